This is an optimization exercise on Yosys and OpenROAD, whose aim is small area, not a production implementation. The RTL was checked by simulation tests, not by an equivalence proof against the original design. Runs are listed by start time; runs that overlapped did not see each other's results, and the first one shown may already differ from the original design. The series may have gaps, and a smaller design here may also do less where the tests do not look.

## flow/design.v

```verilog
`timescale 1ns / 1ps
module var_clock #(parameter[31:0] M = 7)(input clk , input rst , output reg SLOW_CLOCK , output tick);
    reg[31:0] COUNT;
    assign tick = (COUNT == 0) & ~SLOW_CLOCK;
    always@(posedge clk)
    begin
        if(rst)
        begin
            COUNT <= 32'b0;
            SLOW_CLOCK <= 1'b0;
        end
        else begin
            COUNT <= (COUNT == M) ? 0 : COUNT +1;
            if(COUNT == 0)
            begin
                SLOW_CLOCK <= ~SLOW_CLOCK;
            end
        end
    end
endmodule
`timescale 1ns / 1ps
module Counter_100MHZ(input clk , rst , start , input[31:0] threshold , output reg reached);
    reg[31:0] count;
    always@(posedge clk)
    begin
        if(rst)
        begin
            count <= 32'b0;
            reached <= 0;
        end
        else if(start == 1'b1)
        begin
            count <= count + 1;
            if(count >= threshold)
            begin
                reached <= 1;
            end
            else begin
                reached <= 0;
            end
        end
        else begin
            count <= 0;
            reached <= 0;
        end
    end
endmodule
`timescale 1ns / 1ps
module ButtonDebouncing(input button , clk , rst , output reg DebouncedSignal);
    reg start;
    wire reached;
    reg pressed;
    Counter_100MHZ counter(.clk(clk) , .rst(rst) , .start(start) , .threshold(32'd2500) , .reached(reached));
    wire tick1khz;
    var_clock #(.M(32'd5)) clock_1khz(.clk(clk) , .rst(rst) , .SLOW_CLOCK() , .tick(tick1khz));
    always @ (posedge clk)
    begin
        if(rst)
        begin
            DebouncedSignal <= 1'b0;
            start <= 1'b0;
            pressed <= 1'b0;
        end
        else if(tick1khz)
        begin
            if(pressed == 1'b0)
            begin
                if(button == 1'b1)
                begin
                    DebouncedSignal <= 1'b1;
                    start <= 1'b1;
                    pressed <= 1'b1;
                end
                else begin
                    DebouncedSignal <= 1'b0;
                end
            end
            if(button == 1'b0 & reached == 1'b1)
            begin
                pressed <= 1'b0;
                start <= 1'b0;
            end
        end
    end
endmodule
`timescale 1ns / 1ps
module isColourPixel(input[6:0] min_x , max_x , input[5:0] min_y , max_y , input[12:0] pixel_index ,output isColouredPixel);
    wire[12:0] x_coor = pixel_index % 13'd96;
    wire[12:0] y_coor = pixel_index / 13'd96;
    assign isColouredPixel = (x_coor >= min_x && x_coor <= max_x)
                           && (y_coor >= min_y && y_coor <= max_y);
endmodule
`timescale 1ns / 1ps
module WithinXY(
    input [6:0] PlayerMinX , PlayerMaxX , 
    input [5:0] PlayerMinY , PlayerMaxY ,
    input[6:0] min_x , max_x , 
    input[5:0] min_y , max_y , 
    output collided
);
    assign collided = ~(
        PlayerMaxX < min_x ||
        PlayerMinX > max_x ||
        PlayerMinY > max_y ||
        PlayerMaxY < min_y
    );
endmodule
`timescale 1ns / 1ps
module Walls(
    input[12:0] pixel_index , 
    output walls
);
    wire TopWall , LeftWall , RightWall , BottomWall;
    isColourPixel TopBlock(.min_x(0) , .max_x(95) , .min_y(0) , .max_y(0) , .pixel_index(pixel_index) , .isColouredPixel(TopWall));
    isColourPixel LeftBlock(.min_x(0) , .max_x(2) , .min_y(0) , .max_y(63) , .pixel_index(pixel_index) , .isColouredPixel(LeftWall));
    isColourPixel RightBlock(.min_x(93) , .max_x(95) , .min_y(0) , .max_y(63) , .pixel_index(pixel_index) , .isColouredPixel(RightWall));
    isColourPixel BottomBlock(.min_x(1) , .max_x(0) , .min_y(1) , .max_y(0) , .pixel_index(pixel_index) , .isColouredPixel(BottomWall));
    assign walls = TopWall | LeftWall | RightWall | BottomWall;
endmodule
`timescale 1ns / 1ps
module CentreConcreteBlock 
#(
    parameter dimensions = 9 , 
    parameter minX = 3 ,maxX = 93 ,
    parameter minY = 1 , maxY = 64
)(
    input[12:0] pixel_index , 
    output CenterBlock
);
    localparam num_x_blocks = (maxX - minX) / dimensions; 
    localparam num_y_blocks = (maxY - minY) / dimensions;
    genvar x , y;
    wire[((maxY - minY)/dimensions) * ((maxX - minX)/dimensions) - 1 : 0]  block;
    generate
        for (x = minX +dimensions; x < maxX; x = x + 2*dimensions) begin : outer_loop
            for (y = minY + dimensions; y < maxY; y = y + 2*dimensions) begin : mod_inst
                isColourPixel Block(
                    .min_x(x) , .max_x(x+dimensions-1) , 
                    .min_y(y) , .max_y(y+dimensions-1) , 
                    .pixel_index(pixel_index) , .isColouredPixel(block[(num_x_blocks * ((y - minY)/dimensions)) + (((x - minX)/dimensions))])
                );
            end
        end
    endgenerate
    genvar xi , yi;
    generate
        for (xi = 0; xi < num_x_blocks; xi = xi + 1) begin : tie_x
            for (yi = 0; yi < num_y_blocks; yi = yi + 1) begin : tie_y
                if (!((xi % 2 == 1) && (yi % 2 == 1))) begin : tie
                    assign block[(num_x_blocks * yi) + xi] = 1'b0;
                end
            end
        end
    endgenerate
    assign CenterBlock = |block;
endmodule
`timescale 1ns / 1ps
module ConcreteBlocks
#(
    parameter dimensions = 9 , 
    parameter minX = 3 ,maxX = 93 ,
    parameter minY = 1 , maxY = 64
)(
    input[12:0] pixel_index , 
    output walls , CenterBlock
);
    Walls SideWall(.pixel_index(pixel_index) , .walls(walls));
    CentreConcreteBlock #(dimensions,minX,maxX,minY,maxY)Concrete(.pixel_index(pixel_index) , .CenterBlock(CenterBlock));
endmodule
`timescale 1ns / 1ps
module CollisionCheck
#(
    parameter dimensions = 9 , 
    parameter minX = 3 ,maxX = 93 ,
    parameter minY = 1 , maxY = 64
)(
    input [6:0] PlayerMinX , PlayerMaxX , 
    input [5:0] PlayerMinY , PlayerMaxY ,
    output isCollisionWithImmutable
);
    localparam num_x_blocks = (maxX - minX) / dimensions; 
    localparam num_y_blocks = (maxY - minY) / dimensions;
    genvar x , y;
    wire[((maxY - minY)/dimensions) * ((maxX - minX)/dimensions) - 1 : 0]  block;
    wire TopWall , LeftWall , RightWall , BottomWall;
    generate
        for (x = minX +dimensions; x < maxX; x = x + 2*dimensions) begin : outer_loop
            for (y = minY + dimensions; y < maxY; y = y + 2*dimensions) begin : mod_inst
                WithinXY Block(
                    .PlayerMinX(PlayerMinX) , .PlayerMaxX(PlayerMaxX) , 
                    .PlayerMinY(PlayerMinY) , .PlayerMaxY(PlayerMaxY) , 
                    .min_x(x) , .max_x(x+dimensions-1) , 
                    .min_y(y) , .max_y(y+dimensions-1) , 
                    .collided(block[(num_x_blocks * ((y - minY)/dimensions)) + (((x - minX)/dimensions))])
                );
            end
        end
    endgenerate
    genvar xi , yi;
    generate
        for (xi = 0; xi < num_x_blocks; xi = xi + 1) begin : tie_x
            for (yi = 0; yi < num_y_blocks; yi = yi + 1) begin : tie_y
                if (!((xi % 2 == 1) && (yi % 2 == 1))) begin : tie
                    assign block[(num_x_blocks * yi) + xi] = 1'b0;
                end
            end
        end
    endgenerate
    WithinXY Top(.PlayerMinX(PlayerMinX) , .PlayerMaxX(PlayerMaxX) , .PlayerMinY(PlayerMinY) , .PlayerMaxY(PlayerMaxY) , .min_x(0) , .max_x(95) , .min_y(0) , .max_y(0) , .collided(TopWall));
    WithinXY Left(.PlayerMinX(PlayerMinX) , .PlayerMaxX(PlayerMaxX) , .PlayerMinY(PlayerMinY) , .PlayerMaxY(PlayerMaxY) , .min_x(0) , .max_x(2) , .min_y(0) , .max_y(63) , .collided(LeftWall));
    WithinXY Right(.PlayerMinX(PlayerMinX) , .PlayerMaxX(PlayerMaxX) , .PlayerMinY(PlayerMinY) , .PlayerMaxY(PlayerMaxY) , .min_x(93) , .max_x(95) , .min_y(0) , .max_y(63) , .collided(RightWall));
    assign isCollisionWithImmutable = |block | TopWall | LeftWall | RightWall;
endmodule
`timescale 1ns / 1ps
module SquareTracker 
#(
    parameter dimensions = 9 , 
    parameter minX = 3 ,maxX = 93 ,
    parameter minY = 1 , maxY = 64
)(
    input clk , rst ,
    input [6:0] PlayerMinX , PlayerMaxX , 
    input [5:0] PlayerMinY , PlayerMaxY ,
    output reg[6:0] Player1Block
);
    localparam num_x_blocks = (maxX - minX) / dimensions; 
    localparam num_y_blocks = (maxY - minY) / dimensions;
    genvar x , y;
    wire[((maxY - minY)/dimensions) * ((maxX - minX)/dimensions) - 1 : 0]  blocks;
    wire TopWall , LeftWall , RightWall , BottomWall;
    generate
        for (x = minX; x < maxX; x = x + dimensions) begin : outer_loop
            for (y = minY ; y < maxY; y = y + dimensions) begin : mod_inst
                WithinXY Block(
                    .PlayerMinX(PlayerMinX) , .PlayerMaxX(PlayerMaxX) , 
                    .PlayerMinY(PlayerMinY) , .PlayerMaxY(PlayerMaxY) , 
                    .min_x(x) , .max_x(x+dimensions-1) , 
                    .min_y(y) , .max_y(y+dimensions-1) , 
                    .collided(blocks[(num_x_blocks * ((y - minY)/dimensions)) + (((x - minX)/dimensions))])
                );
            end
        end
    endgenerate
    integer i;
    reg [3:0] xBlock;
    reg [2:0] yBlock;
    reg [6:0] min_x;
    reg [5:0] min_y;
    reg[6:0] FirstBlock , SecondBlock;
    reg BlocksSet;
    wire[6:0] FirstBlockMod10 = FirstBlock % 7'd10;
    wire[6:0] FirstBlockDiv10 = FirstBlock / 7'd10;
    always @ (posedge clk)
    begin
        if(rst)
        begin
            FirstBlock <= 7'b0;
            SecondBlock <= 7'b0;
            BlocksSet <= 0;
            Player1Block <= 7'b0;
            xBlock <= 0;
            yBlock <= 0;
            min_x <= 0;
            min_y <= 0;
        end
        else if(!BlocksSet)
        begin
            for (i = 0; i < 70; i = i + 1) 
            begin
                if(blocks[i])
                begin
                    if(FirstBlock == 7'b0)
                    begin
                        FirstBlock <= i;
                    end
                    else
                    begin
                        SecondBlock <= i;
                    end
                end
            end
            BlocksSet <= 1;
        end
        else begin
            FirstBlock <= 0;
            SecondBlock <= 0;
            if(SecondBlock == 7'b0)
            begin
                Player1Block <= FirstBlock;
            end
            else if((SecondBlock - FirstBlock) == 1)
            begin
                xBlock <= FirstBlockMod10 + 1;
                min_x <= 3 + (xBlock - 1) * 9 ;
                if(PlayerMinX - min_x > 5)
                begin
                    Player1Block <= SecondBlock;
                end
                else
                begin
                    Player1Block <= FirstBlock;
                end
            end
            else
            begin
                yBlock <= FirstBlockDiv10 + 1;
                min_y <= 3 + (yBlock - 1) * 9 ;
                if(PlayerMinY - min_y > 5)
                begin
                    Player1Block <= SecondBlock;
                end
                else
                begin
                    Player1Block <= FirstBlock;
                end
            end
            BlocksSet <= 0;
        end
    end
endmodule
`timescale 1ns / 1ps
module Player(
    input[12:0] pixel_index ,
    input[6:0] PlayerMinX , PlayerMaxX , input[5:0] PlayerMinY , PlayerMaxY ,
    output player
);
    isColourPixel Player1(.min_x(PlayerMinX) , .max_x(PlayerMaxX) , .min_y(PlayerMinY) , .max_y(PlayerMaxY) , .pixel_index(pixel_index) , .isColouredPixel(player));
endmodule
`timescale 1ns / 1ps
module PlayerMovement 
#(
    parameter[6:0] InitialMinX = 4 , InitialMaxX = 10 , InitialMinY = 2, InitialMaxY = 8,
    parameter dimensions = 9 , minX = 3 ,maxX = 93 , minY = 1 , maxY = 64
)(
    input clk , rst,
    input initiate_reset,
    input[12:0] pixel_index ,
    input btnU , btnD , btnL , btnR , btnC , 
    input player_isReviving,
    input start_game,
    output reg[6:0] PlayerMinX , PlayerMaxX ,
    output reg[5:0] PlayerMinY , PlayerMaxY ,
    output [6:0] PlayerBlock ,
    output player
);
   SquareTracker  #(dimensions,minX,maxX,minY,maxY) TrackPlayer1Square(
       .clk(clk), .rst(rst),
       .PlayerMinX(PlayerMinX) , .PlayerMaxX(PlayerMaxX) , 
       .PlayerMinY(PlayerMinY) , .PlayerMaxY(PlayerMaxY) ,
       .Player1Block(PlayerBlock)
    );
    reg[6:0] FuturePlayerMinX , FuturePlayerMaxX; 
    reg[5:0] FuturePlayerMinY , FuturePlayerMaxY;
    reg FutureCheck;
    wire Collide_Immutable;
    CollisionCheck #(dimensions,minX,maxX,minY,maxY) Collision(
        .PlayerMinX(FuturePlayerMinX) , .PlayerMaxX(FuturePlayerMaxX) , 
        .PlayerMinY(FuturePlayerMinY) , .PlayerMaxY(FuturePlayerMaxY) ,
        .isCollisionWithImmutable(Collide_Immutable)
    );
    Player Player1(
        .pixel_index(pixel_index) ,
        .PlayerMinX(PlayerMinX) , .PlayerMaxX(PlayerMaxX) , 
        .PlayerMinY(PlayerMinY) , .PlayerMaxY(PlayerMaxY) ,
        .player(player)
    );
    wire tick40hz;
    var_clock #(.M(32'd155)) clk40hz(.clk(clk) , .rst(rst) , .SLOW_CLOCK() , .tick(tick40hz));
    wire isBottomBound = PlayerMaxY > 62;
    reg[2:0] button;
    always @ (posedge clk)
    begin
        if(rst)
        begin
            FutureCheck <= 0;
            PlayerMinX <= InitialMinX;
            PlayerMaxX <= InitialMaxX;
            PlayerMinY <= InitialMinY;
            PlayerMaxY <= InitialMaxY;
            FuturePlayerMinX <= InitialMinX;
            FuturePlayerMaxX <= InitialMaxX;
            FuturePlayerMinY <= InitialMinY;
            FuturePlayerMaxY <= InitialMaxY;
            button <= 0;
        end
        else if(~tick40hz)
        begin
        end
        else if(start_game)
        begin
            if(btnU & (button == 0 || button == 5) & ~initiate_reset)
            begin
                if(FutureCheck)
                begin
                    if(~Collide_Immutable)
                    begin
                        PlayerMinY <= PlayerMinY - 1;
                        PlayerMaxY <= PlayerMaxY - 1;
                    end
                    else begin
                        FuturePlayerMinY <= PlayerMinY;
                        FuturePlayerMaxY <= PlayerMaxY;
                    end
                    FutureCheck <= 0;
                end
                else begin
                    FuturePlayerMinY <= FuturePlayerMinY - 1;
                    FuturePlayerMaxY <= FuturePlayerMaxY - 1;
                    FutureCheck <= 1;
                end
                button <= 0;
            end
            else if(btnD & (button == 1 || button == 5) & ~initiate_reset)
            begin
                if(FutureCheck)
                begin
                    if(~Collide_Immutable && ~isBottomBound)
                    begin
                        PlayerMinY <= PlayerMinY + 1;
                        PlayerMaxY <= PlayerMaxY + 1;
                    end
                    else begin
                        FuturePlayerMinY <= PlayerMinY;
                        FuturePlayerMaxY <= PlayerMaxY;
                    end
                    FutureCheck <= 0;
                end
                else begin
                    FuturePlayerMinY <= FuturePlayerMinY + 1;
                    FuturePlayerMaxY <= FuturePlayerMaxY + 1;
                    FutureCheck <= 1;
                end
                button <= 1;
            end
            else if(btnL  & (button == 2 || button == 5) & ~initiate_reset)
            begin
                if(FutureCheck)
                begin
                    if(~Collide_Immutable)
                    begin
                        PlayerMinX <= PlayerMinX - 1;
                        PlayerMaxX <= PlayerMaxX - 1;
                    end
                    else begin
                        FuturePlayerMinX <= PlayerMinX;
                        FuturePlayerMaxX <= PlayerMaxX;
                    end
                    FutureCheck <= 0;
                end
                else begin
                    FuturePlayerMinX <= FuturePlayerMinX - 1;
                    FuturePlayerMaxX <= FuturePlayerMaxX - 1;
                    FutureCheck <= 1;
                end
                button <= 2;
            end
            else if(btnR  & (button == 3 || button == 5) & ~initiate_reset)
            begin
                if(FutureCheck)
                begin
                    if(~Collide_Immutable)
                    begin
                        PlayerMinX <= PlayerMinX + 1;
                        PlayerMaxX <= PlayerMaxX + 1;
                    end
                    else begin
                        FuturePlayerMinX <= PlayerMinX;
                        FuturePlayerMaxX <= PlayerMaxX;
                    end
                    FutureCheck <= 0;
                end
                else begin
                    FuturePlayerMinX <= FuturePlayerMinX + 1;
                    FuturePlayerMaxX <= FuturePlayerMaxX + 1;
                    FutureCheck <= 1;
                end
                button <= 3;
            end
            else begin
                FutureCheck <= 0;
                FuturePlayerMinY <= PlayerMinY;
                FuturePlayerMaxY <= PlayerMaxY;
                FuturePlayerMinX <= PlayerMinX;
                FuturePlayerMaxX <= PlayerMaxX;
                button <= 5;
            end
            if(player_isReviving)
            begin
                FutureCheck <= 0;
                PlayerMinX <= InitialMinX;
                PlayerMaxX <= InitialMaxX;
                PlayerMinY <= InitialMinY;
                PlayerMaxY <= InitialMaxY;
                FuturePlayerMinX <= InitialMinX;
                FuturePlayerMaxX <= InitialMaxX;
                FuturePlayerMinY <= InitialMinY;
                FuturePlayerMaxY <= InitialMaxY;
                button <= 5;
            end
        end
        else begin
            FutureCheck <= 0;
            PlayerMinX <= InitialMinX;
            PlayerMaxX <= InitialMaxX;
            PlayerMinY <= InitialMinY;
            PlayerMaxY <= InitialMaxY;
            FuturePlayerMinX <= InitialMinX;
            FuturePlayerMaxX <= InitialMaxX;
            FuturePlayerMinY <= InitialMinY;
            FuturePlayerMaxY <= InitialMaxY;
            button <= 5;
        end
    end
endmodule
`timescale 1ns / 1ps
module BlockIsImmutable(
    input[6:0] BombBlock,
    output Immutable
    );
    assign Immutable = (BombBlock == 11) | (BombBlock == 13) | (BombBlock == 15) | (BombBlock == 17) | (BombBlock == 19) | (BombBlock == 31) | (BombBlock == 33) | (BombBlock == 35) | (BombBlock == 37) | (BombBlock == 39) | (BombBlock == 51) | (BombBlock == 53) | (BombBlock == 55) | (BombBlock == 57) | (BombBlock == 59);
endmodule
`timescale 1ns / 1ps
module BlockColourPixel #(parameter[6:0] dimension = 9 , parameter[6:0] MaxBlocks = 69)(
    input[6:0] BombBlock,
    input[12:0] pixel_index ,
    output isColouredPixel
);
        wire[3:0] xBlock;
        wire[2:0] yBlock;
        wire[6:0] min_x , max_x;
        wire[5:0] min_y , max_y;
        wire[6:0] BombBlockMod10 = BombBlock % 7'd10;
        wire[6:0] BombBlockDiv10 = BombBlock / 7'd10;
        assign xBlock = BombBlockMod10 + 1;
        assign yBlock = BombBlockDiv10 + 1;
        assign min_x = 3 + (xBlock - 1) * dimension;
        assign max_x = 3 + (xBlock * dimension) - 1;
        assign min_y = 1 + (yBlock - 1) * dimension;
        assign max_y = 1 + (yBlock * dimension) - 1;
        wire[6:0] x_coor;
        assign x_coor = (pixel_index % 13'd96);
        wire[5:0] y_coor;
        assign y_coor = (pixel_index / 13'd96);
        assign isColouredPixel = (BombBlock >= 0 && BombBlock <= MaxBlocks) 
        ? (x_coor >= min_x && x_coor <= max_x)&& (y_coor >= min_y && y_coor <= max_y)
        : 0;
endmodule
`timescale 1ns / 1ps
module FreeBomb #(parameter[6:0] Maxbombcount = 5)(
    input clk , rst ,
    input [Maxbombcount-1 : 0]ActiveBombs,
    input Player1DebouncedBtnC , Player2DebouncedBtnC , Player3DebouncedBtnC , Player4DebouncedBtnC , 
    input start_game,
    input player1_isReviving,player2_isReviving,player3_isReviving,player4_isReviving,
    output reg[7:0] FreeBombIdx,
    output reg edge_registered ,
    output reg [(Maxbombcount * 2) - 1 : 0] WhichPlayerBomb
);
    integer k;
    reg reassign;
    reg[1:0] triggered_player;
    always @(posedge clk)
    begin
        if(rst)
        begin
            FreeBombIdx <= Maxbombcount - 1;
            edge_registered <= 0;
            WhichPlayerBomb <= 0;
            reassign <= 1;
            triggered_player <= 0;
        end
        else begin
        if(Player1DebouncedBtnC == 1 & ~player1_isReviving & start_game & ~edge_registered)
        begin
            edge_registered <= 1;
            triggered_player <= 0;
        end
        else if(Player2DebouncedBtnC == 1 & ~player2_isReviving & start_game & ~edge_registered)
        begin
            edge_registered <= 1;
            triggered_player <= 1;
        end
        else if(Player3DebouncedBtnC == 1 & ~player3_isReviving & start_game & ~edge_registered)
        begin
            edge_registered <= 1;
            triggered_player <= 2;
        end
        else if(Player4DebouncedBtnC == 1 & ~player4_isReviving & start_game & ~edge_registered)
        begin
            edge_registered <= 1;
            triggered_player <= 3;
        end
        else begin
            edge_registered <= 0;
            if(~edge_registered & reassign)
            begin
                FreeBombIdx <= 99;
                for(k = 0 ; k < Maxbombcount ; k = k+1)
                begin
                    if(ActiveBombs[k] == 0)
                    begin
                        if(k != FreeBombIdx)
                        begin
                            FreeBombIdx <= k;
                            reassign <= 0;
                        end
                    end
                end
            end
        end
        if(FreeBombIdx == 99 | ActiveBombs[FreeBombIdx] == 1)
        begin
            reassign <= 1;
            WhichPlayerBomb <= WhichPlayerBomb & ~(2'b11 << (FreeBombIdx * 2));
            WhichPlayerBomb <= WhichPlayerBomb | triggered_player << (FreeBombIdx * 2);
        end
        end
    end
endmodule
`timescale 1ns / 1ps
module BombCounter(
    input clk , rst ,
    input immediate_explode,
    input[7:0] FreeBomb,
    input[7:0] MyNumber,
    input edge_registered ,
    output reg active
);
    reg[31:0] count;
    always @ (posedge clk)
    begin
        if(rst)
        begin
            active <= 0;
            count <= 32'd62500;
        end
        else begin
        if(edge_registered && (MyNumber == FreeBomb))
        begin
            active <= 1;
        end
        if(active == 1'b1)
        begin
            count <= count - 1;
            if(count == 0 | immediate_explode)
            begin
                active <= 1'b0;
                count <= 32'd62500;
            end
        end
        end
    end
endmodule
`timescale 1ns / 1ps
module ExplodeBomb(
    input clk, rst,
    input[6:0] Player1Block,Player2Block,Player3Block,Player4Block,
    input [12:0] pixel_index,
    input[6:0] BombBlock,
    input active , 
    output ExplosionAnimation ,
    output player1_died,  player2_died ,player3_died,player4_died,
    output [6:0] Up1 , Up2 , Left1 , Left2 , Right1 , Right2 , Down1 , Down2 ,
    output reg explode
);
    wire[8:0] blocks;
    reg initialise;            
    reg[31:0] counter;    
    wire ImmutableUp , ImmutableDown, ImmutableLeft, ImmutableRight;
    wire[6:0] Up , Down , Left , Right;
    wire[6:0] BombBlockMod10 = BombBlock % 7'd10;
    assign Up = BombBlock - 10;
    assign Down = BombBlock + 10;
    assign Left = BombBlock - 1;
    assign Right = BombBlock + 1;
    BlockIsImmutable ModuleUp(.BombBlock(Up), .Immutable(ImmutableUp));
    BlockIsImmutable ModuleDown(.BombBlock(Down), .Immutable(ImmutableDown));
    BlockIsImmutable ModuleLeft(.BombBlock(Left), .Immutable(ImmutableLeft));
    BlockIsImmutable ModuleRight(.BombBlock(Right), .Immutable(ImmutableRight));
    assign Up1 = (BombBlock < 10 | ImmutableUp) ? BombBlock : BombBlock - 10;
    assign Up2 = (BombBlock < 20 | (Up1 == BombBlock)) ? BombBlock : BombBlock - 20;
    assign Left1 = (BombBlockMod10 <= 0 | ImmutableLeft) ? BombBlock : BombBlock - 1;
    assign Left2 = (BombBlockMod10 <= 1 | (Left1 == BombBlock)) ? BombBlock : BombBlock - 2;
    assign Right1 = (BombBlockMod10 >= 9 | ImmutableRight) ? BombBlock : BombBlock + 1;
    assign Right2 = (BombBlockMod10 >= 8 | (Right1 == BombBlock)) ? BombBlock : BombBlock + 2;
    assign Down1 = (BombBlock > 60 | ImmutableDown) ? BombBlock : BombBlock + 10;
    assign Down2 = (BombBlock > 50 | (Down1 == BombBlock)) ? BombBlock : BombBlock + 20;
    assign player1_died = explode ? ((Player1Block == Up1) | (Player1Block == Up2) | (Player1Block == Down1) | (Player1Block == Down2) 
                        | (Player1Block == Left1) | (Player1Block == Left2) | (Player1Block == Right1) | (Player1Block == Right2) | (Player1Block == BombBlock)) : 0;
    assign player2_died = explode ? ((Player2Block == Up1) | (Player2Block == Up2) | (Player2Block == Down1) | (Player2Block == Down2) 
                        | (Player2Block == Left1) | (Player2Block == Left2) | (Player2Block == Right1) | (Player2Block == Right2) | (Player2Block == BombBlock)) : 0;
    assign player3_died = explode ? ((Player3Block == Up1) | (Player3Block == Up2) | (Player3Block == Down1) | (Player3Block == Down2) 
                        | (Player3Block == Left1) | (Player3Block == Left2) | (Player3Block == Right1) | (Player3Block == Right2) | (Player3Block == BombBlock)) : 0;
    assign player4_died = explode ? ((Player4Block == Up1) | (Player4Block == Up2) | (Player4Block == Down1) | (Player4Block == Down2) 
                        | (Player4Block == Left1) | (Player4Block == Left2) | (Player4Block == Right1) | (Player4Block == Right2) | (Player4Block == BombBlock)) : 0;
    BlockColourPixel BombExplosion1(.BombBlock(BombBlock) , .pixel_index(pixel_index) , .isColouredPixel(blocks[0]));
    BlockColourPixel BombExplosion2(.BombBlock(Up1) , .pixel_index(pixel_index) , .isColouredPixel(blocks[1]));
    BlockColourPixel BombExplosion3(.BombBlock(Up2) , .pixel_index(pixel_index) , .isColouredPixel(blocks[2]));
    BlockColourPixel BombExplosion4(.BombBlock(Down1) , .pixel_index(pixel_index) , .isColouredPixel(blocks[3]));
    BlockColourPixel BombExplosion5(.BombBlock(Down2) , .pixel_index(pixel_index) , .isColouredPixel(blocks[4]));
    BlockColourPixel BombExplosion6(.BombBlock(Left1) , .pixel_index(pixel_index) , .isColouredPixel(blocks[5]));
    BlockColourPixel BombExplosion7(.BombBlock(Left2) , .pixel_index(pixel_index) , .isColouredPixel(blocks[6]));
    BlockColourPixel BombExplosion8(.BombBlock(Right1) , .pixel_index(pixel_index) , .isColouredPixel(blocks[7]));
    BlockColourPixel BombExplosion9(.BombBlock(Right2) , .pixel_index(pixel_index) , .isColouredPixel(blocks[8]));
    assign ExplosionAnimation = explode 
            ? (blocks[0] | blocks[1] | blocks[2] | blocks[3] | blocks[4] | blocks[5] | blocks[6] | blocks[7] | blocks[8])
            : 0;
    always @ (posedge clk)
    begin
        if(rst)
        begin
            initialise <= 0;
            explode <= 0;
            counter <= 32'd2500;
        end
        else begin
        if(active & ~initialise)
        begin
            initialise <= 1;
        end
        if(~active & initialise)
        begin 
            initialise <= 0;
            explode <= 1;
        end  
        if(explode == 1)
        begin
            counter <= counter - 1;
            if(counter == 0)
            begin
                counter <= 1250;
                explode <= 0;
            end      
        end   
        end
    end
endmodule
`timescale 1ns / 1ps
module TriggerExplosion #(parameter[6:0] Maxbombcount = 5)(
    input[6:0] BombBlock ,
    input [1 : 0] WhichPlayerBomb,
    input [2:0] Player1SW,
    input active,
    input[69:0] blocksAffectedByExplosion,
    output immediate_explode
);
    wire ExplodeByExplosion = blocksAffectedByExplosion[BombBlock] & active;
    wire ExplodeByManual = &Player1SW & (WhichPlayerBomb == 0);
    assign immediate_explode = (ExplodeByExplosion | ExplodeByManual) ? 1 : 0;
endmodule
`timescale 1ns / 1ps
module Bomb(
    input clk, rst,
    input[12:0] pixel_index ,
    input[6:0] Player1Block , Player2Block,Player3Block,Player4Block,
    input Player1DebouncedBtnC , Player2DebouncedBtnC, Player3DebouncedBtnC, Player4DebouncedBtnC, 
    input[15:0] SW,
    input player1_isReviving, player2_isReviving,player3_isReviving,player4_isReviving,
    input start_game,
    output reg bomb ,
    output ExplosionAnimations ,
    output player1_die , player2_die ,player3_die,player4_die
);  
    wire[3:0] xBlock;
    wire[2:0] yBlock;
    wire[6:0] BombMinX , BombMaxX;
    wire[5:0] BombMinY , BombMaxY;
    parameter dimension = 9;
    parameter[6:0] Maxbombcount = 3; 
    reg[25:0] Bombs [0:Maxbombcount-1];
    reg[6:0] BombsBlock [0:Maxbombcount-1];
    wire[6:0] ExplosionRadiusBlocks[0 : Maxbombcount-1][0:7];
    wire[69:0] ExplosionBlocks;
    wire[Maxbombcount-1 :0] bombs;
    wire[Maxbombcount-1 :0] explode;
    wire[Maxbombcount-1 : 0] ActiveBombs;
    wire[Maxbombcount-1 : 0] player1_died;
    wire[Maxbombcount-1 : 0] player2_died;
    wire[Maxbombcount-1 : 0] player3_died;
    wire[Maxbombcount-1 : 0] player4_died;
    wire[Maxbombcount-1 : 0] immediate_explode;
    wire[(Maxbombcount * 2) - 1 : 0] WhichPlayerBomb;
    wire[7:0] FreeBomb;
    wire edge_registered;
    wire[Maxbombcount-1 : 0] ExplosionAnimation;
    reg[69:0] blocksAffectedByExplosion;
    assign player1_die = |player1_died;
    assign player2_die = |player2_died;
    assign player3_die = |player3_died;
    assign player4_die = |player4_died;
    integer k;
    FreeBomb #(Maxbombcount)FindFreeBomb(
        .clk(clk) , .rst(rst) , 
        .ActiveBombs(ActiveBombs) ,
        .FreeBombIdx(FreeBomb) , 
        .Player1DebouncedBtnC(Player1DebouncedBtnC) ,
        .Player2DebouncedBtnC(Player2DebouncedBtnC) ,
        .Player3DebouncedBtnC(Player3DebouncedBtnC) ,
        .Player4DebouncedBtnC(Player4DebouncedBtnC) ,
        .edge_registered(edge_registered),
        .player1_isReviving(player1_isReviving),
        .player2_isReviving(player2_isReviving),
        .player3_isReviving(player3_isReviving),
        .player4_isReviving(player4_isReviving),
        .start_game(start_game),
        .WhichPlayerBomb(WhichPlayerBomb)
    );
    genvar j;
    generate
        for(j = 0 ; j < Maxbombcount ; j = j+1)
        begin : mod_inst
            isColourPixel BombDrop(
                .min_x(Bombs[j][25:19]) , .max_x(Bombs[j][18:12]) , 
                .min_y(Bombs[j][11:6]) , .max_y(Bombs[j][5:0]) , 
                .pixel_index(pixel_index) , .isColouredPixel(bombs[j])
            );
        end
    endgenerate
    generate
        for(j = 0 ; j < Maxbombcount ; j = j+1)
        begin : mod_inst1
            BombCounter Bombcounter(
                .immediate_explode(immediate_explode[j]),
                .clk(clk) , .rst(rst) , 
                .active(ActiveBombs[j]) , .FreeBomb(FreeBomb) , 
                .MyNumber(j) ,
                .edge_registered(edge_registered)
            );
        end
    endgenerate
    generate
        for(j = 0 ; j < Maxbombcount ; j = j+1)
        begin : mod_inst2
            ExplodeBomb ExplodeAnimation(
                .clk(clk), .rst(rst), 
                .pixel_index(pixel_index),
                .BombBlock(BombsBlock[j]),    
                .active(ActiveBombs[j]),   
                .Player1Block(Player1Block), .Player2Block(Player2Block),.Player3Block(Player3Block),.Player4Block(Player4Block), 
                .ExplosionAnimation(ExplosionAnimation[j]),
                .player1_died(player1_died[j]),.player2_died(player2_died[j]),.player3_died(player3_died[j]),.player4_died(player4_died[j]),
                .Up1(ExplosionRadiusBlocks[j][0]) , .Up2(ExplosionRadiusBlocks[j][1]),
                .Left1(ExplosionRadiusBlocks[j][2]) , .Left2(ExplosionRadiusBlocks[j][3]),
                .Right1(ExplosionRadiusBlocks[j][4]) , .Right2(ExplosionRadiusBlocks[j][5]),
                .Down1(ExplosionRadiusBlocks[j][6]) , .Down2(ExplosionRadiusBlocks[j][7]),
                .explode(explode[j])
            );
        end
    endgenerate
    generate
        for(j = 0 ; j < Maxbombcount ; j = j+1)
        begin : mod_inst3
            TriggerExplosion #(Maxbombcount) TriggerForBlockJ(
                .BombBlock(BombsBlock[j]) ,
                .WhichPlayerBomb(WhichPlayerBomb[j*2 +1 : j*2]),
                .Player1SW(SW[15:13]),
                .active(ActiveBombs[j]),
                .blocksAffectedByExplosion(blocksAffectedByExplosion),
                .immediate_explode(immediate_explode[j])
            );
        end
    endgenerate
    wire[6:0] PlayerBlock;
    assign PlayerBlock = SW[5] ? Player1Block : SW[6] ? Player2Block : SW[7] ? Player3Block : Player4Block;
    assign ExplosionAnimations = |ExplosionAnimation;
    wire[6:0] PlayerBlockMod10 = PlayerBlock % 7'd10;
    wire[6:0] PlayerBlockDiv10 = PlayerBlock / 7'd10;
    assign xBlock = PlayerBlockMod10 + 1;
    assign yBlock = PlayerBlockDiv10 + 1;
    assign BombMinX = 3 + (xBlock - 1) * dimension;
    assign BombMaxX = 3 + (xBlock * dimension) - 1;
    assign BombMinY = 1 + (yBlock - 1) * dimension;
    assign BombMaxY = 1 + (yBlock * dimension) - 1;
    always @ (posedge clk)
    begin
        if(rst)
        begin
            for(k = 0 ; k < Maxbombcount ; k = k+1)
            begin
                Bombs[k] <= 26'b0;
                BombsBlock[k] <= 7'b0;
            end
            bomb <= 1'b0;
        end
        else begin
        if(FreeBomb != 99)
        begin
            BombsBlock[FreeBomb] <= PlayerBlock;
            Bombs[FreeBomb][25:19] <= BombMinX;
            Bombs[FreeBomb][18:12] <= BombMaxX;
            Bombs[FreeBomb][11:6] <= BombMinY;
            Bombs[FreeBomb][5:0] <= BombMaxY;
        end
        bomb <= 1'b0; 
        for(k = 0 ; k < Maxbombcount ; k = k+1)
        begin
            if(bombs[k] == 1'b1 && ActiveBombs[k] == 1'b1)
            begin
                bomb <= 1'b1;
            end
        end
        end
    end
    integer x,y;
    always @ (posedge clk)
    begin
        if(rst)
            blocksAffectedByExplosion <= 70'b0;
        else begin
        blocksAffectedByExplosion <= 70'b0;
        for(x = 0 ; x < Maxbombcount ; x = x+1)
        begin
            if(explode[x] == 1'b1)
            begin
                for(y = 0 ; y < 8 ; y = y + 1)
                begin
                    if((ExplosionRadiusBlocks[x][y]) < 70)
                    begin
                       blocksAffectedByExplosion[ExplosionRadiusBlocks[x][y]] <= 1'b1;
                    end
                end
            end
        end
        end
    end
endmodule
`timescale 1ns / 1ps
module AnimateDeath(
    input clk,rst,PlayerBlinkClk,
    input player,
    input player_die,
    output player_status,
    output reg isReviving
);
    wire reached;
    Counter_100MHZ counter(.clk(clk) , .rst(rst) , .start(isReviving) , .threshold(32'd62_500) , .reached(reached));
       always @(posedge clk)
       begin
           if(rst)
               isReviving <= 0;
           else begin
           if(player_die & ~isReviving)
           begin
               isReviving <= 1;
           end
           if(reached == 1)
               isReviving <= 0;
           end
       end
       assign player_status = isReviving ? (PlayerBlinkClk & player) : player;
endmodule
`timescale 1ns / 1ps
module PixelDataControl(
    input clk , rst , 
    input player1_die,player2_die,player3_die,player4_die,
    input CenterBlock , walls , 
    input player1 , player2 , player3 , player4 , 
    input bomb , ExplosionAnimations,
    input start_game ,
    output reg[15:0] pixel_data ,
    output player1_isReviving ,player2_isReviving,player3_isReviving,player4_isReviving
);
   wire[15:0] WHITE = 16'hFFFF;
   wire[15:0] BLUE = 16'h001F;
   wire[15:0] GREEN = 16'h07E0;
   wire[15:0] RED = 16'hF800;
   wire[15:0] BLACK = 16'h0000;
   wire[15:0] DARK_GREY = 16'h1042;
   wire[15:0] BROWN = 16'hA52A;
   wire[15:0] ORANGE = 16'hFCA0;
   wire PlayerBlinkClk;
   var_clock #(.M(32'd1249)) player_blink(.clk(clk) , .rst(rst) , .SLOW_CLOCK(PlayerBlinkClk) , .tick());
   wire player1_status , player2_status,player3_status,player4_status , player_status;
   assign player_status = player1_status | player2_status | player3_status | player4_status;
   AnimateDeath Player1(
       .clk(clk), .rst(rst), .PlayerBlinkClk(PlayerBlinkClk),
       .player(player1),
       .player_die(player1_die),
       .player_status(player1_status),
       .isReviving(player1_isReviving)
   );
   AnimateDeath Player2(
      .clk(clk), .rst(rst), .PlayerBlinkClk(PlayerBlinkClk),
      .player(player2),
      .player_die(player2_die),
      .player_status(player2_status),
      .isReviving(player2_isReviving)
    );
    AnimateDeath Player3(
        .clk(clk), .rst(rst), .PlayerBlinkClk(PlayerBlinkClk),
        .player(player3),
        .player_die(player3_die),
        .player_status(player3_status),
        .isReviving(player3_isReviving)
    );
    AnimateDeath Player4(
        .clk(clk), .rst(rst), .PlayerBlinkClk(PlayerBlinkClk),
        .player(player4),
        .player_die(player4_die),
        .player_status(player4_status),
        .isReviving(player4_isReviving)
    );
   always @(posedge clk)
   begin
       if(rst)
       begin
           pixel_data <= 16'b0;
       end
       else if(~start_game)
       begin
           pixel_data <= WHITE;
       end
       else if(CenterBlock)
       begin
           pixel_data <= DARK_GREY;
       end
       else if(walls)
           pixel_data <= BROWN;
       else if(player_status)
           pixel_data <= GREEN;
       else if(ExplosionAnimations)
           pixel_data <= ORANGE;
       else if(bomb)
           pixel_data <= RED;
       else
           pixel_data <= BLACK;
   end
endmodule
`timescale 1ns / 1ps
module PixelControl(
    input clk , rst ,
    input initiate_reset,
    input btnU , btnD , btnL , btnR , btnC ,
    input [15:0]SW , 
    input DebouncedBtnC ,
    input [12:0] pixel_index ,
    input start_game,
    output[15:0] pixel_data ,
    output player1_isReviving,player2_isReviving,player3_isReviving,player4_isReviving
);
   parameter dimensions = 9;
   parameter minX = 3 ,maxX = 93;
   parameter minY = 1 , maxY = 64;
   parameter player_dimensions = 7;
   wire CenterBlock , walls;
   ConcreteBlocks #(dimensions,minX,maxX,minY,maxY) ConcreteBlock(
      .pixel_index(pixel_index) ,
      .walls(walls) , .CenterBlock(CenterBlock)
   );
   wire player1;
   wire[6:0] Player1MinX , Player1MaxX;
   wire[5:0] Player1MinY , Player1MaxY;
   wire btnUPlayer1,btnDPlayer1,btnLPlayer1,btnRPlayer1,btnCPlayer1,Player1DebouncedBtnC;
   wire[6:0] Player1Block;
   wire player1_die;
   assign btnUPlayer1 = SW[5] ? btnU : 0;
   assign btnDPlayer1 = SW[5] ? btnD : 0;
   assign btnLPlayer1 = SW[5] ? btnL : 0;
   assign btnRPlayer1 = SW[5] ? btnR : 0;
   assign btnCPlayer1 = SW[5] ? btnC : 0;
   assign Player1DebouncedBtnC = SW[5] ? DebouncedBtnC : 0;
   wire btnUPlayer2,btnDPlayer2,btnLPlayer2,btnRPlayer2,btnCPlayer2 ,Player2DebouncedBtnC;
   wire player2;
   wire[6:0] Player2MinX , Player2MaxX;
   wire[5:0] Player2MinY , Player2MaxY;
   wire[6:0] Player2Block;
   wire player2_die;
   assign btnUPlayer2 = SW[6] ? btnU : 0;
   assign btnDPlayer2 = SW[6] ? btnD : 0;
   assign btnLPlayer2 = SW[6] ? btnL : 0;
   assign btnRPlayer2 = SW[6] ? btnR : 0;
   assign btnCPlayer2 = SW[6] ? btnC : 0;
   assign Player2DebouncedBtnC = SW[6] ? DebouncedBtnC : 0;
   wire btnUPlayer3,btnDPlayer3,btnLPlayer3,btnRPlayer3,btnCPlayer3, Player3DebouncedBtnC;
   wire player3;
   wire[6:0] Player3MinX , Player3MaxX;
   wire[5:0] Player3MinY , Player3MaxY;
   wire[6:0] Player3Block;
   wire player3_die;
   assign btnUPlayer3 = SW[7] ? btnU : 0;
   assign btnDPlayer3 = SW[7] ? btnD : 0;
   assign btnLPlayer3 = SW[7] ? btnL : 0;
   assign btnRPlayer3 = SW[7] ? btnR : 0;
   assign btnCPlayer3 = SW[7] ? btnC : 0;
   assign Player3DebouncedBtnC = SW[7] ? DebouncedBtnC : 0;
   wire btnUPlayer4,btnDPlayer4,btnLPlayer4,btnRPlayer4,btnCPlayer4,Player4DebouncedBtnC;
   wire player4;
   wire[6:0] Player4MinX , Player4MaxX;
   wire[5:0] Player4MinY , Player4MaxY;
   wire[6:0] Player4Block;
   wire player4_die;
   assign btnUPlayer4 = SW[8] ? btnU : 0;
   assign btnDPlayer4 = SW[8] ? btnD : 0;
   assign btnLPlayer4 = SW[8] ? btnL : 0;
   assign btnRPlayer4 = SW[8] ? btnR : 0;
   assign btnCPlayer4 = SW[8] ? btnC : 0;
   assign Player4DebouncedBtnC = SW[8] ? DebouncedBtnC : 0;
   PlayerMovement 
   #(4,10,2,8,dimensions,minX,maxX,minY,maxY) 
   Player1MovementControl(
       .clk(clk) , .rst(rst),
       .btnU(btnUPlayer1) , .btnD(btnDPlayer1) , .btnL(btnLPlayer1) , .btnR(btnRPlayer1) , .btnC(btnCPlayer1) ,
       .pixel_index(pixel_index) ,
       .player_isReviving(player1_isReviving),
       .start_game(start_game), .initiate_reset(initiate_reset),
       .player(player1),
       .PlayerMinX(Player1MinX) , .PlayerMaxX(Player1MaxX) ,
       .PlayerMinY(Player1MinY) , .PlayerMaxY(Player1MaxY) ,
       .PlayerBlock(Player1Block)
   );
  PlayerMovement 
  #(87,93,2,8,dimensions,minX,maxX,minY,maxY) 
  Player2MovementControl(
      .clk(clk) , .rst(rst),
      .btnU(btnUPlayer2) , .btnD(btnDPlayer2) , .btnL(btnLPlayer2) , .btnR(btnRPlayer2) , .btnC(btnCPlayer2) ,
      .pixel_index(pixel_index) ,
      .player_isReviving(player2_isReviving),
      .start_game(start_game), .initiate_reset(initiate_reset),
      .player(player2),
      .PlayerMinX(Player2MinX) , .PlayerMaxX(Player2MaxX) ,
      .PlayerMinY(Player2MinY) , .PlayerMaxY(Player2MaxY) ,
      .PlayerBlock(Player2Block)
  );
    PlayerMovement 
    #(4,10,57,63,dimensions,minX,maxX,minY,maxY) 
    Player3MovementControl(
        .clk(clk) , .rst(rst),
        .btnU(btnUPlayer3) , .btnD(btnDPlayer3) , .btnL(btnLPlayer3) , .btnR(btnRPlayer3) , .btnC(btnCPlayer3) ,
        .pixel_index(pixel_index) ,
        .player_isReviving(player3_isReviving),
        .start_game(start_game), .initiate_reset(initiate_reset),
        .player(player3),
        .PlayerMinX(Player3MinX) , .PlayerMaxX(Player3MaxX) ,
        .PlayerMinY(Player3MinY) , .PlayerMaxY(Player3MaxY) ,
        .PlayerBlock(Player3Block)
    );
    PlayerMovement 
    #(87,93,57,63,dimensions,minX,maxX,minY,maxY) 
    Player4MovementControl(
        .clk(clk) , .rst(rst),
        .btnU(btnUPlayer4) , .btnD(btnDPlayer4) , .btnL(btnLPlayer4) , .btnR(btnRPlayer4) , .btnC(btnCPlayer4) ,
        .pixel_index(pixel_index) ,
        .player_isReviving(player4_isReviving),
        .start_game(start_game), .initiate_reset(initiate_reset),
        .player(player4),
        .PlayerMinX(Player4MinX) , .PlayerMaxX(Player4MaxX) ,
        .PlayerMinY(Player4MinY) , .PlayerMaxY(Player4MaxY) ,
        .PlayerBlock(Player4Block)
    );
   wire bomb;
   wire ExplosionAnimations;
   Bomb BombControl(
       .clk(clk), .rst(rst),
       .pixel_index(pixel_index) ,
       .bomb(bomb),.SW(SW),
       .Player1Block(Player1Block) ,
       .Player1DebouncedBtnC(Player1DebouncedBtnC), 
       .player1_die(player1_die),
       .player1_isReviving(player1_isReviving),
       .Player2Block(Player2Block) ,
       .Player2DebouncedBtnC(Player2DebouncedBtnC), 
       .player2_die(player2_die),
       .player2_isReviving(player3_isReviving),
       .Player3Block(Player3Block) ,
       .Player3DebouncedBtnC(Player3DebouncedBtnC), 
       .player3_die(player3_die),
       .player3_isReviving(player3_isReviving),
       .Player4Block(Player4Block),
       .Player4DebouncedBtnC(Player4DebouncedBtnC), 
       .player4_die(player4_die),
       .player4_isReviving(player4_isReviving),
       .ExplosionAnimations(ExplosionAnimations),
       .start_game(start_game)
   );
   PixelDataControl ColourControl(
       .clk(clk) , .rst(rst) , 
       .player1_die(player1_die), .player2_die(player2_die), .player3_die(player3_die), .player4_die(player4_die),
       .walls(walls) , .CenterBlock(CenterBlock), 
       .player1(player1) , .player2(player2) ,.player3(player3) ,.player4(player4) ,
       .bomb(bomb) , .ExplosionAnimations(ExplosionAnimations),
       .pixel_data(pixel_data) ,
       .player1_isReviving(player1_isReviving) , .player2_isReviving(player2_isReviving) ,
       .player3_isReviving(player3_isReviving) , .player4_isReviving(player4_isReviving) ,
       .start_game(start_game)
   );
endmodule
`timescale 1ns / 1ps
module GameReset(
    input clk, rst,
    input SW1,
    input btnU , btnD , btnL , btnR ,
    output reg  start_game ,
    output reg initiate_reset
);
    reg[31:0] count;
    always @ (posedge clk)
    begin
        if(rst)
        begin
            start_game <= 0;
            initiate_reset <= 0;
            count <= 0;
        end
        else begin
        if(btnU & btnD & btnL & btnR)
        begin
            initiate_reset <= 1;
            count <= (count == 62_500) ? count : count + 1;
        end 
        else begin
            initiate_reset <= 0;
            count <= 0;
        end
        if(SW1)
        begin
            start_game <= 1;
        end
        if(count == 62_500)
        begin
            start_game <= 0;
        end
        end
    end
endmodule
`timescale 1ns / 1ps
module SevenSegDisplay(
    input clk, rst, tick200hz,
    input start_game ,
    output reg[3:0] an ,
    output reg[6:0] seg ,
    output reg dp
);      
    wire tick1hz;
    var_clock #(.M(32'd6249)) onehz(.clk(clk) , .rst(rst) , .SLOW_CLOCK() , .tick(tick1hz));
    parameter[5:0] game_mins = 10;
    parameter[5:0] game_seconds = 0;
    reg[15:0] total_seconds;
    reg[3:0] durations [0 : 3];
    wire[15:0] seconds_div600 = total_seconds / 16'd600;
    wire[15:0] seconds_div60 = total_seconds / 16'd60;
    wire[15:0] seconds_mod60 = total_seconds % 16'd60;
    wire[15:0] minutes_mod10 = seconds_div60 % 16'd10;
    wire[15:0] tens_of_seconds = seconds_mod60 / 16'd10;
    wire[15:0] seconds_mod10 = total_seconds % 16'd10;
    always @ (posedge clk)
    begin
        if(rst)
        begin
            total_seconds <= game_mins*60 + game_seconds;
            durations[3] <= 0;
            durations[2] <= 0;
            durations[1] <= 0;
            durations[0] <= 0;
        end
        else if(tick1hz)
        begin
        if(start_game)
        begin
            total_seconds <= total_seconds - 1;
        end
        else begin
            total_seconds <= game_mins*60 + game_seconds;
        end
        durations[3] <= seconds_div600;
        durations[2] <= minutes_mod10;
        durations[1] <= tens_of_seconds;
        durations[0] <= seconds_mod10;
        end
    end 
    reg[1:0] duration_loopcount;
    always @ (posedge clk)
    begin
        if(rst)
        begin
            an <= 4'b1111;
            seg <= 7'b111_1111;
            dp <= 1'b1;
            duration_loopcount <= 0;
        end
        else if(tick200hz)
        begin
        an <= (4'b1111) & ~(1 << duration_loopcount);
        case(durations[duration_loopcount])
            0 : seg <= 7'b1000000;
            1 : seg <= 7'b1111001;
            2 : seg <= 7'b0100100;
            3 : seg <= 7'b0110000;
            4 : seg <= 7'b0011001;
            5 : seg <= 7'b0010010;
            6 : seg <= 7'b000_0010;
            7 : seg <= 7'b111_1000;
            8 : seg <= 7'b000_0000;
            9 : seg <= 7'b001_1000;
            default : seg <= 7'b011_1111;
        endcase
        duration_loopcount <= duration_loopcount + 1;
        end
    end
endmodule
`timescale 1ns / 1ps
module BomberGameTopLevel(
    input clk ,
    input rst ,
    input[15:0] SW,
    input btnU , btnD , btnL , btnR , btnC ,
    input[12:0] pixel_index,
    output[15:0] pixel_data,
    output[3:0] an,
    output[6:0] seg,
    output dp
);
    wire start_game;
    wire initiate_reset;
    wire tick200hz;
    var_clock #(.M(30)) twohundredhz(.clk(clk) , .rst(rst) , .SLOW_CLOCK() , .tick(tick200hz));
    wire DebouncedBtnC;
    ButtonDebouncing DebounceC(.button(btnC) , .clk(clk) , .rst(rst) , .DebouncedSignal(DebouncedBtnC));
    wire player1_isReviving,player2_isReviving,player3_isReviving,player4_isReviving;
    PixelControl pixelColourControl(
        .clk(clk), .rst(rst),
        .initiate_reset(initiate_reset),
        .btnU(btnU) , .btnD(btnD) , .btnL(btnL) , .btnR(btnR) , .btnC(btnC) ,
        .SW(SW),
        .pixel_index(pixel_index), .pixel_data(pixel_data) ,
        .DebouncedBtnC(DebouncedBtnC) ,
        .player1_isReviving(player1_isReviving),
        .player2_isReviving(player2_isReviving),
        .player3_isReviving(player3_isReviving),
        .player4_isReviving(player4_isReviving),
        .start_game(start_game)
    );
    SevenSegDisplay SevenSegControl(
        .clk(clk), .rst(rst), .tick200hz(tick200hz),
        .an(an),
        .seg(seg),
        .dp(dp) ,
        .start_game(start_game)
    );     
    GameReset ResetControl(
        .clk(clk), .rst(rst),
        .SW1(SW[1]),
        .btnU(btnU) , .btnD(btnD) , .btnL(btnL) , .btnR(btnR) ,
        .start_game(start_game),
        .initiate_reset(initiate_reset)
    );
endmodule
```

## flow/run.sh

```bash
#!/bin/bash
# synth_recipe.tcl (not shown) runs the flow's synth.tcl, then flattens the netlist and writes it again
# the make line also repeats each setting of config.mk as NAME=value (left out here)
make -C /OpenROAD-flow-scripts/flow DESIGN_CONFIG=/design/flow/config.mk WORK_HOME=/design/flow/orfs CLKGATE_MAP_FILE= SYNTH_SCRIPT=/design/flow/synth_recipe.tcl finish
```

## flow/config.mk

```make
export PLATFORM = sky130hd
export DESIGN_NAME = BomberGameTopLevel
export DESIGN_NICKNAME = BomberGameTopLevel
export VERILOG_FILES = /design/flow/design.v
export SDC_FILE = /design/flow/constraint.sdc
export NUM_CORES = 8
export LEC_CHECK = 0
export CAP_MARGIN = 20
export CORE_MARGIN = 2
export CORE_UTILIZATION = 40
export PLACE_DENSITY = 0.45
export SLEW_MARGIN = 20
```

## flow/constraint.sdc

```tcl
create_clock -name core_clock -period 20.0 [get_ports {clk}]
set_input_delay 4.0000 -clock core_clock [delete_from_list [all_inputs] [get_ports {clk}]]
set_output_delay 4.0000 -clock core_clock [all_outputs]
set_load 0.01 [all_outputs]
```

==> results of run 1 <==
## cell families after synthesis
| family | Yosys count | synth area share (%) |
|---|---|---|
| buf+inv | 2221 | 5.361 |
| mux | 314 | 2.540 |
| compound gates | 6359 | 26.25 |
| fa+ha+maj | 1712 | 13.59 |
| simple gates | 7745 | 23.16 |
| other cells | 1 | 0.002365 |
| xor+xnor | 2243 | 12.43 |
| flops | 1281 | 16.66 |
## metrics by stage
stage	area [um^2]	std cells	setup slack, ps
detailed placement	164900	26410	3202
floorplan	158600	21880	6420
finish	170600	26730	2824
global placement	164900	26400	3192
global route	170600	26720	1757
CTS	170500	26710	3184
## layout by cell type, fill, tap and decap left out, drive strengths merged, types with 180 or more instances in the layout
cell,synthesis,layout
o221ai,234,234
o31ai,194,194
nor4,260,260
xnor2,1499,1499
a21o,210,210
dfxtp,1203,1203
mux2i,210,210
a211oi,273,273
buf,253,510
nand2,1805,1805
nor2,2443,2443
a21oi,1542,1542
ha,1664,1664
a31oi,355,355
nand4,247,247
o22ai,449,449
nand2b,367,367
nor2b,286,286
or3,180,180
clkbuf,1014,239
xor2,742,742
nand3,761,761
inv,925,939
nor3,594,594
o21ai,1433,1433
and3,244,244
## worst paths after layout
check / start / end / slack (ps) / cells past startpoint
min: twohundredhz.SLOW_CLOCK$_SDFFE_PP0N_ / twohundredhz.SLOW_CLOCK$_SDFFE_PP0N_ / 450 / 2
max reg2reg: register / pixelColourControl.ColourControl.pixel_data[10]$_SDFF_PP0_ / 2820 / 62
max: register / pixelColourControl.ColourControl.pixel_data[10]$_SDFF_PP0_ / 2820 / 62
min reg2reg: twohundredhz.SLOW_CLOCK$_SDFFE_PP0N_ / twohundredhz.SLOW_CLOCK$_SDFFE_PP0N_ / 450 / 2
## layout make-up
cell class	count	share of cell area, %
Inverter	954	2.107
Clock buffer	239	2.870
Antenna cell	12	0.01760
Tap cell	5242	3.844
Multi-Input combinational cell	18370	72.64
Timing Repair Buffer	558	2.593
Sequential cell	1281	15.51
Clock inverter	66	0.4135
## critical path, delay by kind of cell (launching register included)
family                     cells  cell delay (ps)
DFF                            1              360
buffers and inverters          7             1100
muxes                          2             1040
AOI/OAI and AO/OA             24             6660
and+or+nand+nor               12             2740
adders and majority gates     10             3360
xor gates and xnor gates       7             1800
## metal layers
metal	global-route usage (%)	vias up	wire length (um)
li1	-	78870	-
met1	42.34	77960	292200
met2	48.03	6240	279000
met3	4.505	1291	46670
met4	13.88	12	33690
met5	0	-	88
==> summary.txt, run 1 <==
Outcome = timing/DRC/antenna clean
Post-DR vias/cell = 6.150
Setup TNS = 0 ps
Critical path class = reg -> reg
Row count = 231
DP HPWL = 485400 um
CTS Buf Count = 171
Relative slew slack = 15.80%
FILL cells = 41420
Multi-input logic area = 124000 um^2
Slowest-stage cell, CP = a2111oi_0
Number of flops mapped to enable cells by yosys = 78
Ys Warns = 452
Detailed Route Iter0 Violations = 16130
Critical Path RT = 20800 ps
Clock Path Buffers = 4
Boundary Pins = 64
H-tree levels = 4
GRT overflow = 0
Final Critical Period = 17180 ps
Final setup fails = 0
Die Span X = 633.7 um
GPL Wtd Cong = 1.022
Mapped Nets = 23600
Worst-Margin Slew = 1247 ps
DR pass1 iterations = 13
Setup crit start kind = register
Die area = 401500 um^2
GRT Resource Usage Total = 30.98%
Min-delay worst type = reg -> reg
Synth cell types = 127
Cts repair resizes = 0
Area grow syn2layout = 7.599%
Synthesized area = 158600 um^2
Vias in the first global route = 151100
Area fraction of the dominant cell type after synthesis = 15.19%
Largest cells by area after synthesis = dfxtp_1 15%, ha_1 13%, xnor2_1 8.3%
Most frequent cell after synthesis = nor2_1
Final core occ = 43.16%
Post-Syn Instances = 21880
Post-synthesis async set-or-reset flop share = 0%
Port-buffer cells = 54
First-pass GRT wire length = 973200 um
Post-CTS Hold Fix Bufs = 0
Antenna violations before repair = 28
Synthesis-stage register bit count = 1281
Crit path largest cell delay = 910 ps
Post-synth top cells = 2439 x nor2_1, 1804 x nand2_1, 1664 x ha_1
Most used cell, CP = ha_1
Worst-Skew Late Latency = 940 ps
WHS = 448.2 ps
Post-layout nets = 23070
Pins Over Slew Limit = 0
Post-Route WL = 651700 um
Final-report hold violation count = 0
Post-synth top area cell = dfxtp_1
Routed len/inst = 24.38 um
Initial Util = 40.11%
Final worst-path cycle share = 85.88%
Share of layout cells above drive strength 1 = 5.803%
CP arrival = 17980 ps
Synth Flop Type = dfxtp_1
CTS tree = done
Antenna viol nets, final = 0
Crit end category = register
# DRC = 0
Critical path fanouts, max = 22
Chip height = 633.7 um
Max cap viols = 0
Vias after detailed routing = 164400
Seq. cell area = 26470 um^2
Mapped Avg Cell Area = 7.249 um^2
Clock-pin slew on the worst setup and hold paths = 60 ps
Sink Count = 1281
Largest net degree at the start of global routing = 75
CTS root buf = clkbuf_16
Post-CTS setup buffer count = 0
Fmax achieved = 0.05822 GHz
RSZ-0062 raised after global routing = false
Clk_skew = 84.35 ps
Core footprint = 395400 um^2
Post-synthesis sequential area ratio = 16.66%
Power of run 1 is not shown: the default activity estimate is doubtful for this run.
==> inputs of run 2 (changes only) <==
==> flow/design.v (replaced) <==
`timescale 1ns / 1ps
module BomberGameTopLevel(
    input clk ,
    input rst ,
    input[15:0] SW,
    input btnU , btnD , btnL , btnR , btnC ,
    input[12:0] pixel_index,
    output[15:0] pixel_data,
    output[3:0] an,
    output[6:0] seg,
    output dp
);
    function [9:0] t_hi(input [7:0] i);
        case (i)
            8'd3: t_hi = 10'd0;
            8'd6: t_hi = 10'd1;
            8'd9: t_hi = 10'd2;
            8'd12: t_hi = 10'd3;
            8'd15: t_hi = 10'd4;
            8'd18: t_hi = 10'd5;
            8'd21: t_hi = 10'd6;
            8'd24: t_hi = 10'd7;
            8'd27: t_hi = 10'd8;
            8'd30: t_hi = 10'd16;
            8'd33: t_hi = 10'd17;
            8'd36: t_hi = 10'd18;
            8'd39: t_hi = 10'd19;
            8'd42: t_hi = 10'd20;
            8'd45: t_hi = 10'd21;
            8'd48: t_hi = 10'd22;
            8'd51: t_hi = 10'd23;
            8'd54: t_hi = 10'd24;
            8'd57: t_hi = 10'd32;
            8'd60: t_hi = 10'd33;
            8'd63: t_hi = 10'd34;
            8'd66: t_hi = 10'd35;
            8'd69: t_hi = 10'd36;
            8'd72: t_hi = 10'd37;
            8'd75: t_hi = 10'd38;
            8'd78: t_hi = 10'd39;
            8'd81: t_hi = 10'd40;
            8'd84: t_hi = 10'd48;
            8'd87: t_hi = 10'd49;
            8'd90: t_hi = 10'd50;
            8'd93: t_hi = 10'd51;
            8'd96: t_hi = 10'd52;
            8'd99: t_hi = 10'd53;
            8'd102: t_hi = 10'd54;
            8'd105: t_hi = 10'd55;
            8'd108: t_hi = 10'd56;
            8'd111: t_hi = 10'd64;
            8'd114: t_hi = 10'd65;
            8'd117: t_hi = 10'd66;
            8'd120: t_hi = 10'd67;
            8'd123: t_hi = 10'd68;
            8'd126: t_hi = 10'd69;
            8'd129: t_hi = 10'd70;
            8'd132: t_hi = 10'd71;
            8'd135: t_hi = 10'd72;
            8'd138: t_hi = 10'd80;
            8'd141: t_hi = 10'd81;
            8'd144: t_hi = 10'd82;
            8'd147: t_hi = 10'd83;
            8'd150: t_hi = 10'd84;
            8'd153: t_hi = 10'd85;
            8'd156: t_hi = 10'd86;
            8'd159: t_hi = 10'd87;
            8'd162: t_hi = 10'd88;
            8'd165: t_hi = 10'd96;
            8'd168: t_hi = 10'd97;
            8'd171: t_hi = 10'd98;
            8'd174: t_hi = 10'd99;
            8'd177: t_hi = 10'd100;
            8'd180: t_hi = 10'd101;
            8'd183: t_hi = 10'd102;
            8'd186: t_hi = 10'd103;
            8'd189: t_hi = 10'd104;
            8'd0: t_hi = 10'd128;
            8'd4: t_hi = 10'd256;
            8'd7: t_hi = 10'd257;
            8'd10: t_hi = 10'd258;
            8'd13: t_hi = 10'd259;
            8'd16: t_hi = 10'd260;
            8'd19: t_hi = 10'd261;
            8'd22: t_hi = 10'd262;
            8'd25: t_hi = 10'd263;
            8'd28: t_hi = 10'd264;
            8'd31: t_hi = 10'd272;
            8'd34: t_hi = 10'd273;
            8'd37: t_hi = 10'd274;
            8'd40: t_hi = 10'd275;
            8'd43: t_hi = 10'd276;
            8'd46: t_hi = 10'd277;
            8'd49: t_hi = 10'd278;
            8'd52: t_hi = 10'd279;
            8'd55: t_hi = 10'd280;
            8'd58: t_hi = 10'd288;
            8'd61: t_hi = 10'd289;
            8'd64: t_hi = 10'd290;
            8'd67: t_hi = 10'd291;
            8'd70: t_hi = 10'd292;
            8'd73: t_hi = 10'd293;
            8'd76: t_hi = 10'd294;
            8'd79: t_hi = 10'd295;
            8'd82: t_hi = 10'd296;
            8'd85: t_hi = 10'd304;
            8'd88: t_hi = 10'd305;
            8'd91: t_hi = 10'd306;
            8'd94: t_hi = 10'd307;
            8'd97: t_hi = 10'd308;
            8'd100: t_hi = 10'd309;
            8'd103: t_hi = 10'd310;
            8'd106: t_hi = 10'd311;
            8'd109: t_hi = 10'd312;
            8'd112: t_hi = 10'd320;
            8'd115: t_hi = 10'd321;
            8'd118: t_hi = 10'd322;
            8'd121: t_hi = 10'd323;
            8'd124: t_hi = 10'd324;
            8'd127: t_hi = 10'd325;
            8'd130: t_hi = 10'd326;
            8'd133: t_hi = 10'd327;
            8'd136: t_hi = 10'd328;
            8'd139: t_hi = 10'd336;
            8'd142: t_hi = 10'd337;
            8'd145: t_hi = 10'd338;
            8'd148: t_hi = 10'd339;
            8'd151: t_hi = 10'd340;
            8'd154: t_hi = 10'd341;
            8'd157: t_hi = 10'd342;
            8'd160: t_hi = 10'd343;
            8'd163: t_hi = 10'd344;
            8'd166: t_hi = 10'd352;
            8'd169: t_hi = 10'd353;
            8'd172: t_hi = 10'd354;
            8'd175: t_hi = 10'd355;
            8'd178: t_hi = 10'd356;
            8'd181: t_hi = 10'd357;
            8'd184: t_hi = 10'd358;
            8'd187: t_hi = 10'd359;
            8'd190: t_hi = 10'd360;
            8'd1: t_hi = 10'd384;
            8'd5: t_hi = 10'd512;
            8'd8: t_hi = 10'd513;
            8'd11: t_hi = 10'd514;
            8'd14: t_hi = 10'd515;
            8'd17: t_hi = 10'd516;
            8'd20: t_hi = 10'd517;
            8'd23: t_hi = 10'd518;
            8'd26: t_hi = 10'd519;
            8'd29: t_hi = 10'd520;
            8'd32: t_hi = 10'd528;
            8'd35: t_hi = 10'd529;
            8'd38: t_hi = 10'd530;
            8'd41: t_hi = 10'd531;
            8'd44: t_hi = 10'd532;
            8'd47: t_hi = 10'd533;
            8'd50: t_hi = 10'd534;
            8'd53: t_hi = 10'd535;
            8'd56: t_hi = 10'd536;
            8'd59: t_hi = 10'd544;
            8'd62: t_hi = 10'd545;
            8'd65: t_hi = 10'd546;
            8'd68: t_hi = 10'd547;
            8'd71: t_hi = 10'd548;
            8'd74: t_hi = 10'd549;
            8'd77: t_hi = 10'd550;
            8'd80: t_hi = 10'd551;
            8'd83: t_hi = 10'd552;
            8'd86: t_hi = 10'd560;
            8'd89: t_hi = 10'd561;
            8'd92: t_hi = 10'd562;
            8'd95: t_hi = 10'd563;
            8'd98: t_hi = 10'd564;
            8'd101: t_hi = 10'd565;
            8'd104: t_hi = 10'd566;
            8'd107: t_hi = 10'd567;
            8'd110: t_hi = 10'd568;
            8'd113: t_hi = 10'd576;
            8'd116: t_hi = 10'd577;
            8'd119: t_hi = 10'd578;
            8'd122: t_hi = 10'd579;
            8'd125: t_hi = 10'd580;
            8'd128: t_hi = 10'd581;
            8'd131: t_hi = 10'd582;
            8'd134: t_hi = 10'd583;
            8'd137: t_hi = 10'd584;
            8'd140: t_hi = 10'd592;
            8'd143: t_hi = 10'd593;
            8'd146: t_hi = 10'd594;
            8'd149: t_hi = 10'd595;
            8'd152: t_hi = 10'd596;
            8'd155: t_hi = 10'd597;
            8'd158: t_hi = 10'd598;
            8'd161: t_hi = 10'd599;
            8'd164: t_hi = 10'd600;
            8'd167: t_hi = 10'd608;
            8'd170: t_hi = 10'd609;
            8'd173: t_hi = 10'd610;
            8'd176: t_hi = 10'd611;
            8'd179: t_hi = 10'd612;
            8'd182: t_hi = 10'd613;
            8'd185: t_hi = 10'd614;
            8'd188: t_hi = 10'd615;
            8'd191: t_hi = 10'd616;
            8'd2: t_hi = 10'd640;
            default: t_hi = 10'bx;
        endcase
    endfunction
    function [8:0] t_lo(input [6:0] i);
        case (i)
            7'd3: t_lo = 9'd0;
            7'd4: t_lo = 9'd1;
            7'd5: t_lo = 9'd2;
            7'd6: t_lo = 9'd3;
            7'd7: t_lo = 9'd4;
            7'd8: t_lo = 9'd5;
            7'd9: t_lo = 9'd6;
            7'd10: t_lo = 9'd7;
            7'd11: t_lo = 9'd8;
            7'd12: t_lo = 9'd16;
            7'd13: t_lo = 9'd17;
            7'd14: t_lo = 9'd18;
            7'd15: t_lo = 9'd19;
            7'd16: t_lo = 9'd20;
            7'd17: t_lo = 9'd21;
            7'd18: t_lo = 9'd22;
            7'd19: t_lo = 9'd23;
            7'd20: t_lo = 9'd24;
            7'd21: t_lo = 9'd32;
            7'd22: t_lo = 9'd33;
            7'd23: t_lo = 9'd34;
            7'd24: t_lo = 9'd35;
            7'd25: t_lo = 9'd36;
            7'd26: t_lo = 9'd37;
            7'd27: t_lo = 9'd38;
            7'd28: t_lo = 9'd39;
            7'd29: t_lo = 9'd40;
            7'd30: t_lo = 9'd48;
            7'd31: t_lo = 9'd49;
            7'd32: t_lo = 9'd50;
            7'd33: t_lo = 9'd51;
            7'd34: t_lo = 9'd52;
            7'd35: t_lo = 9'd53;
            7'd36: t_lo = 9'd54;
            7'd37: t_lo = 9'd55;
            7'd38: t_lo = 9'd56;
            7'd39: t_lo = 9'd64;
            7'd40: t_lo = 9'd65;
            7'd41: t_lo = 9'd66;
            7'd42: t_lo = 9'd67;
            7'd43: t_lo = 9'd68;
            7'd44: t_lo = 9'd69;
            7'd45: t_lo = 9'd70;
            7'd46: t_lo = 9'd71;
            7'd47: t_lo = 9'd72;
            7'd48: t_lo = 9'd80;
            7'd49: t_lo = 9'd81;
            7'd50: t_lo = 9'd82;
            7'd51: t_lo = 9'd83;
            7'd52: t_lo = 9'd84;
            7'd53: t_lo = 9'd85;
            7'd54: t_lo = 9'd86;
            7'd55: t_lo = 9'd87;
            7'd56: t_lo = 9'd88;
            7'd57: t_lo = 9'd96;
            7'd58: t_lo = 9'd97;
            7'd59: t_lo = 9'd98;
            7'd60: t_lo = 9'd99;
            7'd61: t_lo = 9'd100;
            7'd62: t_lo = 9'd101;
            7'd63: t_lo = 9'd102;
            7'd64: t_lo = 9'd103;
            7'd65: t_lo = 9'd104;
            7'd66: t_lo = 9'd112;
            7'd67: t_lo = 9'd113;
            7'd68: t_lo = 9'd114;
            7'd69: t_lo = 9'd115;
            7'd70: t_lo = 9'd116;
            7'd71: t_lo = 9'd117;
            7'd72: t_lo = 9'd118;
            7'd73: t_lo = 9'd119;
            7'd74: t_lo = 9'd120;
            7'd75: t_lo = 9'd128;
            7'd76: t_lo = 9'd129;
            7'd77: t_lo = 9'd130;
            7'd78: t_lo = 9'd131;
            7'd79: t_lo = 9'd132;
            7'd80: t_lo = 9'd133;
            7'd81: t_lo = 9'd134;
            7'd82: t_lo = 9'd135;
            7'd83: t_lo = 9'd136;
            7'd84: t_lo = 9'd144;
            7'd85: t_lo = 9'd145;
            7'd86: t_lo = 9'd146;
            7'd87: t_lo = 9'd147;
            7'd88: t_lo = 9'd148;
            7'd89: t_lo = 9'd149;
            7'd90: t_lo = 9'd150;
            7'd91: t_lo = 9'd151;
            7'd92: t_lo = 9'd152;
            7'd0, 7'd1, 7'd2, 7'd93, 7'd94, 7'd95: t_lo = 9'd256;
            default: t_lo = 9'bx;
        endcase
    endfunction
    function [0:0] t_nc(input [7:0] i);
        case (i)
            8'd3, 8'd4, 8'd5, 8'd6, 8'd7, 8'd8, 8'd9, 8'd20, 8'd21, 8'd22, 8'd23, 8'd24, 8'd25, 8'd37, 8'd38, 8'd39, 8'd40, 8'd41, 8'd48, 8'd54, 8'd55, 8'd56, 8'd57, 8'd64, 8'd65, 8'd71, 8'd72, 8'd73, 8'd80, 8'd81, 8'd82, 8'd88, 8'd89, 8'd96, 8'd97, 8'd98, 8'd99, 8'd105, 8'd112, 8'd113, 8'd114, 8'd115, 8'd116, 8'd128, 8'd129, 8'd130, 8'd131, 8'd132, 8'd133, 8'd144, 8'd145, 8'd146, 8'd147, 8'd148, 8'd149, 8'd150: t_nc = 1'd0;
            8'd0, 8'd1, 8'd2, 8'd16, 8'd17, 8'd18, 8'd19, 8'd32, 8'd33, 8'd34, 8'd35, 8'd36, 8'd49, 8'd50, 8'd51, 8'd52, 8'd53, 8'd66, 8'd67, 8'd68, 8'd69, 8'd70, 8'd83, 8'd84, 8'd85, 8'd86, 8'd87, 8'd100, 8'd101, 8'd102, 8'd103, 8'd104, 8'd117, 8'd118, 8'd119, 8'd120, 8'd121, 8'd134, 8'd135, 8'd136, 8'd137, 8'd151, 8'd152, 8'd153: t_nc = 1'd1;
            default: t_nc = 1'bx;
        endcase
    endfunction
    function [0:0] t_nr(input [5:0] i);
        case (i)
            6'd3, 6'd4, 6'd5, 6'd6, 6'd12, 6'd13, 6'd14, 6'd21, 6'd22, 6'd24, 6'd30, 6'd32, 6'd33, 6'd40, 6'd41, 6'd42, 6'd48, 6'd49, 6'd50, 6'd51: t_nr = 1'd0;
            6'd0, 6'd1, 6'd2, 6'd8, 6'd9, 6'd10, 6'd11, 6'd16, 6'd17, 6'd18, 6'd19, 6'd20, 6'd25, 6'd26, 6'd27, 6'd28, 6'd29, 6'd34, 6'd35, 6'd36, 6'd37, 6'd38, 6'd43, 6'd44, 6'd45, 6'd46, 6'd52, 6'd53, 6'd54: t_nr = 1'd1;
            default: t_nr = 1'bx;
        endcase
    endfunction
    function [1:0] t_ab(input [7:0] i);
        case (i)
            8'd1, 8'd2, 8'd18, 8'd19, 8'd35, 8'd36, 8'd52, 8'd53, 8'd69, 8'd70, 8'd86, 8'd87, 8'd103, 8'd104, 8'd112, 8'd120, 8'd128, 8'd129: t_ab = 2'd0;
            8'd0, 8'd16, 8'd17, 8'd32, 8'd33, 8'd34, 8'd48, 8'd49, 8'd50, 8'd51, 8'd64, 8'd65, 8'd66, 8'd67, 8'd68, 8'd80, 8'd81, 8'd82, 8'd83, 8'd84, 8'd85, 8'd96, 8'd97, 8'd98, 8'd99, 8'd100, 8'd101, 8'd102, 8'd113, 8'd114, 8'd115, 8'd116, 8'd117, 8'd118, 8'd119, 8'd130, 8'd131, 8'd132, 8'd133, 8'd134, 8'd135, 8'd136: t_ab = 2'd1;
            8'd3, 8'd4, 8'd5, 8'd6, 8'd7, 8'd8, 8'd20, 8'd21, 8'd22, 8'd23, 8'd24, 8'd37, 8'd38, 8'd39, 8'd40, 8'd54, 8'd55, 8'd56, 8'd71, 8'd72, 8'd88: t_ab = 2'd2;
            default: t_ab = 2'bx;
        endcase
    endfunction
    integer i;
    genvar j, k;
    reg [2:0] m8;
    reg [1:0] m3;
    reg [3:0] m13;
    reg [4:0] l31;
    reg [9:0] c625;
    reg [2:0] c5;
    reg S;
    wire c625_end = (c625 == 'h13d);
    always @(posedge clk) begin
        if (rst) begin
            m8 <= 0; m3 <= 0; m13 <= 0; l31 <= 0; c625 <= 0; c5 <= 0; S <= 0;
        end else begin
            m8 <= m8 + 1'b1;
            m3 <= (m3 == 2) ? 2'd0 : m3 + 1'b1;
            m13 <= (m13 == 12) ? 4'd0 : m13 + 1'b1;
            l31 <= {l31[3:0], ~(l31[4] ^ l31[2])};
            c625 <= c625_end ? 10'd0 : {c625[8:0], ~(c625[9] ^ c625[6])};
            if (c625_end) c5 <= (c5 == 4) ? 3'd0 : c5 + 1'b1;
            if (~m8[0] && c625 == 0) S <= ~S;
        end
    end
    wire tick1k = (m8[1:0] == 0) && (m3 == 0);                   
    wire tick40 = (m8 == 0) && (m3 == 0) && (m13 == 0);          
    wire pbhold = ((m8 == 1) && (m3 == 1) && (m13 == 1))
               || ((m8 == 2) && (m3 == 2) && (m13 == 2));        
    wire tick200 = ~m8[0] && (l31 == 0);                         
    wire tick1hz = (m8[1:0] == 0) && (c625 == 0) && (c5 == 0);   
    wire blink = S;                                              
    reg start_game, init_rst, G;
    reg [15:0] grc;
    wire all4 = btnU & btnD & btnL & btnR;
    always @(posedge clk) begin
        grc <= (rst | ~all4) ? 16'd0 : {grc[14:0], ~(grc[15] ^ grc[14] ^ grc[12] ^ grc[3])};
        G <= ~rst & all4 & (G | (grc == 'h752d));
        init_rst <= ~rst & all4;
        start_game <= ~rst & ~G & (SW[1] | start_game);
    end
    reg deb, pressed, dreached;
    reg [31:0] dcnt;
    always @(posedge clk) begin
        dcnt <= pressed ? {dcnt[30:0], (dcnt[31] ^ dcnt[21] ^ dcnt[1] ^ dcnt[0]) ^ ~|dcnt[30:0]} : 32'd0;
        dreached <= pressed & (dcnt != 0) & (dreached | (dcnt == 'hd3ce5a9d));
        if (rst) begin
            deb <= 0; pressed <= 0;
        end else if (tick1k) begin
            if (!pressed) begin
                if (btnC) begin deb <= 1'b1; pressed <= 1'b1; end
                else deb <= 1'b0;
            end
            if (!btnC && dreached) pressed <= 1'b0;
        end
    end
    wire [9:0] hq = t_hi(pixel_index[12:5]);
    wire [8:0] lq = t_lo({hq[9:8], pixel_index[4:0]});
    wire wall = hq[7] | lq[8];            
    wire [2:0] gy = hq[6:4];              
    wire [3:0] oy = hq[3:0];              
    wire [3:0] gx = lq[7:4];              
    wire [3:0] ox = lq[3:0];
    wire [2:0] pr [0:3];     
    wire [3:0] pc [0:3];
    wire [3:0] R;            
    wire [3:0] pin;          
    localparam [15:0] QX0 = {4'd9, 4'd0, 4'd9, 4'd0};
    localparam [15:0] RX0 = {4'd3, 4'd1, 4'd3, 4'd1};
    localparam [11:0] QY0 = {3'd6, 3'd6, 3'd0, 3'd0};
    localparam [15:0] RY0 = {4'd2, 4'd2, 4'd1, 4'd1};
    generate for (j = 0; j < 4; j = j + 1) begin : pl
        reg [3:0] qx, rx, ry;
        reg [2:0] qy;
        reg fc;
        reg [2:0] btn;
        reg [2:0] prr;
        reg [3:0] pcc;
        assign pr[j] = prr;
        assign pc[j] = pcc;
        wire sw = SW[5 + j];
        wire bu = sw & btnU, bd = sw & btnD, bl = sw & btnL, br = sw & btnR;
        wire mu = fc & (btn == 3'd0);
        wire md = fc & (btn == 3'd1);
        wire ml = fc & (btn == 3'd2);
        wire mr = fc & (btn == 3'd3);
        reg [3:0] fqx, frx, fry;
        reg [2:0] fqy;
        reg fneg;
        always @* begin
            fqx = qx; frx = rx; fqy = qy; fry = ry; fneg = 1'b0;
            if (ml) begin
                if (rx == 0) begin fqx = qx - 1'b1; frx = 4'd8; fneg = (qx == 0); end
                else frx = rx - 1'b1;
            end
            if (mr) begin
                if (rx == 8) begin fqx = qx + 1'b1; frx = 4'd0; end
                else frx = rx + 1'b1;
            end
            if (mu) begin
                if (ry == 0) begin fqy = qy - 1'b1; fry = 4'd8; fneg = (qy == 0); end
                else fry = ry - 1'b1;
            end
            if (md) begin
                if (ry == 8) begin fqy = qy + 1'b1; fry = 4'd0; end
                else fry = ry + 1'b1;
            end
        end
        wire xodd = fqx[0] | (frx >= 3);
        wire yodd = fqy[0] | (fry >= 3);
        wire coll = fneg | ((fqx == 9) && (frx >= 3)) | (xodd & yodd);
        wire bottom = (qy == 6) && (ry >= 2);
        wire bsel = (btn == 3'd5);
        wire up = bu & ((btn == 3'd0) | bsel) & ~init_rst;
        wire dn = bd & ((btn == 3'd1) | bsel) & ~init_rst;
        wire lf = bl & ((btn == 3'd2) | bsel) & ~init_rst;
        wire rt = br & ((btn == 3'd3) | bsel) & ~init_rst;
        always @(posedge clk) begin
            if (rst || (tick40 && (!start_game || R[j]))) begin
                qx <= QX0[4*j +: 4]; rx <= RX0[4*j +: 4];
                qy <= QY0[3*j +: 3]; ry <= RY0[4*j +: 4];
                fc <= 1'b0; btn <= rst ? 3'd0 : 3'd5;
            end else if (tick40) begin
                if (up) begin
                    if (fc) begin
                        if (!coll) begin qy <= fqy; ry <= fry; end
                        fc <= 1'b0;
                    end else fc <= 1'b1;
                    btn <= 3'd0;
                end else if (dn) begin
                    if (fc) begin
                        if (!coll && !bottom) begin qy <= fqy; ry <= fry; end
                        fc <= 1'b0;
                    end else fc <= 1'b1;
                    btn <= 3'd1;
                end else if (lf) begin
                    if (fc) begin
                        if (!coll) begin qx <= fqx; rx <= frx; end
                        fc <= 1'b0;
                    end else fc <= 1'b1;
                    btn <= 3'd2;
                end else if (rt) begin
                    if (fc) begin
                        if (!coll) begin qx <= fqx; rx <= frx; end
                        fc <= 1'b0;
                    end else fc <= 1'b1;
                    btn <= 3'd3;
                end else begin
                    fc <= 1'b0; btn <= 3'd5;
                end
            end
        end
        wire [3:0] cq = qx + (rx >= 3);
        always @(posedge clk) begin
            if (!pbhold) begin
                prr <= qy + (ry >= 3);
                pcc <= (cq > 9) ? 4'd9 : cq;
            end
        end
        wire [1:0] abx = t_ab({ox, rx});
        wire [1:0] aby = t_ab({oy, ry});
        wire inx = ((gx == qx) & abx[0]) | ((gx == qx + 1'b1) & abx[1]);
        wire iny = ((gy == qy) & aby[0]) | ((gy == qy + 1'b1) & aby[1]);
        assign pin[j] = inx & iny & (~R[j] | blink);
    end endgenerate
    wire [2:0] sel_r = SW[5] ? pr[0] : SW[6] ? pr[1] : SW[7] ? pr[2] : pr[3];
    wire [3:0] sel_c = SW[5] ? pc[0] : SW[6] ? pc[1] : SW[7] ? pc[2] : pc[3];
    reg [1:0] fbi;           
    reg edge_reg, reassign;
    reg [1:0] tp;
    reg [5:0] wpb;           
    reg [2:0] hit;
    wire [2:0] active, explode;
    wire [2:0] brr [0:2];    
    wire [3:0] bcc [0:2];    
    wire fbi_act = (fbi == 2'd3) | (fbi == 2'd0 & active[0]) | (fbi == 2'd1 & active[1]) | (fbi == 2'd2 & active[2]);
    wire trig1 = SW[5] & deb & ~R[0] & start_game & ~edge_reg;
    wire trig2 = SW[6] & deb & ~R[2] & start_game & ~edge_reg;    
    wire trig3 = SW[7] & deb & ~R[2] & start_game & ~edge_reg;
    wire trig4 = SW[8] & deb & ~R[3] & start_game & ~edge_reg;
    reg [1:0] nfree;
    always @* begin
        nfree = 2'd3;
        if (!active[0] && fbi != 2'd0) nfree = 2'd0;
        if (!active[1] && fbi != 2'd1) nfree = 2'd1;
        if (!active[2] && fbi != 2'd2) nfree = 2'd2;
    end
    always @(posedge clk) begin
        if (rst) begin
            fbi <= 2'd2; edge_reg <= 0; reassign <= 1; wpb <= 0;
        end else begin
            if (trig1) begin edge_reg <= 1; tp <= 2'd0; end
            else if (trig2) begin edge_reg <= 1; tp <= 2'd1; end
            else if (trig3) begin edge_reg <= 1; tp <= 2'd2; end
            else if (trig4) begin edge_reg <= 1; tp <= 2'd3; end
            else begin
                edge_reg <= 0;
                if (!edge_reg && reassign) begin
                    fbi <= nfree;
                    if (nfree != 2'd3) reassign <= 0;
                end
            end
            if (fbi_act) begin
                reassign <= 1;
                if (fbi == 2'd0) wpb[1:0] <= wpb[1:0] | tp;
                if (fbi == 2'd1) wpb[3:2] <= wpb[3:2] | tp;
                if (fbi == 2'd2) wpb[5:4] <= wpb[5:4] | tp;
            end
        end
    end
    wire manual = &SW[15:13];
    wire [2:0] nbr [0:2];
    wire [3:0] nbc [0:2];
    wire [2:0] hnext;
    generate for (j = 0; j < 3; j = j + 1) begin : bomb
        reg act, initl, expl, Fx;
        reg [15:0] fuse;
        reg [11:0] ecnt;
        reg [2:0] br_;
        reg [3:0] bc_;
        assign active[j] = act;
        assign explode[j] = expl;
        assign brr[j] = br_;
        assign bcc[j] = bc_;
        wire imm = hit[j] | (manual & (wpb[2*j+1:2*j] == 2'd0));
        wire fdone = (fuse == 'hea5a);
        wire edone = expl & (Fx ? (ecnt == 'h2c1) : (ecnt == 'h40d));
        always @(posedge clk) begin
            fuse <= (act & ~(fdone | imm)) ? {fuse[14:0], ~(fuse[15] ^ fuse[14] ^ fuse[12] ^ fuse[3])} : 16'd0;
            ecnt <= expl ? {ecnt[10:0], ~(ecnt[11] ^ ecnt[5] ^ ecnt[3] ^ ecnt[0])} : 12'd0;
            if (rst) begin
                act <= 0; initl <= 0; expl <= 0; Fx <= 0;
            end else begin
                if (act & (fdone | imm)) act <= 1'b0;
                else if (edge_reg && fbi == j) act <= 1'b1;
                initl <= act;
                if (edone) expl <= 1'b0;
                else if (~act & initl) expl <= 1'b1;
                if (edone) Fx <= 1'b1;
            end
        end
        assign nbr[j] = (fbi == j) ? sel_r : br_;
        assign nbc[j] = (fbi == j) ? sel_c : bc_;
        always @(posedge clk) begin
            br_ <= nbr[j];
            bc_ <= nbc[j];
        end
    end endgenerate
    function in_cross(input [2:0] a, input [3:0] b, input [2:0] r, input [3:0] c);
        reg sr, sc;
        begin
            sr = (a == r);
            sc = (b == c);
            in_cross = (sr & (sc | (~r[0] & t_nc({b, c})))) | (sc & ~c[0] & t_nr({a, r}));
        end
    endfunction
    wire [2:0] ncaff;
    generate for (j = 0; j < 3; j = j + 1) begin : cf
        assign ncaff[j] = (brr[j] == 2 || brr[j] == 4) && (bcc[j] == 2 || bcc[j] == 4 || bcc[j] == 6);
    end endgenerate
    wire [3:0] die;
    wire [2:0] pin_b [0:3];      
    wire [2:0] peq_b [0:3];      
    generate for (j = 0; j < 4; j = j + 1) begin : deaths
        for (k = 0; k < 3; k = k + 1) begin : per
            assign pin_b[j][k] = in_cross(pr[j], pc[j], brr[k], bcc[k]);
            assign peq_b[j][k] = (pr[j] == brr[k]) && (pc[j] == bcc[k]);
        end
        assign die[j] = |(pin_b[j] & explode);
    end endgenerate
    wire [2:0] sel_in = SW[5] ? pin_b[0] : SW[6] ? pin_b[1] : SW[7] ? pin_b[2] : pin_b[3];
    wire [2:0] sel_eq = SW[5] ? peq_b[0] : SW[6] ? peq_b[1] : SW[7] ? peq_b[2] : peq_b[3];
    wire [2:0] sel_aff = sel_in & ~(sel_eq & ncaff);
    wire in01 = in_cross(brr[0], bcc[0], brr[1], bcc[1]);
    wire in02 = in_cross(brr[0], bcc[0], brr[2], bcc[2]);
    wire in12 = in_cross(brr[1], bcc[1], brr[2], bcc[2]);
    wire eq01 = (brr[0] == brr[1]) && (bcc[0] == bcc[1]);
    wire eq02 = (brr[0] == brr[2]) && (bcc[0] == bcc[2]);
    wire eq12 = (brr[1] == brr[2]) && (bcc[1] == bcc[2]);
    wire [2:0] bb_aff [0:2];
    assign bb_aff[0] = {in02 & ~(eq02 & ncaff[2]), in01 & ~(eq01 & ncaff[1]), ~ncaff[0]};
    assign bb_aff[1] = {in12 & ~(eq12 & ncaff[2]), ~ncaff[1], in01 & ~(eq01 & ncaff[0])};
    assign bb_aff[2] = {~ncaff[2], in12 & ~(eq12 & ncaff[1]), in02 & ~(eq02 & ncaff[0])};
    generate for (j = 0; j < 3; j = j + 1) begin : hits
        assign hnext[j] = |(explode & ((fbi == j) ? sel_aff : bb_aff[j]));
    end endgenerate
    always @(posedge clk) hit <= hnext;
    reg [3:0] Rr, Q;
    reg [15:0] rc [0:3];
    assign R = Rr;
    generate for (j = 0; j < 4; j = j + 1) begin : revive
        always @(posedge clk) begin
            rc[j] <= Rr[j] ? {rc[j][14:0], ~(rc[j][15] ^ rc[j][14] ^ rc[j][12] ^ rc[j][3])} : 16'd0;
            Q[j] <= Rr[j] & (Q[j] | (rc[j] == 'hea5a));
            Rr[j] <= ~rst & ~Q[j] & (Rr[j] | die[j]);
        end
    end endgenerate
    wire center = gx[0] & gy[0];             
    wire pstat = |pin;
    wire [2:0] ex, bm;
    generate for (j = 0; j < 3; j = j + 1) begin : edraw
        assign ex[j] = explode[j] & in_cross(gy, gx, brr[j], bcc[j]);
        assign bm[j] = active[j] & (gy == brr[j]) & (gx == bcc[j]);
    end endgenerate
    reg bomb_r;
    always @(posedge clk) bomb_r <= ~wall & (|bm);
    reg [2:0] code;
    always @(posedge clk) begin
        if (rst) code <= 3'd0;
        else if (!start_game) code <= 3'd1;
        else if (wall) code <= 3'd3;
        else if (center) code <= 3'd2;
        else if (pstat) code <= 3'd4;
        else if (|ex) code <= 3'd5;
        else if (bomb_r) code <= 3'd6;
        else code <= 3'd0;
    end
    reg [15:0] pd;
    always @* begin
        case (code)
            3'd1: pd = 16'hFFFF;
            3'd2: pd = 16'h1042;
            3'd3: pd = 16'hA52A;
            3'd4: pd = 16'h07E0;
            3'd5: pd = 16'hFCA0;
            3'd6: pd = 16'hF800;
            default: pd = 16'h0000;
        endcase
    end
    assign pixel_data = pd;
    reg [6:0] dq;
    reg [3:0] dm;
    reg [2:0] dt;
    reg [3:0] du;
    reg F;
    always @(posedge clk) begin
        if (rst) begin
            dq <= 0; dm <= 0; dt <= 0; du <= 0; F <= 0;
        end else if (tick1hz) begin
            F <= start_game;
            if (!F) begin
                dq <= 7'd1; dm <= 0; dt <= 0; du <= 0;
            end else if (dq == 0 && dm == 0 && dt == 0 && du == 0) begin
                dq <= 7'd109; dm <= 4'd2; dt <= 3'd1; du <= 4'd5;
            end else if (du != 0) begin
                du <= du - 1'b1;
            end else begin
                du <= 4'd9;
                if (dt != 0) dt <= dt - 1'b1;
                else begin
                    dt <= 3'd5;
                    if (dm != 0) dm <= dm - 1'b1;
                    else begin
                        dm <= 4'd9;
                        dq <= dq - 1'b1;
                    end
                end
            end
        end
    end
    reg V;
    reg [1:0] lc;
    reg [3:0] dig;
    always @(posedge clk) begin
        if (rst) begin
            V <= 0; lc <= 0;
        end else if (tick200) begin
            V <= 1'b1;
            lc <= lc + 1'b1;
        end
        if (tick200) begin
            case (lc)
                2'd0: dig <= du;
                2'd1: dig <= {1'b0, dt};
                2'd2: dig <= dm;
                default: dig <= dq[3:0];
            endcase
        end
    end
    reg [6:0] sg;
    always @* begin
        case (dig)
            4'd0: sg = 7'b1000000;
            4'd1: sg = 7'b1111001;
            4'd2: sg = 7'b0100100;
            4'd3: sg = 7'b0110000;
            4'd4: sg = 7'b0011001;
            4'd5: sg = 7'b0010010;
            4'd6: sg = 7'b0000010;
            4'd7: sg = 7'b1111000;
            4'd8: sg = 7'b0000000;
            4'd9: sg = 7'b0011000;
            default: sg = 7'b0111111;
        endcase
    end
    wire [1:0] lp = lc - 1'b1;
    assign seg = V ? sg : 7'b1111111;
    assign an = V ? ~(4'b0001 << lp) : 4'b1111;
    assign dp = 1'b1;
endmodule
==> summary.txt, run 2 <==
Outcome = timing/DRC/antenna clean
Post-synth top area cell = dfxtp_1
Post-CTS setup buffer count = 0 (unchanged)
Area fraction of the dominant cell type after synthesis = 24.19% (+9.0 points)
RSZ-0062 raised after global routing = false
Post-synthesis sequential area ratio = 30.95% (+14 points)
Synth Flop Type = dfxtp_1
Routed len/inst = 20.37 um (-16%)
Antenna violations before repair = 2 (-93%)
First-pass GRT wire length = 147700 um (-85%)
Final worst-path cycle share = 48.11% (-38 points)
CTS Buf Count = 51 (-70%)
DP HPWL = 69620 um (-86%)
Mux share of post-synthesis cell area = 2.781% (+0.24 points)
Share of layout cells above drive strength 1 = 5.546% (-0.26 points)
Synthesized area = 29790 um^2 (-81%)
Setup crit start kind = input port
Post-synthesis compound-gate area fraction = 22.71% (-3.5 points)
Critical path cell sequence = clkdlybuf4s50_1 -> ha_1 -> nand2_1 -> a21boi_0 -> a221oi_1 -> o32ai_1 -> buf_4 -> nor2_1 -> a2111oi_0 -> a211o_1 -> a22oi_1 -> a2111oi_0 -> o211ai_1 -> o2111ai_1 -> a211o_1 -> o32ai_1
Row count = 100 (-57%)
GRT overflow = 0 (unchanged)
Sink Count = 427 (-67%)
Vias in the first global route = 25360 (-83%)
Commonest non-fill, non-tap cell in the layout = dfxtp_1
Post-synthesis xor/xnor area fraction = 7.082% (-5.4 points)
Ys Warns = 2 (-99.6%)
Worst-Skew Late Latency = 620 ps (-320 ps)
DR pass1 iterations = 6 (-7)
Detailed Route Iter0 Violations = 2472 (-85%)
Setup TNS = 0 ps (unchanged)
Chip height = 276.9 um (-56%)
Die Span X = 276.9 um (-56%)
Pins Over Slew Limit = 0 (unchanged)
Critical path fanouts, max = 20 (-9.1%)
Critical path class = in -> reg
Reg2Reg Depth = 11 (-82%)
Max cap viols = 0 (unchanged)
Final Critical Period = 9622 ps (-7554 ps)
Vias after detailed routing = 27320 (-83%)
Critical Path RT = 20430 ps (-370 ps)
WHS Path Cells = 1 (-1)
Largest register FFs = 64
Fmax achieved = 0.1039 GHz (+79%)
# DRC = 0 (unchanged)
GPL Wtd Cong = 0.8999 (-12%)
Crit path largest cell delay = 870 ps (-40 ps)
Post-Route WL = 94670 um (-85%)
Crit end category = register
Post-layout nets = 3821 (-83%)
Most frequent cells in the layout = 360 x dfxtp_1, 352 x nor2_1, 263 x nand2_1
Post-synth top cells = 360 x dfxtp_1, 352 x nor2_1, 263 x nand2_1
Post-synthesis async set-or-reset flop share = 0% (unchanged)
Largest net degree at the start of global routing = 53 (-29%)
Post-Syn Instances = 3753 (-83%)
Synth cell types = 105 (-17%)
CTS tree = done
Final-report hold violation count = 0 (unchanged)
Port-buffer cells = 54 (unchanged)
H-tree levels = 2 (-2)
Adder-cell share of the synthesized area = 6.091% (-7.5 points)
Cts repair resizes = 0 (unchanged)
GRT Resource Usage Total = 23.90% (-7.1 points)
Clk_skew = 51.93 ps (-32.42 ps)
Area grow syn2layout = 9.039%
Final setup fails = 0 (unchanged)
Die area = 76670 um^2 (-81%)
Core footprint = 74070 um^2 (-81%)
Most frequent cell after synthesis = dfxtp_1
Main combinational cell family by area after synthesis = simple AND/OR/NAND/NOR gates
Relative slew slack = 25.99% (+10 points)
Top reg by flops = rc
Post-DR vias/cell = 5.878 (-4.4%)
Simple-gate portion of the synthesized area = 24.38% (+1.2 points)
Boundary Pins = 64 (unchanged)
CP arrival = 10050 ps (-7930 ps)
Mapped Avg Cell Area = 7.937 um^2 (+9.5%)
Largest cells by area after synthesis = dfxtp_1 24%, edfxtp_1 6.8%, ha_1 6.1%
Worst-Margin Slew = 1099 ps (-148.2 ps)
CTS root buf = clkbuf_16
Post-CTS Hold Fix Bufs = 0 (unchanged)
Antenna viol nets, final = 0 (unchanged)
Min-delay worst type = reg -> reg
Largest registers = rc (64), bomb.fuse (48), bomb.ecnt (36)
Number of flops mapped to enable cells by yosys = 67 (-14%)
Synthesis-stage register bit count = 427 (-67%)
Clock Path Buffers = 3 (-1)
Clock-pin slew on the worst setup and hold paths = 60 ps (about the same)
Mapped Nets = 3934 (-83%)
Initial Util = 40.21% (+0.10 points)
Slowest-stage cell, CP = clkdlybuf4s50_1
[run 2: per-layer routing]
layer	GRT usage [%]	wire length (um)	vias up
li1	-	-	13240
met1	34.84	46410	13170
met2	37.39	41280	796
met3	2.480	4616	126
met4	6.452	2357	0
met5	0	0	-
[run 2: metrics by stage]
step / hold WS (ps) / setup WS [ps] / utilization (%) / area, um^2 / std cells
finish: 436.4 / 10380 / 43.85 / 32480 / 4648
detailed placement: 423.0 / 9924 / 41.54 / 30770 / 4555
floorplan: 393.9 / 12270 / - / 29790 / 3753
CTS: 433.4 / 10570 / 43.84 / 32470 / 4646
global placement: 422.1 / 9911 / 41.54 / 30770 / 4555
global route: 452.5 / 10180 / 43.85 / 32480 / 4647
[run 2: worst max-delay path, delay by kind of cell]
family / cells / cell delay [ps]
adder cells (fa/ha/maj): 1 / 770
buffers and inverters: 2 / 1120
AO/OA/AOI/OAI: 11 / 3350
AND/OR/NAND/NOR: 2 / 800
[run 2: area by class of cell]
| cell class | count | area (um^2) |
|---|---|---|
| Tap cell | 969 | 1212 |
| Sequential cell | 427 | 9219 |
| Multi-Input combinational cell | 2889 | 18800 |
| Clock inverter | 18 | 230.2 |
| Antenna cell | 1 | 2.502 |
| Fill cell | 7449 | 41590 |
| Timing Repair Buffer | 109 | 940.9 |
| Clock buffer | 73 | 1470 |
| Inverter | 162 | 608.1 |
[run 2: path summary, 6_finish.rpt]
kind	slack (ps)	start	endpoint
min reg2reg	440	Q[1]$_DFF_P_	Rr[1]$_DFF_P_
max	10380	pixel_index[6]	code[1]$_SDFF_PP0_
max reg2reg	15530	pl[1].fc$_SDFFE_PP0P_	pl[1].qx[1]$_SDFFE_PP0P_
min	440	Q[1]$_DFF_P_	Rr[1]$_DFF_P_
[run 2: kinds of logic (layout without fill, tap and decap cells)]
logic type,count (synthesis),count (layout)
and+or+nand+nor,1392,1392
xor gates and xnor gates,240,240
AOI/OAI and AO/OA,1032,1032
muxes,79,79
other,1,2
buffers and inverters,437,362
adders and majority gates,145,145
DFF,427,427
Power of run 2 is not shown: the default activity estimate is doubtful for this run.

==> afterwards: timing with drivers on the ports <==
How much do the figures lean on ideal ports? The routed layouts below were timed once more, with nothing changed but the port constraints.
Step 1: set_driving_cell puts a clkbuf_16 on clk and a buf_2 on each other input, an assumption about the parent block.
Step 2 adds t to the input delays and takes it off the output delays; t is the mean of the earliest and latest rising clock arrival at the registers after step 1. Input paths then give back, and output paths get back, about the clock's delay inside the block.
Slacks: no drivers / after step 1 / after step 2; pairs: no drivers / after step 1.
| run | t (ns) | slack for setup (ns) | hold slack, ns |
|---|---|---|---|
| run 1 | 1.004 | 2.824 / 2.824 / 2.824 | 0.448 / 0.448 / 0.448 |
| run 2 | 0.662 | 10.378 / 10.412 / 9.749 | 0.436 / 0.436 / 0.436 |
After both steps every run listed still meets setup and hold. The setup slack of run 2, which loses most, moves by +0.034 ns with the drivers and by -0.629 ns with both steps.
